Source: an optimization exercise on an open RTL-to-GDS flow (aim: small area). Production flows keep margins and buffers that such runs may drop.
Where RTL was checked, it was by simulation tests only, not by an equivalence proof against the original.
Order is by start time. A run may have started before the one above it ended, and the first run may already hold edits.
Some runs may be left out. An edit can pass the tests and still lose a function that they never use.
No functional check of the RTL was part of runs 1 and 2.
The clock port is modelled as an ideal driver; clocking choices that lean on that would not hold on a real chip.
No activity file was given, so power comes from the tool's default toggle rates.

<file path="design/flow/constraint.sdc">
create_clock -name core_clock -period 13.4 [get_ports {i_CLK_74m25}]
set_input_delay 2.6800 -clock core_clock [delete_from_list [all_inputs] [get_ports {i_CLK_74m25}]]
set_output_delay 2.6800 -clock core_clock [all_outputs]
set_load 0.01 [all_outputs]
</file>
<file path="design/flow/design.v">
`timescale 1ns / 1ps
module crcSMPTE (
	input [17:0] crcIn,
	input [9:0] data,
	output [17:0] crcOut
);
	wire [9:0] t = crcIn[9:0] ^ data;
	assign crcOut[0]  = crcIn[10];
	assign crcOut[1]  = crcIn[11];
	assign crcOut[2]  = crcIn[12];
	assign crcOut[3]  = t[0] ^ crcIn[13];
	assign crcOut[4]  = t[0] ^ t[1] ^ crcIn[14];
	assign crcOut[5]  = t[1] ^ t[2] ^ crcIn[15];
	assign crcOut[6]  = t[2] ^ t[3] ^ crcIn[16];
	assign crcOut[7]  = t[3] ^ t[4] ^ crcIn[17];
	assign crcOut[8]  = t[0] ^ t[4] ^ t[5];
	assign crcOut[9]  = t[1] ^ t[5] ^ t[6];
	assign crcOut[10] = t[2] ^ t[6] ^ t[7];
	assign crcOut[11] = t[3] ^ t[7] ^ t[8];
	assign crcOut[12] = t[4] ^ t[8] ^ t[9];
	assign crcOut[13] = t[5] ^ t[9];
	assign crcOut[14] = t[6];
	assign crcOut[15] = t[7];
	assign crcOut[16] = t[8];
	assign crcOut[17] = t[9];
endmodule
`timescale 1ns / 100ps
module SMPTE274(
  input           i_CLK_74m25,
  input           i_RST_N,
  input           i_EN,
  input  [ 9 : 0] i_data_Y,
  input  [ 9 : 0] i_data_C,
  output [11 : 0] PIX_CNT_o,
  output [10 : 0] LINE_CNT_o,
  output          VSYNC_o,
  output          HSYNC_o,
  output          DATA_RQ_o,
  output [ 9 : 0] Y_data_o,
  output [ 9 : 0] C_data_o
  );
reg  [11 : 0] pix_cnt;
reg  [10 : 0] line_cnt;
reg           i_EN_d;
reg           running;       
reg           frame;         
reg           V;
reg           vsync;
reg           line_data_rq;
reg  [ 9 : 0] pdata_Y, pdata_C;
reg  [17 : 0] crc_Y, crc_C;
wire [11 : 0] p = pix_cnt;
wire [10 : 0] l = line_cnt;
wire hi      = p[11];                         
wire top     = &p[10:7];                      
wire pix_end = hi & p[7] & p[4] & p[2] & p[1] & p[0];      
wire sav     = hi & p[7] & p[4] & p[2];                    
wire q_lo    = ~|p[6:3];                                   
wire eav     = ~hi & top & q_lo & ~p[2];                   
wire lncrc   = ~hi & top & q_lo &  p[2];                   
wire trs     = eav | sav;                                  
wire data    = ~hi & ~top;                                 
wire H       = ~hi;                                        
wire line_end = l[10] & l[6] & l[5] & l[2] & l[0];         
wire line_41  = (l == 11'd41);
wire line_1121 = l[10] & l[6] & l[5] & ~l[2] & ~l[1] & l[0];
wire [10 : 0] line_inc = line_cnt + 1'b1;    
always @(negedge i_CLK_74m25 or negedge i_RST_N)
  if (!i_RST_N)
    pix_cnt <= 0;
  else if (pix_end)
    pix_cnt <= 0;
  else if (running)
    pix_cnt <= pix_cnt + 1'b1;
always @(posedge i_CLK_74m25 or negedge i_RST_N)
  if (!i_RST_N)
    line_cnt <= 0;
  else if (line_end)
    line_cnt <= 0;
  else if (pix_end)
    line_cnt <= line_inc;
always @(posedge i_CLK_74m25 or negedge i_RST_N)
  if (!i_RST_N) begin
    i_EN_d       <= 1'b0;
    running      <= 1'b0;
    frame        <= 1'b0;
    V            <= 1'b0;
    vsync        <= 1'b0;
    line_data_rq <= 1'b0;
  end else begin
    i_EN_d       <= i_EN;
    running      <= running | (i_EN ^ i_EN_d);
    frame        <= line_41 | (frame & ~line_1121);
    V            <= ~frame;
    vsync        <= V;
    line_data_rq <= frame & ~hi & ~top & ~(p[10:0] == 11'h77f);    
  end
assign HSYNC_o = hi | (top & |p[6:0]);        
wire [17:0] crcOut_Y, crcOut_C;
crcSMPTE CRC_Y (.crcIn(crc_Y), .data(pdata_Y), .crcOut(crcOut_Y));
crcSMPTE CRC_C (.crcIn(crc_C), .data(pdata_C), .crcOut(crcOut_C));
wire crc_clr = ~|p[10:0];
always @(posedge i_CLK_74m25) begin
  crc_Y <= crc_clr ? 18'd0 : crcOut_Y;
  crc_C <= crc_clr ? 18'd0 : crcOut_C;
end
wire [9:0] xyz  = {1'b1, 1'b0, V, H, V ^ H, H, V, V ^ H, 2'b00};
wire [9:0] ln0  = {~line_inc[6], line_inc[6:0], 2'b00};
wire [9:0] ln1  = {4'b1000, line_inc[10:7], 2'b00};
reg [9:0] w_Y, w_C;
always @* begin
  if (data) begin
    w_Y = i_data_Y;
    w_C = i_data_C;
  end else if (trs) begin
    case (p[1:0])
      2'd0:    begin w_Y = 10'h3ff; w_C = 10'h3ff; end
      2'd3:    begin w_Y = xyz;     w_C = xyz;     end
      default: begin w_Y = 10'h000; w_C = 10'h000; end
    endcase
  end else if (lncrc) begin
    case (p[1:0])
      2'd0:    begin w_Y = ln0; w_C = ln0; end
      2'd1:    begin w_Y = ln1; w_C = ln1; end
      2'd2:    begin w_Y = {~crcOut_Y[8], crcOut_Y[8:0]};
                     w_C = {~crcOut_C[8], crcOut_C[8:0]}; end
      default: begin w_Y = {~crc_Y[17], crc_Y[17:9]};
                     w_C = {~crc_C[17], crc_C[17:9]}; end
    endcase
  end else begin
    w_Y = 10'h040;
    w_C = 10'h200;
  end
end
always @(posedge i_CLK_74m25 or negedge i_RST_N)
  if (!i_RST_N) begin
    pdata_Y <= 0;
    pdata_C <= 0;
  end else begin
    pdata_Y <= w_Y;
    pdata_C <= w_C;
  end
assign PIX_CNT_o  = pix_cnt;
assign LINE_CNT_o = line_cnt;
assign Y_data_o   = pdata_Y;
assign C_data_o   = pdata_C;
assign VSYNC_o    = vsync;
assign DATA_RQ_o  = line_data_rq;
endmodule
</file>
<file path="design/flow/config.mk">
export PLATFORM = sky130hd
export DESIGN_NAME = SMPTE274
export DESIGN_NICKNAME = SMPTE274
export VERILOG_FILES = /design/flow/design.v
export SDC_FILE = /design/flow/constraint.sdc
export NUM_CORES = 4
export LEC_CHECK = 0
export CAP_MARGIN = 20
export CORE_MARGIN = 2
export CORE_UTILIZATION = 40
export PLACE_DENSITY = 0.6
export SLEW_MARGIN = 20
</file>
<file path="design/flow/run.sh">
#!/bin/bash
# synth_recipe.tcl (not shown) runs the flow's synth.tcl, then flattens the netlist and writes it again
# the make line also repeats each setting of config.mk as NAME=value (left out here)
make -C /OpenROAD-flow-scripts/flow DESIGN_CONFIG=/design/flow/config.mk WORK_HOME=/design/flow/orfs CLKGATE_MAP_FILE= SYNTH_SCRIPT=/design/flow/synth_recipe.tcl finish
</file>
==> results.ini, run 1 <==
[outcome]
status = finished clean

[timing]
hold_violations = 0
max_slew_margin_pct = 39.8
setup_tns_ns = 0
hold_slack_ns = 0.434
grt_setup_unrepaired = no
final_max_slew_viol_count = 0
final-setup-viol-count = 0
final.setup_skew_ns = 0.0251
tightest_slew_ns = 0.899

[power_and_ir_drop]
p_total_mw = 1.06
p_leak_nw = 2.13
ir_drop_v = 0.000123
power_density_nw_per_um2 = 198

[drt]
drtIter0Drc = 212
postRouteAntennaNets = 0
drc = 0
wire_per_inst_um = 17.8
first_pass_iters = 5
num_vias = 3635
via_per_inst = 5.47
routed_wl_mm = 11.8

[place]
place_congestion = 0.845
port_buffers = 68
dp_hpwl_mm = 8.58

[worst_hold_path]
worst_hold_path.endpoint = V$_DFF_PN0_
hold_depth = 1
hp-start = frame$_DFF_PN0_
hp-class = reg -> reg

[final_layout]
area_delta_synth_final_pct = 22.0
diodes = 0
fillers = 1021
layout-drive-gt1-share_pct = 6.49
final_nets = 549

[grt]
grt_pass1_wl_mm = 18.7
use_met2_pct = 32.8
grtUsageMet3_pct = 3.17
grt_max_degree = 36
busiest_layer = met2
grt_pass1_vias = 3485
grtUsageMet1_pct = 29.7
grt_overflow = 0
grt_usage_pct = 21.1
antenna_found_initial = 0

[clocking]
htree_levels = 3
cts.hold.buffers_added = 0
post_cts_buffers = 0
insertion_delay_ns = 0.36
clockRootBuffer = clkbuf_8
cts_buffer_depth = 2
cts_sinks = 85
cts.repair.resized = 0
clk_pin_slew_ns = 0.09
cts_tree = yes
cts_buffers = 9

[floorplan]
pin_count = 69
die_h_um = 109
core_region_area_um2 = 10800
fp.dieArea_um2 = 11800
die_w_um = 109
rows = 38
start_util_pct = 40.7

[synthesis]
syn_nets = 492
synth_top_area_cell = dfrtp_1
ys_warn_count = 1
yosysSeqAreaShare_pct = 44.3
yosys-top-cells-area = dfrtp_1 (21%), dfxtp_1 (16%), xnor2_1 (11%)
netlist_area_um2 = 4390
synth_ff_type = dfrtp_1
synth_top_area_share_pct = 21.1
synth_edf_count = 0
synthCells = 462
synth-seq-cells = 85
avgSynthCellArea_um2 = 9.51
synth_cell_types = 64
ys_async_sr_fraction_pct = 57.6

[setup_path]
crit_slowest_cell = ha_1
required_ns = 10.72
endpoint_kind = output port
crit_fanout = 15
critical_path_class = reg -> out
arrival_ns = 9.00
rr_endpoint = pdata_Y[4]$_DFF_PN0_
worstSetupStartpoint = pix_cnt[0]$_DFFE_NN0P_
start_kind = register
crit_chain = inv_1, ha_1, nand2_1, a21o_1, clkdlybuf4s50_1
regToRegSetupSlack_ns = 4.35
slowest_delay_ns = 0.48
r2r_cells = 7
crit-reg2reg-launch = pix_cnt[0]$_DFFE_NN0P_

[run]
drv_cap = 0

-- routing by layer --
layer,routed length (um),part of all wire [%]
met4,305,2.6
met2,5370,45
met1,5420,46
met3,745,6.3
met5,0,0
-- power breakdown --
group | internal, mW | switching [mW]
clock | 0.0890 | 0.103
combinational | 0.232 | 0.251
sequential | 0.336 | 0.0525
total | 0.657 | 0.407
-- logic make-up after synthesis --
group	synth area share, %
simple gates	17.5
compound gates	15.5
flops	44.3
xor+xnor	16.3
buf+inv	3.96
fa+ha+maj	1.99
mux	0.484
-- cell usage in the layout, fill, tap and decap left out, types with 4 or more instances in the layout --
cell type / instances
dfrtp_1: 37
a31oi_1: 7
a22oi_1: 4
clkbuf_8: 9
o22a_1: 8
buf_4: 4
dfrtn_1: 12
nand3_1: 11
dfxtp_1: 36
xnor2_1: 53
a211o_1: 4
nand2_1: 23
clkdlybuf4s50_1: 67
xor2_1: 18
or3_1: 4
nor3_1: 10
a21oi_1: 17
inv_1: 13
o21ai_0: 25
nor2_1: 64
nand4_1: 9
ha_1: 7
nor2b_1: 9
-- worst max-delay path: cells and delay by family (launching register included) --
family,cells,cell delay (ns)
flip-flops,1,0.41
buffers and inverters,2,0.64
AO/OA/AOI/OAI,1,0.24
adder cells (fa/ha/maj),1,0.48
AND/OR/NAND/NOR,1,0.19
-- final cells by class --
cell class                 instances  area, um^2  share of cell area (%)
timing repair buffer              72         706                    13.2
inverter                          14        52.6                   0.981
tap                              140         175                    3.27
clock inverter                     7        78.8                    1.47
multi-input combinational        337        2280                    42.5
clock buffer                       9         124                    2.31
sequential                        85        1950                    36.3
-- flip-flops by register name, summed over array words and instances (netlist names) --
name          cells
pdata_Y          10
line_data_rq      1
i_EN_d            1
crc_C            18
crc_Y            18
running           1
frame             1
line_cnt         11
vsync             1
pix_cnt          12
pdata_C          10
V                 1
-- synthesized netlist by cell type, types with 11 or more instances --
library cell,instances
a21oi_1,17
clkbuf_1,17
dfrtn_1,12
dfrtp_1,37
dfxtp_1,36
inv_1,13
nand2_1,23
nand3_1,11
nor2_1,65
o21ai_0,25
xnor2_1,53
xor2_1,18
-- per-stage QoR --
| stage | setup WS [ns] | area (um^2) | util, % | cells |
|---|---|---|---|---|
| 6_report | 1.72 | 5360 | 49.7 | 664 |
| 5_1_grt | 1.59 | 5360 | 49.7 | 664 |
| 4_1_cts | 1.72 | 5360 | 49.7 | 664 |
| 3_5_place_dp | 2.12 | 5160 | 47.8 | 648 |
| 3_3_place_gp | 2.13 | 5160 | 47.8 | 648 |
| 2_1_floorplan | 2.58 | 4390 | - | 462 |
-- worst max-delay path by stage --
| stage | slack, ns | to |
|---|---|---|
| final | 1.72 | HSYNC_o |
| after global routing | 1.59 | HSYNC_o |
| after CTS | 1.72 | HSYNC_o |
| after detailed placement | 2.12 | HSYNC_o |
| after global placement | 2.13 | HSYNC_o |
| after floorplan | 2.58 | HSYNC_o |
==> run 2, diff against run 1 <==
==> design/flow/flow/run.sh (new file) <==
#!/bin/bash
# Own layout flow: the standard flow (standard.sh) with
#  - an area-oriented ABC script for the combinational mapping (registers untouched),
#  - the smallest buffer for the port buffers,
# everything else as standard.sh runs it. Logs: flow.log here, ORFS logs under orfs/logs.
set -euo pipefail
W=$PWD
# Synthesis: the standard flow's own script, with abc given flow/area.abc instead of ORFS's script.
cat > "$W/flow_synth.tcl" <<TCL
proc abc {args} {
  set i [lsearch -exact \$args -script]
  if {\$i >= 0} { lset args [expr {\$i+1}] {$W/flow/area.abc} }
  yosys abc {*}\$args
}
source {$W/synth_recipe.tcl}
TCL
sed -e "s#SYNTH_SCRIPT=[^ ]*#SYNTH_SCRIPT=$W/flow_synth.tcl#" standard.sh > flow_standard.sh
grep -q "SYNTH_SCRIPT=$W/flow_synth.tcl" flow_standard.sh
export BUFFER_PORTS_ARGS="-buffer_cell sky130_fd_sc_hd__buf_1"
bash flow_standard.sh > "$W/flow.log" 2>&1
==> design/flow/flow/area.abc (new file) <==
strash
&get -n
&fraig -x
&put
dc2
strash
&get -n
&dch -f
&nf -a
&put
==> design/flow/standard.sh (new file) <==
#!/bin/bash
# synth_recipe.tcl (not shown) runs the flow's synth.tcl, then flattens the netlist and writes it again
# the make line also repeats each setting of config.mk as NAME=value (left out here)
make -C /OpenROAD-flow-scripts/flow DESIGN_CONFIG=/design/flow/config.mk WORK_HOME=/design/flow/orfs CLKGATE_MAP_FILE= SYNTH_SCRIPT=/design/flow/synth_recipe.tcl "${@:-finish}"
removed: design/flow/run.sh
==> run 2 against run 1 <==
  * Die area is 8.8% lower
  * Sequential power is 5.2% higher
  * Via count is 7.0% lower
  * Worst setup slack worse by 0.13 ns
  * Global-route usage is 0.73 points lower
  * Combinational power is 7.5% higher
  * Sequential cell count stayed put
  * Clock power hardly changed
  * Still clean
==> results.ini, run 2 <==
[setup_path]
crit_fanout = 11  ; -4
critical_path_buf_inv_count = 3  ; +1
start_kind = register
arrival_ns = 9.13  ; +0.13 ns
cp_top_family = simple AND/OR/NAND/NOR gates
crit_slowest_cell = or3_1
slowest_delay_ns = 0.63  ; +0.15 ns
crit_chain = clkinv_1, ha_1, clkinv_1, or3_1, nor2_1, nor2_1, buf_1
critical_path_class = reg -> out
required_ns = 10.72  ; about the same
endpoint_kind = output port

[place]
dp_hpwl_mm = 7.64  ; -11%
port_buffers = 68  ; unchanged
dpl_cell_area_um2 = 4440  ; -14%
place_congestion = 0.814  ; -3.6%

[synthesis]
synthCells = 417  ; -9.7%
synth_top_area_cell = dfrtp_1
synth_edf_count = 0  ; unchanged
ys_async_sr_fraction_pct = 57.6  ; unchanged
synth_cell_types = 42  ; -34%
avgSynthCellArea_um2 = 9.58  ; +0.73%
synth.most_common_cell = nor2_1
synth_ff_type = dfrtp_1
ys_warn_count = 1  ; unchanged
synth_common_cells = nor2_1 (40), a21oi_1 (37), dfrtp_1 (37)
synth-seq-cells = 85  ; unchanged
yosysSeqAreaShare_pct = 48.7  ; +4.4 points
yosys-top-cells-area = dfrtp_1 (23%), dfxtp_1 (18%), dfrtn_1 (7.5%)
syn_nets = 447  ; -9.1%
netlist_area_um2 = 4000  ; -9.1%
synth_top_area_share_pct = 23.2  ; +2.1 points

[timing]
grt_setup_unrepaired = no
final.setup_skew_ns = 0.0232  ; -0.00193 ns
final-setup-viol-count = 0  ; unchanged
setup_tns_ns = 0  ; unchanged
hold_violations = 0  ; unchanged
hold_slack_ns = 0.435  ; +0.00125 ns
tightest_slew_ns = 0.996  ; +0.0966 ns
max_slew_margin_pct = 33.6  ; -6.2 points
final_max_slew_viol_count = 0  ; unchanged

[floorplan]
rows = 36  ; -5.3%
start_util_pct = 41.1  ; +0.35 points
die_h_um = 104  ; -4.5%
pin_count = 69  ; unchanged
die_w_um = 104  ; -4.5%
fp.dieArea_um2 = 10800  ; -8.8%
core_region_area_um2 = 9730  ; -9.9%

[clocking]
cts_buffers = 9  ; unchanged
cts_tree = yes
insertion_delay_ns = 0.36  ; about the same
cts_buffer_depth = 2  ; unchanged
cts.repair.resized = 0  ; unchanged
clockRootBuffer = clkbuf_8
post_cts_buffers = 0  ; unchanged
cts_sinks = 85  ; unchanged
clk_pin_slew_ns = 0.09  ; about the same
htree_levels = 3  ; unchanged
cts.hold.buffers_added = 0  ; unchanged

[final_layout]
layout_common_cells = buf_1 (67), nor2_1 (40), dfrtp_1 (37)
final_common_cell = buf_1
final_area_um2 = 4650  ; -13%
diodes = 0  ; unchanged
top_regs = crc_C: 18 flops, crc_Y: 18 flops, pix_cnt: 12 flops
layout-drive-gt1-share_pct = 4.17  ; -2.3 points
area_delta_synth_final_pct = 16.4
final_nets = 528  ; -3.8%

[grt]
grt_pass1_vias = 3170  ; -9.0%
grt_overflow = 0  ; unchanged
grt_usage_pct = 20.3  ; -0.73 points
grt_max_degree = 50  ; +39%
grt_pass1_wl_mm = 17.3  ; -7.3%
antenna_found_initial = 0  ; unchanged

[worst_hold_path]
hp-class = reg -> reg

[drt]
via_per_inst = 5.31  ; -2.9%
drtIter0Drc = 199  ; -6.1%
first_pass_iters = 6  ; +1
postRouteAntennaNets = 0  ; unchanged
drc = 0  ; unchanged
num_vias = 3380  ; -7.0%
routed_wl_mm = 10.9  ; -8.3%
wire_per_inst_um = 17.1  ; -4.3%

[outcome]
status = finished clean

[power_and_ir_drop]
power_density_nw_per_um2 = 241  ; +22%
p_leak_nw = 1.84  ; -14%
ir_drop_v = 0.000119  ; -3.3%
p_total_mw = 1.12  ; +5.4%

[run]
drv_cap = 0  ; unchanged

[run 2: cell types whose count changed after synthesis, sizes merged, moves of 11 or more]
cell    previous run  this run
a21oi             18        37
clkbuf            17         0
clkinv             1        14
inv               13         0
nand2             23        35
nor2              65        40
xnor2             53        30
xor2              18        29
[run 2: power breakdown]
| part | leakage, nW | internal (mW) | switching [mW] |
|---|---|---|---|
| registers | 0.903 | 0.346 | 0.0621 |
| clock network | 0.105 | 0.0942 | 0.0996 |
| logic | 0.831 | 0.219 | 0.301 |
[run 2: path summary, 6_finish.rpt]
path                                   startpoint                      to  slack (ns)  cells after the start
max                        pix_cnt[0]$_DFFE_NN0P_                 HSYNC_o        1.59                      7
min                                   V$_DFF_PN0_         vsync$_DFF_PN0_        0.43                      0
max reg2reg                pix_cnt[0]$_DFFE_NN0P_    pdata_Y[6]$_DFF_PN0_        3.91                      8
min reg2reg                           V$_DFF_PN0_         vsync$_DFF_PN0_        0.43                      0
max in group asynchronous                 i_RST_N  pix_cnt[0]$_DFFE_NN0P_        3.91                      2
min in group asynchronous                 i_RST_N    pdata_C[6]$_DFF_PN0_        2.41                      2
[run 2: cell type report]
cell class | count | area, um^2
well taps | 133 | 166
flip-flops and latches | 85 | 1950
fillers | 953 | 5080
clock buffers | 10 | 138
inverters | 14 | 52.6
repair buffers | 71 | 279
clock inverters | 6 | 75.1
multi-input cells | 317 | 1990
[run 2: kinds of logic after synthesis]
family                   Yosys count  synth area share, %
buffers and inverters             15                 1.50
AND/OR/NAND/NOR                  131                 15.8
XOR/XNOR                          59                 12.9
flip-flops                        85                 48.7
AO/OA/AOI/OAI                    120                 18.8
adder cells (fa/ha/maj)            7                 2.19
[run 2: per-stage QoR]
step                      cells  setup slack, ns  utilization [%]
after floorplan             417             2.37                -
after global placement      620             2.05             45.6
after detailed placement    620             1.98             45.6
after CTS                   636             1.59             47.8
after global routing        636             1.37             47.8
final                       636             1.59             47.8
[run 2: worst reg2reg max path: stages, from the launching register on]
cell and delay, ns:
dfrtn_1 0.55, ha_1 0.19, buf_4 0.31, clkinv_1 0.48, nand2_1 0.36, nor2_1 0.08
a2111oi_0 0.40, o21ai_0 0.18, o21a_1 0.17
[run 2: layer usage]
layer | vias to the layer above | part of all wire, % | global-route usage (%)
met4 | 0 | 1.2 | 4.54
li1 | 1645 | - | -
met3 | 14 | 6.3 | 4.45
met1 | 1604 | 46 | 29.4
met2 | 117 | 46 | 31.3
met5 | - | 0 | 0
==> run 3, diff against run 2 <==
==> design/flow/design.v (replaced) <==
`timescale 1ns / 1ps
module crcSMPTE (
	input [17:0] crcIn,
	input [9:0] data,
	output [17:0] crcOut
);
	wire [9:0] t = crcIn[9:0] ^ data;
	assign crcOut[0]  = crcIn[10];
	assign crcOut[1]  = crcIn[11];
	assign crcOut[2]  = crcIn[12];
	assign crcOut[3]  = t[0] ^ crcIn[13];
	assign crcOut[4]  = t[0] ^ t[1] ^ crcIn[14];
	assign crcOut[5]  = t[1] ^ t[2] ^ crcIn[15];
	assign crcOut[6]  = t[2] ^ t[3] ^ crcIn[16];
	assign crcOut[7]  = t[3] ^ t[4] ^ crcIn[17];
	assign crcOut[8]  = t[0] ^ t[4] ^ t[5];
	assign crcOut[9]  = t[1] ^ t[5] ^ t[6];
	assign crcOut[10] = t[2] ^ t[6] ^ t[7];
	assign crcOut[11] = t[3] ^ t[7] ^ t[8];
	assign crcOut[12] = t[4] ^ t[8] ^ t[9];
	assign crcOut[13] = t[5] ^ t[9];
	assign crcOut[14] = t[6];
	assign crcOut[15] = t[7];
	assign crcOut[16] = t[8];
	assign crcOut[17] = t[9];
endmodule
`timescale 1ns / 100ps
module SMPTE274(
  input           i_CLK_74m25,
  input           i_RST_N,
  input           i_EN,
  input  [ 9 : 0] i_data_Y,
  input  [ 9 : 0] i_data_C,
  output [11 : 0] PIX_CNT_o,
  output [10 : 0] LINE_CNT_o,
  output          VSYNC_o,
  output          HSYNC_o,
  output          DATA_RQ_o,
  output [ 9 : 0] Y_data_o,
  output [ 9 : 0] C_data_o
  );
reg  [11 : 0] pix_cnt;
reg  [10 : 0] line_cnt;
reg           running;       
reg           frame;         
reg           V;
reg           vsync;
reg  [ 9 : 0] pdata_Y, pdata_C;
reg  [17 : 0] crc_Y, crc_C;
wire [11 : 0] p = pix_cnt;
wire [10 : 0] l = line_cnt;
wire [12 : 0] pc;
assign pc[0] = running;
genvar i;
generate for (i = 0; i < 12; i = i + 1) begin : g_pc
  assign pc[i+1] = pc[i] & p[i];
end endgenerate
wire pix_end = pc[3] & p[4] & p[7] & p[11];                
wire [11 : 0] pix_sum = p ^ pc[11:0];
wire [11 : 0] pix_clr = {pix_end, 3'b000, pix_end, 2'b00, pix_end, pix_end, 3'b000};
always @(negedge i_CLK_74m25 or negedge i_RST_N)
  if (!i_RST_N)
    pix_cnt <= 0;
  else
    pix_cnt <= pix_sum & ~pix_clr;
wire [11 : 0] lc;
assign lc[0] = 1'b1;
generate for (i = 0; i < 11; i = i + 1) begin : g_lc
  assign lc[i+1] = lc[i] & l[i];
end endgenerate
wire [10 : 0] line_inc = l ^ lc[10:0];      
wire line_end  = l[10] & l[6] & l[5] & l[2] & l[0];        
wire [10 : 0] line_clr = {line_end, 3'b000, line_end, line_end, 2'b00, line_end, 1'b0, line_end};
always @(posedge i_CLK_74m25 or negedge i_RST_N)
  if (!i_RST_N)
    line_cnt <= 0;
  else if (pix_end)
    line_cnt <= line_inc;
  else
    line_cnt <= l & ~line_clr;
wire hi      = p[11];                         
wire top     = &p[10:7];                      
wire sav     = hi & p[7] & p[4] & p[2];       
wire q_lo    = ~|p[6:3];                      
wire eav     = ~hi & top & q_lo & ~p[2];      
wire lncrc   = ~hi & top & q_lo &  p[2];      
wire trs     = eav | sav;                     
wire data    = ~hi & ~top;                    
wire blank   = ~data & ~trs & ~lncrc;         
wire s_3ff   = trs & ~p[1] & ~p[0];
wire s_xyz   = trs &  p[1] &  p[0];
wire x_eav   = s_xyz & ~hi;                   
wire s_ln0   = lncrc & ~p[1] & ~p[0];
wire s_ln1   = lncrc & ~p[1] &  p[0];
wire s_crc0  = lncrc &  p[1] & ~p[0];
wire s_crc1  = lncrc &  p[1] &  p[0];
wire line_41   = l[5] & l[3] & l[0];
wire line_1121 = l[10] & l[6] & l[5] & l[0];
always @(posedge i_CLK_74m25 or negedge i_RST_N)
  if (!i_RST_N) begin
    running      <= 1'b0;
    frame        <= 1'b0;
    V            <= 1'b0;
    vsync        <= 1'b0;
  end else begin
    running      <= running | i_EN;
    frame        <= line_41 | (frame & ~line_1121);
    V            <= ~frame;       
    vsync        <= V;
  end
wire crc_clr = ~|p[10:0];
assign DATA_RQ_o = data & ~crc_clr & ~V;
assign HSYNC_o = hi | (top & |p[6:0]);        
wire [17:0] crcOut_Y, crcOut_C;
crcSMPTE CRC_Y (.crcIn(crc_Y), .data(pdata_Y), .crcOut(crcOut_Y));
crcSMPTE CRC_C (.crcIn(crc_C), .data(pdata_C), .crcOut(crcOut_C));
always @(posedge i_CLK_74m25) begin
  crc_Y <= crcOut_Y & ~{18{crc_clr}};
  crc_C <= crcOut_C & ~{18{crc_clr}};
end
wire vh = x_eav ^ (s_xyz & V);                
wire xv = s_xyz & V;
wire [9:0] cw;
assign cw[0] = s_3ff;
assign cw[1] = s_3ff;
assign cw[2] = s_3ff | vh    | s_ln0 & line_inc[0] | s_ln1 & line_inc[7];
assign cw[3] = s_3ff | xv    | s_ln0 & line_inc[1] | s_ln1 & line_inc[8];
assign cw[4] = s_3ff | x_eav | s_ln0 & line_inc[2] | s_ln1 & line_inc[9];
assign cw[5] = s_3ff | vh    | s_ln0 & line_inc[3] | s_ln1 & line_inc[10];
assign cw[6] = s_3ff | x_eav | s_ln0 & line_inc[4];
assign cw[7] = s_3ff | xv    | s_ln0 & line_inc[5];
assign cw[8] = s_3ff |         s_ln0 & line_inc[6];
assign cw[9] = s_3ff | s_xyz | s_ln0 & ~line_inc[6] | s_ln1;
wire [9:0] crc0_Y = {~crcOut_Y[8], crcOut_Y[8:0]};
wire [9:0] crc0_C = {~crcOut_C[8], crcOut_C[8:0]};
wire [9:0] crc1_Y = {~crc_Y[17], crc_Y[17:9]};
wire [9:0] crc1_C = {~crc_C[17], crc_C[17:9]};
wire [9:0] w_Y = {10{data}} & i_data_Y | {10{s_crc0}} & crc0_Y | {10{s_crc1}} & crc1_Y
               | cw | {3'b000, blank, 6'b000000};                   
wire [9:0] w_C = {10{data}} & i_data_C | {10{s_crc0}} & crc0_C | {10{s_crc1}} & crc1_C
               | cw | {blank, 9'b000000000};                        
always @(posedge i_CLK_74m25 or negedge i_RST_N)
  if (!i_RST_N) begin
    pdata_Y <= 0;
    pdata_C <= 0;
  end else begin
    pdata_Y <= w_Y;
    pdata_C <= w_C;
  end
assign PIX_CNT_o  = pix_cnt;
assign LINE_CNT_o = line_cnt;
assign Y_data_o   = pdata_Y;
assign C_data_o   = pdata_C;
assign VSYNC_o    = vsync;
endmodule
==> design/flow/flow/run.sh (replaced) <==
#!/bin/bash
# Own layout flow: the standard flow (standard.sh) with
#  - an area-oriented ABC script for the combinational mapping (the registers
#    come from the same synthesis steps as before, untouched by ABC),
#  - the smallest buffer for the port buffers,
#  - a clock tree of few buffers (flow/cts_args).
# Each tool's log stays where ORFS writes it (orfs/logs/...); make's output is in flow.log.
set -euo pipefail
W=$PWD
cat > "$W/flow_synth.tcl" <<TCL
proc abc {args} {
  set i [lsearch -exact \$args -script]
  if {\$i >= 0} { lset args [expr {\$i+1}] {$W/flow/area.abc} }
  yosys abc {*}\$args
}
source {$W/synth_recipe.tcl}
TCL
sed -e "s#SYNTH_SCRIPT=[^ ]*#SYNTH_SCRIPT=$W/flow_synth.tcl#" standard.sh > flow_standard.sh
grep -q "SYNTH_SCRIPT=$W/flow_synth.tcl" flow_standard.sh
export BUFFER_PORTS_ARGS="-buffer_cell sky130_fd_sc_hd__buf_1"
if [[ -s flow/cts_args ]]; then export CTS_ARGS="$(cat flow/cts_args)"; fi
bash flow_standard.sh "$@" > "$W/flow.log" 2>&1
==> design/flow/flow/area.abc (replaced) <==
strash
&get -n
&deepsyn -T 20
&put
strash
&get -n
&dch -f
&nf -a
&put
==> design/flow/flow/cts_args (new file) <==
-sink_clustering_enable -repair_clock_nets -dont_use_dummy_load
==> run 3 against run 2 <==
  * Synthesized cell count down 17%
  * Count of clock-buffer cells in the layout fell by 1
  * Non-clock buffer count increased by 1
  * Global-route usage decreased by 1.1 points
==> results.ini, run 3 <==
[timing]
hold_violations = 0  ; unchanged
tightest_slew_ns = 0.767  ; -0.228 ns
grt_setup_unrepaired = no
hold_slack_ns = 0.470  ; +0.0355 ns
final.setup_skew_ns = 0.0269  ; +0.00373 ns
worst_slack_ns = 2.03  ; +0.443 ns
max_slew_margin_pct = 48.2  ; +15 points
final-setup-viol-count = 0  ; unchanged
setup_tns_ns = 0  ; unchanged
final_max_slew_viol_count = 0  ; unchanged

[synthesis]
syn_nets = 389  ; -13%
synth_ff_type = dfxtp_1
ys_warn_count = 1  ; unchanged
yosys-top-cells-area = dfrtp_1 (24%), dfxtp_1 (20%), xnor2_1 (8.6%)
yosysSeqAreaShare_pct = 52.0  ; +3.3 points
synth_top_area_cell = dfrtp_1
synth_cell_types = 34  ; -19%
synthCells = 346  ; -17%
synth_edf_count = 0  ; unchanged
netlist_area_um2 = 3650  ; -8.7%
avgSynthCellArea_um2 = 10.5  ; +10%
synth.most_common_cell = nor2_1
synth_top_area_share_pct = 24.0  ; +0.85 points
ys_async_sr_fraction_pct = 56.6  ; -1.0 points
synth-seq-cells = 83  ; -2.4%
synth_common_cells = nor2_1 (45), dfxtp_1 (36), xnor2_1 (36)

[drt]
num_vias = 2788  ; -18%
drc = 0  ; unchanged
postRouteAntennaNets = 0  ; unchanged
first_pass_iters = 4  ; -2
wire_per_inst_um = 16.9  ; -1.1%
routed_wl_mm = 9.02  ; -17%
via_per_inst = 5.22  ; -1.8%
drtIter0Drc = 82  ; -59%

[final_layout]
diodes = 0  ; unchanged
layout-drive-gt1-share_pct = 3.52  ; -0.65 points
final_util_pct = 47.8  ; about the same
area_delta_synth_final_pct = 14.8
fillers = 851  ; -11%
final_common_cell = buf_1
final_nets = 471  ; -11%
layout_common_cells = buf_1 (67), nor2_1 (44), xnor2_1 (36), dfxtp_1 (36), dfrtp_1 (35)
top_regs = crc_C: 18 flops, crc_Y: 18 flops, pix_cnt: 12 flops

[place]
place_ws_ns = 2.40  ; +0.417 ns
dp_hpwl_mm = 6.65  ; -13%
place_congestion = 0.825  ; +1.4%
port_buffers = 68  ; unchanged

[worst_hold_path]
hp-class = reg -> reg

[run]
drv_cap = 0  ; unchanged

[clocking]
cts_sinks = 83  ; -2.4%
htree_levels = 3  ; unchanged
cts_buffer_depth = 2  ; unchanged
insertion_delay_ns = 0.35  ; about the same
clk_pin_slew_ns = 0.07  ; -0.02 ns
cts.hold.buffers_added = 0  ; unchanged
cts_buffers = 9  ; unchanged
post_cts_buffers = 0  ; unchanged
cts.repair.resized = 0  ; unchanged
cts_tree = yes
clockRootBuffer = clkbuf_8

[setup_path]
crit_fanout = 7  ; -4
arrival_ns = 8.69  ; -0.44 ns
crit_chain = nor4_1, nand3_1, nor2_2, nor4_1, buf_1
cp_top_family = simple AND/OR/NAND/NOR gates
critical_path_buf_inv_count = 1  ; -2
start_kind = register
endpoint_kind = output port
required_ns = 10.72  ; about the same
slowest_delay_ns = 0.51  ; -0.12 ns
critical_path_class = reg -> out
crit_slowest_cell = nor4_1
crit_path_frequent_cell = nor4_1

[grt]
grt_usage_pct = 19.2  ; -1.1 points
grt_pass1_vias = 2881  ; -9.1%
grt_pass1_wl_mm = 14.6  ; -16%
grt_max_degree = 48  ; -4.0%
grt_overflow = 0  ; unchanged
antenna_found_initial = 0  ; unchanged

[power_and_ir_drop]
p_leak_nw = 1.87  ; +1.4%
p_total_mw = 0.837  ; -25%
power_density_nw_per_um2 = 200  ; -17%
ir_drop_v = 0.000102  ; -14%

[floorplan]
die_w_um = 99.5  ; -4.3%
start_util_pct = 41.6  ; +0.54 points
core_region_area_um2 = 8760  ; -9.9%
rows = 34  ; -5.6%
die_h_um = 99.5  ; -4.3%
fp.dieArea_um2 = 9890  ; -8.4%
pin_count = 69  ; unchanged

[outcome]
status = finished clean

-- run 3: changes by cell type after synthesis, moves of 8 or more --
cell,change
xor2_1,-11
ha_1,+13
a211oi_1,-8
nand4_1,+8
a21oi_1,-30
clkinv_1,-8
o21ai_0,-21
-- run 3: cell type report --
cell class / count / area [um^2] / area share, %
sequential: 83 / 1900 / 45.3
multi-input combinational: 256 / 1720 / 41.1
timing repair buffer: 72 / 287 / 6.84
tap: 108 / 135 / 3.23
clock buffer: 9 / 124 / 2.96
inverter: 6 / 22.5 / 0.538
-- run 3: kinds of logic (layout without fill, tap and decap cells) --
group           count (synthesis)  in the layout  synth area share [%]
simple gates                  132            132                  17.0
compound gates                 46             46                  9.13
mux                             4              4                  1.24
xor+xnor                       54             54                  13.0
fa+ha+maj                      20             20                  6.86
buf+inv                         7             87                 0.824
flops                          83             83                  52.0
-- run 3: metal layers --
layer | part of all wire (%) | track usage, %
met2 | 46 | 29.9
met3 | 5.4 | 5.97
met5 | 0 | 0
met1 | 47 | 25.6
met4 | 1.9 | 6.22
-- run 3: through the flow --
step                instance area [um^2]  cells
floorplan                           3650    346
global placement                    4060    525
detailed placement                  4060    525
CTS                                 4190    534
global route                        4190    534
finish                              4190    534
-- run 3: worst paths after layout --
check / startpoint / end / slack (ns) / depth (start not counted)
min in group asynchronous: i_RST_N / pdata_C[1]$_DFF_PN0_ / 2.42 / 2
min: frame$_DFF_PN0_ / V$_DFF_PN0_ / 0.47 / 1
max reg2reg: pix_cnt[4]$_DFF_NN0_ / pdata_Y[2]$_DFF_PN0_ / 3.81 / 6
max: pix_cnt[4]$_DFF_NN0_ / DATA_RQ_o / 2.03 / 5
min reg2reg: frame$_DFF_PN0_ / V$_DFF_PN0_ / 0.47 / 1
max in group asynchronous: i_RST_N / pix_cnt[1]$_DFF_NN0_ / 3.88 / 2
-- run 3: power breakdown --
| group | switching (mW) | leakage, nW | internal, mW | total [mW] |
|---|---|---|---|---|
| Clock | 0.0783 | 0.0647 | 0.0602 | 0.138 |
| Combinational | 0.171 | 0.917 | 0.148 | 0.318 |
| Sequential | 0.0512 | 0.884 | 0.329 | 0.380 |
| Total | 0.300 | 1.87 | 0.537 | 0.837 |
==> run 4, diff against run 3 <==
==> design/flow/flow/area.abc (replaced) <==
strash
&get -n
&deepsyn -T 20
&put
strash
&get -n
&dch -f
&nf -a -p -R 1000 -F 8 -A 8
&put
--- a/design/flow/config.mk
+++ b/design/flow/config.mk
@@ -9,4 +9,4 @@
 export CORE_MARGIN = 2
-export CORE_UTILIZATION = 40
-export PLACE_DENSITY = 0.6
+export CORE_UTILIZATION = 75
+export PLACE_DENSITY = 0.85
 export SLEW_MARGIN = 20
==> run 4 against run 3 <==
  * Count of clock-buffer cells in the layout stayed put
  * Register-to-register slack worse by 0.17 ns
  * Utilization is 39 points higher
  * Global-route usage is 14 points higher
  * Non-clock buffer count is 1 lower
  * Cell count is 11% lower
  * First-iteration DRC count grew to 2.7 times the previous value
  * Via count is 3.9% higher
  * Sequential cell count stayed put
  * Combinational power is 2% higher
  * Total power is 0.43% higher
  * Wire length is 6.7% lower
  * Critical endpoint unchanged
  * Highest routed layer unchanged
==> results.ini, run 4 <==
[outcome]
status = finished clean

[synthesis]
avgSynthCellArea_um2 = 10.6  ; +0.91%
synth_top_area_share_pct = 24.2  ; +0.13 points
yosysSeqAreaShare_pct = 52.3  ; +0.29 points
syn_nets = 384  ; -1.3%
synth-seq-cells = 83  ; unchanged
synth_ff_type = dfxtp_1
synth_cell_types = 32  ; -5.9%
ys_async_sr_fraction_pct = 56.6  ; unchanged
synthCells = 341  ; -1.4%
ys_warn_count = 1  ; unchanged
netlist_area_um2 = 3630  ; -0.55%
yosys-top-cells-area = dfrtp_1 (24%), dfxtp_1 (20%), xnor2_1 (8.9%)
synth_common_cells = nor2_1 (47), xnor2_1 (37), dfxtp_1 (36)
synth_top_area_cell = dfrtp_1
synth_edf_count = 0  ; unchanged
synth.most_common_cell = nor2_1

[final_layout]
final_nets = 465  ; -1.3%
multi_input_comb_area_um2 = 1710  ; -0.80%
layout_common_cells = buf_1 (67), nor2_1 (45), xnor2_1 (37)
diodes = 0  ; unchanged
top_regs = crc_C: 18 flops, crc_Y: 18 flops, pix_cnt: 12 flops
area_delta_synth_final_pct = 12.9
register_area_um2 = 1900  ; unchanged
layout-drive-gt1-share_pct = 3.57  ; +0.050 points
final_common_cell = buf_1
fillers = 257  ; -70%

[setup_path]
critical_path_class = reg -> out
arrival_ns = 9.07  ; +0.38 ns
start_kind = register
required_ns = 10.72  ; about the same
endpoint_kind = output port
cp_top_family = simple AND/OR/NAND/NOR gates
critical_path_buf_inv_count = 2  ; +1
slowest_delay_ns = 0.62  ; +0.11 ns
crit_fanout = 31  ; +24
crit_slowest_cell = or4_1
crit_chain = or4_1, nor2_1, nand2_1, nor2_2, buf_4, nor3b_1, buf_1

[clocking]
cts.repair.resized = 0  ; unchanged
htree_levels = 3  ; unchanged
cts_tree = yes
insertion_delay_ns = 0.35  ; about the same
cts_buffer_depth = 2  ; unchanged
post_cts_buffers = 0  ; unchanged
cts.hold.buffers_added = 0  ; unchanged
cts_sinks = 83  ; unchanged
clk_pin_slew_ns = 0.05  ; -0.02 ns
cts_buffers = 9  ; unchanged
clockRootBuffer = clkbuf_8

[grt]
grt_pass1_vias = 2853  ; -0.97%
grt_max_degree = 48  ; unchanged
antenna_found_initial = 0  ; unchanged
grt_overflow = 0  ; unchanged
grt_pass1_wl_mm = 13.3  ; -8.4%
grt_usage_pct = 33.6  ; +14 points

[floorplan]
fp.dieArea_um2 = 5410  ; -45%
rows = 25  ; -26%
core_region_area_um2 = 4690  ; -46%
die_h_um = 73.5  ; -26%
start_util_pct = 77.3  ; +36 points
pin_count = 69  ; unchanged
die_w_um = 73.5  ; -26%

[power_and_ir_drop]
p_leak_nw = 1.85  ; -0.93%
power_density_nw_per_um2 = 205  ; +2.7%
ir_drop_v = 0.000121  ; +18%

[drt]
postRouteAntennaNets = 0  ; unchanged
wl_met2_mm = 4.27  ; +2.9%
wl_met3_um = 462  ; -4.3%
drc = 0  ; unchanged
num_vias = 2896  ; +3.9%
via_per_inst = 6.11  ; +17%
wl_met1_mm = 3.39  ; -20%
first_pass_iters = 5  ; +1
drtIter0Drc = 219  ; +170%
highest_layer = met4
wire_per_inst_um = 17.7  ; +5.1%
routed_wl_mm = 8.41  ; -6.7%

[timing]
final_max_slew_viol_count = 0  ; unchanged
max_slew_margin_pct = 34.7  ; -13 points
final.setup_skew_ns = 0.0275  ; +0.000666 ns
grt_setup_unrepaired = no
hold_violations = 0  ; unchanged
final-setup-viol-count = 0  ; unchanged
tightest_slew_ns = 0.979  ; +0.211 ns
worst_slack_ns = 1.65  ; -0.384 ns
setup_tns_ns = 0  ; unchanged

[place]
dp_hpwl_mm = 6.03  ; -9.2%
port_buffers = 68  ; unchanged
place_ws_ns = 2.06  ; -0.336 ns
place_congestion = 0.853  ; +3.3%

[worst_hold_path]
hp-class = reg -> reg

[run]
drv_cap = 0  ; unchanged

[run 4: changes by cell type after synthesis, sizes merged, moves of 2 or more]
cell / change
nand4: -5
o21ai: +2
nand3: -2
o211ai: -3
nor2: +2
o21a: -2
o311ai: +3
and2: +3
nor4: -3
a221o: +3
nand2: -2
nor2b: +3
[run 4: final timing paths]
check / slack [ns] / startpoint / end / depth (start not counted)
hold reg to reg: 0.49 / pix_cnt[5]$_DFF_NN0_ / pix_cnt[5]$_DFF_NN0_ / 1
setup reg to reg: 3.64 / pix_cnt[4]$_DFF_NN0_ / pdata_C[5]$_DFF_PN0_ / 6
setup / recovery: 1.65 / pix_cnt[4]$_DFF_NN0_ / DATA_RQ_o / 7
max in group asynchronous: 3.91 / i_RST_N / pix_cnt[6]$_DFF_NN0_ / 2
hold / removal: 0.49 / pix_cnt[5]$_DFF_NN0_ / pix_cnt[5]$_DFF_NN0_ / 1
min in group asynchronous: 2.41 / i_RST_N / line_cnt[1]$_DFFE_PN0P_ / 2
[run 4: kinds of logic (layout without fill, tap and decap cells)]
logic type	Yosys count	after routing	share of synthesized area, %
xor+xnor	54	54	13.0
simple gates	126	126	16.0
fa+ha+maj	20	20	6.90
flops	83	83	52.3
buf+inv	6	85	0.725
compound gates	48	48	9.73
mux	4	4	1.24
[run 4: stage by stage]
step	util, %	hold slack [ns]	instance area [um^2]	cells	total power, mW
finish	87.3	0.485	4090	474	0.840
global route	87.3	0.500	4090	474	0.893
CTS	87.2	0.486	4090	474	0.837
detailed placement	84.6	0.452	3970	465	0.699
global placement	84.6	0.427	3970	465	0.682
floorplan	-	0.403	3630	341	0.617
[run 4: power by group]
part           switching (mW)  internal, mW  leakage (nW)
registers              0.0536         0.329         0.884
logic                   0.177         0.146         0.900
clock network          0.0745        0.0600        0.0647
[run 4: area by class of cell]
type	count	share of cell area, %
Multi-Input combinational cell	252	41.7
Timing Repair Buffer	71	6.82
Inverter	5	0.458
Sequential cell	83	46.3
Tap cell	54	1.65
Clock buffer	9	3.03
[run 4: worst register-to-register path, stage by stage, from the launching register on]
cell and delay, ns:
dfrtn_1 0.41, or4_1 0.62, nor3_1 0.37, and3_1 0.26, and2_0 0.78, a22oi_1 0.26, o311ai_0 0.21
[run 4: layer usage]
layer | up-vias | GRT usage, %
met4 | 0 | 18.6
met1 | 1390 | 42.9
met2 | 130 | 54.5
met5 | - | 0
li1 | 1351 | -
met3 | 25 | 5.76
==> run 5, diff against run 4 <==
--- a/design/flow/flow/run.sh
+++ b/design/flow/flow/run.sh
@@ -21,2 +21,3 @@
 if [[ -s flow/cts_args ]]; then export CTS_ARGS="$(cat flow/cts_args)"; fi
+if [[ -s flow/clock_tree.tcl ]]; then export PRE_CTS_TCL="$W/flow/clock_tree.tcl"; fi
 bash flow_standard.sh "$@" > "$W/flow.log" 2>&1
==> design/flow/flow/clock_tree.tcl (new file) <==
# Clock tree by hand: the registers in NLEAF groups by location, each group
# driven by one LEAF buffer at its centre, the leaves by one ROOT buffer.
proc my_clock_tree {nleaf leaf root} {
  set block [ord::get_db_block]
  set dbu [$block getDbUnitsPerMicron]
  set clk [$block findNet i_CLK_74m25]
  set pts {}
  foreach it [$clk getITerms] {
    set b [[$it getInst] getBBox]
    lappend pts [list [expr {([$b xMin] + [$b xMax]) / 2.0 / $dbu}] [expr {([$b yMin] + [$b yMax]) / 2.0 / $dbu}] [[$it getInst] getName]/[[$it getMTerm] getName]]
  }
  # k-means with a deterministic start: sinks sorted by angle around the centre
  set n [llength $pts]
  set cx 0; set cy 0
  foreach p $pts { set cx [expr {$cx + [lindex $p 0]}]; set cy [expr {$cy + [lindex $p 1]}] }
  set cx [expr {$cx / $n}]; set cy [expr {$cy / $n}]
  set cent {}
  for {set k 0} {$k < $nleaf} {incr k} {
    set a [expr {2 * 3.14159265 * ($k + 0.5) / $nleaf}]
    lappend cent [list [expr {$cx + 20 * cos($a)}] [expr {$cy + 20 * sin($a)}]]
  }
  for {set iter 0} {$iter < 50} {incr iter} {
    set groups {}
    for {set k 0} {$k < $nleaf} {incr k} { lappend groups {} }
    foreach p $pts {
      set best 0; set bd 1e18
      for {set k 0} {$k < $nleaf} {incr k} {
        set c [lindex $cent $k]
        set d [expr {abs([lindex $p 0] - [lindex $c 0]) + abs([lindex $p 1] - [lindex $c 1])}]
        if {$d < $bd} { set bd $d; set best $k }
      }
      lset groups $best [concat [lindex $groups $best] [list $p]]
    }
    set newc {}
    for {set k 0} {$k < $nleaf} {incr k} {
      set g [lindex $groups $k]
      if {[llength $g] == 0} { lappend newc [lindex $cent $k]; continue }
      set sx 0; set sy 0
      foreach p $g { set sx [expr {$sx + [lindex $p 0]}]; set sy [expr {$sy + [lindex $p 1]}] }
      lappend newc [list [expr {$sx / [llength $g]}] [expr {$sy / [llength $g]}]]
    }
    set cent $newc
  }
  for {set k 0} {$k < $nleaf} {incr k} {
    set g [lindex $groups $k]
    if {[llength $g] == 0} continue
    set pins {}
    foreach p $g { lappend pins [get_pins [lindex $p 2]] }
    set c [lindex $cent $k]
    puts "clock leaf $k: [llength $g] sinks at $c"
    insert_buffer -buffer_cell $leaf -net i_CLK_74m25 -load_pins $pins -location $c -buffer_name clkbuf_leaf_$k -net_name clknet_leaf_$k
  }
  insert_buffer -buffer_cell $root -net i_CLK_74m25 -location [list $cx $cy] -buffer_name clkbuf_root -net_name clknet_root
}
my_clock_tree 6 sky130_fd_sc_hd__clkbuf_8 sky130_fd_sc_hd__clkbuf_2
==> run 5 against run 4 <==
  * Die area stayed put
  * Worst setup slack worse by 0.10 ns
  * Global-route usage is 1.6 points lower
  * Via count is 0.90% lower
  * Highest routed layer unchanged
  * Synthesized area stayed put
  * Sequential share of layout area is 0.41 points higher
  * Critical path depth stayed put
  * Combinational power hardly changed
  * Worst hold slack worse by 0.012 ns
  * First-iteration DRC count is 17% lower
==> results.ini, run 5 <==
[place]
dp_hpwl_mm = 6.03  ; unchanged
port_buffers = 68  ; unchanged
dpl_cell_area_um2 = 3970  ; unchanged
place_congestion = 0.853  ; unchanged

[floorplan]
die_h_um = 73.5  ; unchanged
start_util_pct = 77.3  ; unchanged
rows = 25  ; unchanged
die_w_um = 73.5  ; unchanged
core_region_area_um2 = 4690  ; unchanged
fp.dieArea_um2 = 5410  ; unchanged
pin_count = 69  ; unchanged

[drt]
drc = 0  ; unchanged
postRouteAntennaNets = 0  ; unchanged
wl_met2_mm = 4.25  ; -0.49%
drtIter0Drc = 182  ; -17%
num_vias = 2870  ; -0.90%
wire_per_inst_um = 17.8  ; +0.23%
highest_layer = met4
wl_met1_mm = 3.26  ; -4.0%
first_pass_iters = 4  ; -1
wl_met3_um = 616  ; +33%
via_per_inst = 6.08  ; -0.48%
routed_wl_mm = 8.39  ; -0.19%

[synthesis]
synth_ff_type = dfxtp_1
synth_cell_types = 32  ; unchanged
synth-seq-cells = 83  ; unchanged
yosys-top-cells-area = dfrtp_1 (24%), dfxtp_1 (20%), xnor2_1 (8.9%)
ys_warn_count = 1  ; unchanged
synth_top_area_cell = dfrtp_1
avgSynthCellArea_um2 = 10.6  ; unchanged
netlist_area_um2 = 3630  ; unchanged
synth_edf_count = 0  ; unchanged
synth_common_cells = nor2_1 (47), xnor2_1 (37), dfxtp_1 (36)
synthCells = 341  ; unchanged
syn_nets = 384  ; unchanged
ys_async_sr_fraction_pct = 56.6  ; unchanged
synth.most_common_cell = nor2_1
yosysSeqAreaShare_pct = 52.3  ; unchanged
synth_top_area_share_pct = 24.2  ; unchanged

[timing]
final-setup-viol-count = 0  ; unchanged
tightest_slew_ns = 1.00  ; +0.0246 ns
grt_setup_unrepaired = no
max_slew_margin_pct = 33.1  ; -1.6 points
setup_tns_ns = 0  ; unchanged
final_max_slew_viol_count = 0  ; unchanged
hold_violations = 0  ; unchanged
final.setup_skew_ns = 0.0628  ; +0.0352 ns

[setup_path]
endpoint_kind = output port
start_kind = register
regToRegSetupSlack_ns = 3.69  ; +0.05 ns
arrival_ns = 9.17  ; +0.10 ns
crit_chain = or4_1, nor2_1, nand2_1, nor2_2, buf_4, nor3b_1, buf_1
slowest_delay_ns = 0.62  ; about the same
required_ns = 10.72  ; about the same
rr_endpoint = pdata_C[5]$_DFF_PN0_
crit_fanout = 31  ; unchanged
crit_slowest_cell = or4_1
crit-reg2reg-launch = pix_cnt[4]$_DFF_NN0_
critical_path_class = reg -> out
r2r_cells = 6  ; unchanged

[grt]
grt_pass1_vias = 2812  ; -1.4%
grt_pass1_wl_mm = 13.3  ; -0.25%
grt_max_degree = 48  ; unchanged
antenna_found_initial = 0  ; unchanged
grt_usage_pct = 32.1  ; -1.6 points
grt_overflow = 0  ; unchanged

[final_layout]
layout-drive-gt1-share_pct = 3.11  ; -0.46 points
final_util_pct = 86.5  ; -0.77 points
layout_common_cells = buf_1 (67), nor2_1 (45), xnor2_1 (37)
fillers = 272  ; +5.8%
area_delta_synth_final_pct = 11.9
final_area_um2 = 4060  ; -0.89%
final_common_cell = buf_1
final_nets = 463  ; -0.43%
diodes = 0  ; unchanged
top_regs = crc_C: 18 flops, crc_Y: 18 flops, pix_cnt: 12 flops

[clocking]
clk_pin_slew_ns = 0.08  ; +0.03 ns
cts.repair.resized = 0  ; unchanged
post_cts_buffers = 0  ; unchanged
cts.hold.buffers_added = 0  ; unchanged
insertion_delay_ns = 0.51  ; +0.16 ns

[worst_hold_path]
hp-class = reg -> reg
hp-start = frame$_DFF_PN0_
hold_depth = 1  ; unchanged
worst_hold_path.endpoint = V$_DFF_PN0_

[power_and_ir_drop]
p_leak_nw = 1.83  ; -0.94%
ir_drop_v = 0.000137  ; +13%
power_density_nw_per_um2 = 201  ; -1.9%
p_total_mw = 0.817  ; -2.7%

[run]
drv_cap = 0  ; unchanged

[outcome]
status = finished clean

[run 5: cell counts after synthesis]
Identical to the previous run, type by type.
[run 5: per-layer routing]
metal | vias to the layer above | global-route usage, %
li1 | 1346 | -
met1 | 1383 | 41.8
met2 | 117 | 55.0
met3 | 24 | 4.12
met4 | 0 | 11.5
met5 | - | 0
[run 5: worst max-delay path, delay by kind of cell (launching register included)]
kind	cells	cell delay (ns)
buffers and inverters	2	0.46
DFF	1	0.42
and+or+nand+nor	5	1.13
[run 5: how the worst max path moves through the flow]
stage	start	end	slack (ns)
2_1_floorplan	pix_cnt[4]$_DFF_NN0_	DATA_RQ_o	1.61
3_3_place_gp	pix_cnt[4]$_DFF_NN0_	DATA_RQ_o	2.16
3_5_place_dp	pix_cnt[4]$_DFF_NN0_	DATA_RQ_o	2.06
4_1_cts	pix_cnt[4]$_DFF_NN0_	DATA_RQ_o	2.06
5_1_grt	pix_cnt[4]$_DFF_NN0_	DATA_RQ_o	1.41
6_report	pix_cnt[4]$_DFF_NN0_	DATA_RQ_o	1.55
[run 5: metrics by stage]
step / setup WS [ns] / hold slack, ns / instances
after detailed placement: 2.06 / 0.452 / 465
final: 1.55 / 0.474 / 472
after CTS: 2.06 / 0.456 / 472
after global routing: 1.41 / 0.480 / 472
after global placement: 2.16 / 0.427 / 465
after floorplan: 1.61 / 0.403 / 341
[run 5: cells by family after synthesis]
group | count (synthesis) | share of synthesized area, %
and+or+nand+nor | 126 | 16.0
xor gates and xnor gates | 54 | 13.0
adders and majority gates | 20 | 6.90
DFF | 83 | 52.3
buffers and inverters | 6 | 0.725
muxes | 4 | 1.24
AOI/OAI and AO/OA | 48 | 9.73
[run 5: power breakdown]
part           switching (mW)  total [mW]  internal (mW)
Combinational           0.176       0.322          0.146
Clock                  0.0718       0.113         0.0413
Sequential             0.0537       0.382          0.328
Total                   0.301       0.817          0.516
[run 5: layout make-up]
type                    instances  area (um^2)  area share, %
repair buffers                 71          279           6.88
inverters                       5         18.8          0.463
multi-input cells             252         1710           42.1
flip-flops and latches         83         1900           46.7
well taps                      54         67.6           1.67
==> run 6, diff against run 5 <==
--- a/design/flow/flow/run.sh
+++ b/design/flow/flow/run.sh
@@ -5,3 +5,7 @@
 #  - the smallest buffer for the port buffers,
-#  - a clock tree of few buffers (flow/cts_args).
+#  - no half-adder extraction before ABC (ADDER_MAP_FILE empty), so ABC maps
+#    the counters with the rest of the logic,
+#  - a clock tree built by hand before CTS (flow/clock_tree.tcl: the registers
+#    in six groups by location, a clkbuf_8 for each group, one root buffer);
+#    TritonCTS then finds the clock already buffered and leaves it as it is.
 # Each tool's log stays where ORFS writes it (orfs/logs/...); make's output is in flow.log.
@@ -19,4 +23,4 @@
 grep -q "SYNTH_SCRIPT=$W/flow_synth.tcl" flow_standard.sh
+export ADDER_MAP_FILE=
 export BUFFER_PORTS_ARGS="-buffer_cell sky130_fd_sc_hd__buf_1"
-if [[ -s flow/cts_args ]]; then export CTS_ARGS="$(cat flow/cts_args)"; fi
 if [[ -s flow/clock_tree.tcl ]]; then export PRE_CTS_TCL="$W/flow/clock_tree.tcl"; fi
removed: design/flow/flow/cts_args
==> run 6 against run 5 <==
  * Via count up 3.1%
  * Global-route usage is 1.5 points lower
  * Sequential cell count unchanged
  * Critical path depth is 2 lower
  * Synthesized area fell by 0.59%
  * Die area down 0.56%
  * Total power up 0.89%
  * Clock power hardly changed
  * Wire length is 1.8% lower
  * Final area shrank 0.28%
  * First-iteration DRC count grew 6.6%
  * Highest routed layer unchanged
==> results.ini, run 6 <==
[final_layout]
final_nets = 463  ; unchanged
layout-drive-gt1-share_pct = 2.97  ; -0.14 points
area_delta_synth_final_pct = 12.3
finalNonFillerCells = 492  ; +4.2%
top_regs = crc_C: 18 flops, crc_Y: 18 flops, pix_cnt: 12 flops
final_area_um2 = 4050  ; -0.28%
final_common_cell = buf_1
layout_common_cells = buf_1 (67), nand2_1 (52), xnor2_1 (43)
diodes = 0  ; unchanged
fillers = 270  ; -0.74%

[grt]
grt_overflow = 0  ; unchanged
antenna_found_initial = 0  ; unchanged
grt_usage_pct = 30.6  ; -1.5 points
grt_max_degree = 48  ; unchanged
grt_pass1_wl_mm = 13.0  ; -2.2%
grt_pass1_vias = 2806  ; -0.21%

[synthesis]
synthCells = 359  ; +5.3%
synth_common_cells = nand2_1 (52), xnor2_1 (43), dfxtp_1 (36)
yosys-top-cells-area = dfrtp_1 (24%), dfxtp_1 (20%), xnor2_1 (10%)
synth.most_common_cell = nand2_1
syn_nets = 382  ; -0.52%
avgSynthCellArea_um2 = 10.0  ; -5.6%
ys_warn_count = 1  ; unchanged
netlist_area_um2 = 3600  ; -0.59%
synth_cell_types = 37  ; +16%
synth_top_area_share_pct = 24.3  ; +0.14 points
ys_async_sr_fraction_pct = 56.6  ; unchanged
synth_top_area_cell = dfrtp_1
yosysSeqAreaShare_pct = 52.6  ; +0.31 points
synth_edf_count = 0  ; unchanged
synth-seq-cells = 83  ; unchanged
synth_ff_type = dfxtp_1

[timing]
grt_setup_unrepaired = no
final_max_slew_viol_count = 0  ; unchanged
tightest_slew_ns = 0.816  ; -0.187 ns
max_slew_margin_pct = 45.4  ; +12 points
hold_violations = 0  ; unchanged
worst_slack_ns = 2.17  ; +0.629 ns
final.setup_skew_ns = 0.0683  ; +0.00558 ns
hold_slack_ns = 0.449  ; -0.0252 ns
final-setup-viol-count = 0  ; unchanged
setup_tns_ns = 0  ; unchanged

[clocking]
insertion_delay_ns = 0.48  ; -0.03 ns
cts.repair.resized = 0  ; unchanged
post_cts_buffers = 0  ; unchanged
clk_pin_slew_ns = 0.08  ; about the same
cts.hold.buffers_added = 0  ; unchanged

[drt]
first_pass_iters = 5  ; +1
postRouteAntennaNets = 0  ; unchanged
wire_per_inst_um = 16.8  ; -5.8%
routed_wl_mm = 8.24  ; -1.8%
drtIter0Drc = 194  ; +6.6%
via_per_inst = 6.01  ; -1.1%
drc = 0  ; unchanged
num_vias = 2958  ; +3.1%

[setup_path]
arrival_ns = 8.55  ; -0.62 ns
crit_fanout = 22  ; -29%
critical_path_class = reg -> out
start_kind = register
endpoint_kind = output port
required_ns = 10.72  ; about the same

[outcome]
status = finished clean

[floorplan]
die_w_um = 73.3  ; -0.28%
rows = 25  ; unchanged
fp.dieArea_um2 = 5380  ; -0.56%
pin_count = 69  ; unchanged
core_region_area_um2 = 4690  ; unchanged
die_h_um = 73.3  ; -0.28%
start_util_pct = 76.8  ; -0.45 points

[power_and_ir_drop]
power_frac_seq_pct = 46.6  ; -0.2 points
ir_drop_v = 0.000132  ; -3.8%
power_frac_comb_pct = 39.7  ; +0.3 points
netSwitchingPower_mw = 0.301  ; about the same
clkPwrFrac_pct = 13.7  ; about the same
intPower_mw = 0.524  ; +1.5%
power_density_nw_per_um2 = 204  ; +1.2%
switching_share_pct = 36.5  ; -0.35 points
p_leak_nw = 1.66  ; -9.6%

[place]
dp_hpwl_mm = 5.94  ; -1.6%
port_buffers = 68  ; unchanged
placedCellCount = 484  ; +4.1%
place_congestion = 0.864  ; +1.3%
dpl_cell_area_um2 = 3950  ; -0.41%
place_ws_ns = 2.63  ; +0.570 ns

[worst_hold_path]
hp-class = reg -> reg

[run]
drv_cap = 0  ; unchanged

==> run 6: cell count changes after synthesis, moves of 5 or more <==
cell     previous run  this run
nand2_1            32        52
nor2_1             47        27
a21oi_1             7        14
ha_1               20         0
xnor2_1            37        43
and2_0              6         1
nand3_1            10        17
nor2b_1            16        26
a221o_1             6         0
o21ai_0             9        17
xor2_1             17        22
==> run 6: final timing paths <==
path	startpoint	endpoint	slack [ns]	cells past startpoint
min in group asynchronous	i_RST_N	running$_DFF_PN0_	2.28	2
min	frame$_DFF_PN0_	V$_DFF_PN0_	0.45	1
max in group asynchronous	i_RST_N	pix_cnt[11]$_DFF_NN0_	4.04	2
max reg2reg	pix_cnt[4]$_DFF_NN0_	pdata_C[3]$_DFF_PN0_	4.17	8
min reg2reg	frame$_DFF_PN0_	V$_DFF_PN0_	0.45	1
max	pix_cnt[8]$_DFF_NN0_	HSYNC_o	2.17	5
==> run 6: layout make-up <==
cell class                 count  area, um^2  share of cell area (%)
timing repair buffer          73         294                    7.27
tap                           54        67.6                    1.67
inverter                       2        7.51                   0.186
multi-input combinational    273        1690                    41.8
sequential                    83        1900                    46.9
==> run 6: through the flow <==
| step | util (%) | power (mW) |
|---|---|---|
| 6_report | 86.2 | 0.825 |
| 5_1_grt | 86.2 | 0.873 |
| 4_1_cts | 86.1 | 0.799 |
| 3_5_place_dp | 84.2 | 0.708 |
| 3_3_place_gp | 84.2 | 0.687 |
| 2_1_floorplan | - | 0.629 |
==> run 6: critical path: stages, from the launching register on <==
cell and delay (ns):
dfrtn_1 0.49, and4_1 0.32, nor2_1 0.07, buf_4 0.23, a21oi_1 0.15, buf_1 0.17
==> run 6: metal layers <==
metal	track usage (%)	vias up	share of wire, %
li1	-	1395	-
met1	41.1	1403	42
met2	53.4	140	49
met3	3.02	20	6.7
met4	8.08	0	2.2
met5	0	-	0
==> run 6: cell families after synthesis <==
family,synth area share (%)
buffers and inverters,0.417
AND/OR/NAND/NOR,19.4
XOR/XNOR,15.8
flip-flops,52.6
AO/OA/AOI/OAI,10.5
multiplexers,1.25
==> run 6: power groups by stage <==
stage / combinational [mW] / sequential, mW / clock [mW]
after floorplan: 0.246 / 0.383 / 0
after global placement: 0.304 / 0.383 / 0
after detailed placement: 0.319 / 0.389 / 0
after CTS: 0.323 / 0.389 / 0.0863
after global routing: 0.359 / 0.393 / 0.122
final: 0.327 / 0.384 / 0.113
==> run 7, diff against run 6 <==
--- a/design/flow/design.v
+++ b/design/flow/design.v
@@ -4,5 +4,6 @@
 	input [9:0] data,
+	input mask,
 	output [17:0] crcOut
 );
-	wire [9:0] t = crcIn[9:0] ^ data;
+	wire [9:0] t = (crcIn[9:0] ^ data) & ~{10{mask}};
 	assign crcOut[0]  = crcIn[10];
@@ -113,8 +114,11 @@
 assign HSYNC_o = hi | (top & |p[6:0]);        
+wire crc_m = pix_end | crc_clr;
 wire [17:0] crcOut_Y, crcOut_C;
-crcSMPTE CRC_Y (.crcIn(crc_Y), .data(pdata_Y), .crcOut(crcOut_Y));
-crcSMPTE CRC_C (.crcIn(crc_C), .data(pdata_C), .crcOut(crcOut_C));
+wire [17:0] crcv_Y = {crc_Y[17:13], ~crc_Y[12:10], crc_Y[9:0]};
+wire [17:0] crcv_C = {crc_C[17:13], ~crc_C[12:10], crc_C[9:0]};
+crcSMPTE CRC_Y (.crcIn(crcv_Y), .data(pdata_Y), .mask(crc_m), .crcOut(crcOut_Y));
+crcSMPTE CRC_C (.crcIn(crcv_C), .data(pdata_C), .mask(crc_m), .crcOut(crcOut_C));
 always @(posedge i_CLK_74m25) begin
-  crc_Y <= crcOut_Y & ~{18{crc_clr}};
-  crc_C <= crcOut_C & ~{18{crc_clr}};
+  crc_Y <= {crcOut_Y[17:13], ~crcOut_Y[12:10], crcOut_Y[9:8], crcOut_Y[7:0] & ~{8{crc_clr}}};
+  crc_C <= {crcOut_C[17:13], ~crcOut_C[12:10], crcOut_C[9:8], crcOut_C[7:0] & ~{8{crc_clr}}};
 end
@@ -135,4 +139,4 @@
 wire [9:0] crc0_C = {~crcOut_C[8], crcOut_C[8:0]};
-wire [9:0] crc1_Y = {~crc_Y[17], crc_Y[17:9]};
-wire [9:0] crc1_C = {~crc_C[17], crc_C[17:9]};
+wire [9:0] crc1_Y = {~crcv_Y[17], crcv_Y[17:9]};
+wire [9:0] crc1_C = {~crcv_C[17], crcv_C[17:9]};
 wire [9:0] w_Y = {10{data}} & i_data_Y | {10{s_crc0}} & crc0_Y | {10{s_crc1}} & crc1_Y
--- a/design/flow/flow/area.abc
+++ b/design/flow/flow/area.abc
@@ -9 +9,6 @@
 &put
+strash
+&get -n
+&dch -f
+&nf -a -p -R 1000 -F 8 -A 8
+&put
==> run 7 against run 6 <==
  * Largest power group unchanged
  * First-iteration DRC count up 65%
  * Final area is 2.2% lower
  * Utilization is 2.8 points higher
  * Clock skew is 0.0085 ns higher
  * Via count is 7.3% higher
  * Sequential share of layout area grew 1.1 points
  * Synthesized area fell by 2.2%
  * Largest cell class unchanged
  * Wire length grew 11%
  * Worst setup slack worse by 0.70 ns
  * Global-route usage up 4.9 points
  * Combinational power fell by 4%
==> results.ini, run 7 <==
[synthesis]
yosysSeqAreaShare_pct = 53.8  ; +1.2 points
synthSimpleGateAreaFrac_pct = 14.2  ; -5.2 points
synth_top_area_cell = dfrtp_1
synth_fa_ha_area_share_pct = 0  ; unchanged
synth_top_area_share_pct = 24.8  ; +0.54 points
synth_compound_area_share_pct = 16.7  ; +6.2 points
ys_warn_count = 1  ; unchanged
synth.most_common_cell = nand2_1
synth_common_cells = nand2_1 (39), dfxtp_1 (36), dfrtp_1 (35)
avgSynthCellArea_um2 = 9.99  ; -0.52%
synth_top_family_by_area = compound AO/OA/AOI/OAI gates
yosys-top-cells-area = dfrtp_1 (25%), dfxtp_1 (20%), dfrtn_1 (8.5%)
ys_async_sr_fraction_pct = 56.6  ; unchanged
synthCells = 353  ; -1.7%
syn_nets = 376  ; -1.6%
synth_cell_types = 37  ; unchanged
synth-seq-cells = 83  ; unchanged
synth_edf_count = 0  ; unchanged
netlist_area_um2 = 3530  ; -2.2%
synth.mux.area_fraction_pct = 0  ; -1.2 points
synthXorXnorAreaFrac_pct = 13.7  ; -2.1 points
synth_ff_type = dfxtp_1

[clocking]
cts.hold.buffers_added = 0  ; unchanged
cts.repair.resized = 0  ; unchanged
clk_pin_slew_ns = 0.10  ; +0.02 ns
insertion_delay_ns = 0.51  ; +0.03 ns
post_cts_buffers = 0  ; unchanged

[setup_path]
critical_path_class = reg -> out
rr_endpoint = pdata_Y[5]$_DFF_PN0_
endpoint_kind = output port
regToRegSetupSlack_ns = 3.26  ; -0.91 ns
required_ns = 10.72  ; about the same
crit_fanout = 18  ; -18%
start_kind = register
arrival_ns = 9.24  ; +0.69 ns
r2r_cells = 10  ; +2
crit-reg2reg-launch = pix_cnt[4]$_DFF_NN0_

[timing]
setup_tns_ns = 0  ; unchanged
max_slew_margin_pct = 45.3  ; -0.086 points
worst_slack_ns = 1.48  ; -0.697 ns
hold_violations = 0  ; unchanged
hold_slack_ns = 0.418  ; -0.0312 ns
final.setup_skew_ns = 0.0768  ; +0.00849 ns
final-setup-viol-count = 0  ; unchanged
tightest_slew_ns = 0.820  ; +0.00430 ns
final_max_slew_viol_count = 0  ; unchanged
grt_setup_unrepaired = no

[place]
port_buffers = 68  ; unchanged
dpl_cell_area_um2 = 3860  ; -2.2%
place_ws_ns = 2.02  ; -0.613 ns
dp_hpwl_mm = 6.24  ; +5.0%
place_congestion = 0.853  ; -1.3%
placedCellCount = 475  ; -1.9%

[final_layout]
area_delta_synth_final_pct = 12.2  ; about the same
finalNonFillerCells = 482  ; -2.0%
layout-drive-gt1-share_pct = 2.79  ; -0.18 points
layout_common_cells = buf_1 (67), nand2_1 (39), dfxtp_1 (36)
final_common_cell = buf_1
fillers = 220  ; -19%
final_nets = 455  ; -1.7%
top_regs = crc_C: 18 flops, crc_Y: 18 flops, pix_cnt: 12 flops
final_util_pct = 89.0  ; +2.8 points
diodes = 0  ; unchanged
final_area_um2 = 3960  ; -2.2%

[drt]
via_per_inst = 6.59  ; +9.5%
drc = 0  ; unchanged
drtIter0Drc = 320  ; +65%
routed_wl_mm = 9.13  ; +11%
wire_per_inst_um = 18.9  ; +13%
postRouteAntennaNets = 0  ; unchanged
first_pass_iters = 5  ; unchanged
num_vias = 3174  ; +7.3%

[grt]
antenna_found_initial = 0  ; unchanged
grt_max_degree = 48  ; unchanged
grt_usage_pct = 35.5  ; +4.9 points
grt_pass1_wl_mm = 14.6  ; +12%
grt_overflow = 0  ; unchanged
grt_pass1_vias = 3206  ; +14%

[floorplan]
die_w_um = 72.6  ; -1.0%
core_region_area_um2 = 4440  ; -5.3%
die_h_um = 72.6  ; -1.0%
start_util_pct = 79.3  ; +2.5 points
rows = 24  ; -4.0%
fp.dieArea_um2 = 5270  ; -2.1%
pin_count = 69  ; unchanged

[worst_hold_path]
hold_depth = 0  ; -1
hp-start = V$_DFF_PN0_
worst_hold_path.endpoint = vsync$_DFF_PN0_
hp-class = reg -> reg

[power_and_ir_drop]
p_total_mw = 0.816  ; -1.0%
ir_drop_v = 0.000154  ; +17%
p_leak_nw = 1.61  ; -2.8%
power_density_nw_per_um2 = 206  ; +1.2%

[run]
drv_cap = 0  ; unchanged

[outcome]
status = finished clean

==> run 7: routing by layer <==
metal	global-route usage, %	share of wire [%]	up-vias
li1	-	-	1411
met1	45.6	39	1546
met2	61.8	50	179
met3	4.03	7.7	38
met4	13.6	3.3	0
met5	0	0	-
==> run 7: worst max-delay path by stage <==
| stage | startpoint | endpoint | slack, ns | cells after the start |
|---|---|---|---|---|
| finish | pix_cnt[4]$_DFF_NN0_ | DATA_RQ_o | 1.48 | 5 |
| global placement | pix_cnt[3]$_DFF_NN0_ | DATA_RQ_o | 2.09 | 5 |
| CTS | pix_cnt[5]$_DFF_NN0_ | DATA_RQ_o | 2.01 | 5 |
| global route | pix_cnt[4]$_DFF_NN0_ | DATA_RQ_o | 1.37 | 5 |
| detailed placement | pix_cnt[4]$_DFF_NN0_ | DATA_RQ_o | 2.02 | 5 |
| floorplan | pix_cnt[3]$_DFF_NN0_ | DATA_RQ_o | 2.38 | 4 |
==> run 7: cell families after synthesis <==
group,count (synthesis)
flip-flops,83
AND/OR/NAND/NOR,109
XOR/XNOR,55
buffers and inverters,14
AO/OA/AOI/OAI,92
==> run 7: power breakdown <==
| group | switching, mW | internal, mW | leakage, nW | total [mW] |
|---|---|---|---|---|
| clock network | 0.0729 | 0.0414 | 0.0473 | 0.114 |
| logic | 0.188 | 0.127 | 0.680 | 0.315 |
| registers | 0.0575 | 0.330 | 0.881 | 0.387 |
| total | 0.318 | 0.498 | 1.61 | 0.816 |
==> run 7: cell type report <==
type	count	area, um^2	area share, %
Timing Repair Buffer	71	279	7.05
Inverter	13	48.8	1.23
Tap cell	52	65.1	1.64
Multi-Input combinational cell	256	1580	39.9
Sequential cell	83	1900	47.9
==> run 7: critical path, cell delays in order (launching register included) <==
cell     delay, ns
dfrtn_1       0.42
or4_1         0.56
nor2_1        0.15
and3_1        0.71
nor3b_1       0.10
buf_1         0.16
==> run 8, diff against run 7 <==
==> design/flow/flow/clock_tree.tcl (replaced) <==
# Clock tree by hand: the registers split into NLEAF groups of near-equal size
# by recursive bisection across the longer side of their bounding box; each
# group is driven by one LEAF buffer at its centre, the leaves by one ROOT
# buffer at the centre of all registers.
proc my_split {pts k} {
  if {$k <= 1} { return [list $pts] }
  set xs {}; set ys {}
  foreach p $pts { lappend xs [lindex $p 0]; lappend ys [lindex $p 1] }
  set xs [lsort -real $xs]; set ys [lsort -real $ys]
  set axis [expr {([lindex $xs end] - [lindex $xs 0]) >= ([lindex $ys end] - [lindex $ys 0]) ? 0 : 1}]
  set sorted [lsort -real -index $axis $pts]
  set k1 [expr {$k / 2}]
  set n1 [expr {int(round([llength $pts] * double($k1) / $k))}]
  return [concat [my_split [lrange $sorted 0 [expr {$n1 - 1}]] $k1] \
                 [my_split [lrange $sorted $n1 end] [expr {$k - $k1}]]]
}
proc my_clock_tree {nleaf leaf root} {
  set block [ord::get_db_block]
  set dbu [$block getDbUnitsPerMicron]
  set clk [$block findNet i_CLK_74m25]
  set pts {}
  foreach it [$clk getITerms] {
    set b [[$it getInst] getBBox]
    lappend pts [list [expr {([$b xMin] + [$b xMax]) / 2.0 / $dbu}] \
                      [expr {([$b yMin] + [$b yMax]) / 2.0 / $dbu}] \
                      [[$it getInst] getName]/[[$it getMTerm] getName]]
  }
  set pts [lsort -index 2 $pts]
  set cx 0; set cy 0
  foreach p $pts { set cx [expr {$cx + [lindex $p 0]}]; set cy [expr {$cy + [lindex $p 1]}] }
  set cx [expr {$cx / [llength $pts]}]; set cy [expr {$cy / [llength $pts]}]
  set k 0
  foreach g [my_split $pts $nleaf] {
    set pins {}; set sx 0; set sy 0
    foreach p $g {
      lappend pins [get_pins [lindex $p 2]]
      set sx [expr {$sx + [lindex $p 0]}]; set sy [expr {$sy + [lindex $p 1]}]
    }
    set c [list [expr {$sx / [llength $g]}] [expr {$sy / [llength $g]}]]
    puts "clock leaf $k: [llength $g] sinks at $c"
    insert_buffer -buffer_cell $leaf -net i_CLK_74m25 -load_pins $pins -location $c \
      -buffer_name clkbuf_leaf_$k -net_name clknet_leaf_$k
    incr k
  }
  insert_buffer -buffer_cell $root -net i_CLK_74m25 -location [list $cx $cy] \
    -buffer_name clkbuf_root -net_name clknet_root
}
my_clock_tree 5 sky130_fd_sc_hd__clkbuf_8 sky130_fd_sc_hd__clkbuf_2
==> run 8 against run 7 <==
  * Still clean
  * Die area stayed put
  * First-iteration DRC count shrank 2.8%
  * Final area decreased by 0.35%
  * Via count shrank 0.91%
  * Wire length is 2.4% lower
  * Clock skew shrank 0.022 ns
  * Combinational power fell by 1%
  * Worst hold slack better by 0.029 ns
  * Largest cell class unchanged
  * Highest routed layer unchanged
==> results.ini, run 8 <==
[floorplan]
rows = 24  ; unchanged
die_h_um = 72.6  ; unchanged
pin_count = 69  ; unchanged
core_region_area_um2 = 4440  ; unchanged
start_util_pct = 79.3  ; unchanged
die_w_um = 72.6  ; unchanged
fp.dieArea_um2 = 5270  ; unchanged

[power_and_ir_drop]
power_density_nw_per_um2 = 204  ; -1.1%
switching_share_pct = 38.8  ; -0.13 points
netSwitchingPower_mw = 0.312  ; -1.8%
power_frac_seq_pct = 48.1  ; +0.7 points
power_frac_comb_pct = 38.6  ; about the same
ir_drop_v = 0.000127  ; -18%
clkPwrFrac_pct = 13.2  ; -0.8 points
p_leak_nw = 1.60  ; -0.45%
intPower_mw = 0.492  ; -1.3%

[setup_path]
critical_path_buf_inv_count = 1  ; unchanged
crit-reg2reg-launch = pix_cnt[4]$_DFF_NN0_
required_ns = 10.72  ; about the same
crit_chain = or4_1, nor2_1, and3_1, nor3b_1, buf_1
endpoint_kind = output port
slowest_delay_ns = 0.69  ; -0.02 ns
crit_fanout = 18  ; unchanged
r2r_cells = 10  ; unchanged
crit_slowest_cell = and3_1
cp_top_family = simple AND/OR/NAND/NOR gates
arrival_ns = 9.21  ; -0.03 ns
rr_endpoint = pdata_C[5]$_DFF_PN0_
critical_path_class = reg -> out
regToRegSetupSlack_ns = 3.17  ; -0.09 ns
start_kind = register

[drt]
drtIter0Drc = 311  ; -2.8%
routed_wl_mm = 8.91  ; -2.4%
via_per_inst = 6.54  ; -0.71%
drc = 0  ; unchanged
num_vias = 3145  ; -0.91%
wire_per_inst_um = 18.5  ; -2.2%
postRouteAntennaNets = 0  ; unchanged
first_pass_iters = 5  ; unchanged

[synthesis]
netlist_area_um2 = 3530  ; unchanged
ys_async_sr_fraction_pct = 56.6  ; unchanged
synth_common_cells = nand2_1 (39), dfxtp_1 (36), dfrtp_1 (35)
yosysSeqAreaShare_pct = 53.8  ; unchanged
yosys-top-cells-area = dfrtp_1 (25%), dfxtp_1 (20%), dfrtn_1 (8.5%)
ys_warn_count = 1  ; unchanged
synth-seq-cells = 83  ; unchanged
synth.most_common_cell = nand2_1
synth_cell_types = 37  ; unchanged
synth_ff_type = dfxtp_1
synth_top_area_share_pct = 24.8  ; unchanged
synthCells = 353  ; unchanged
syn_nets = 376  ; unchanged
synth_top_area_cell = dfrtp_1
avgSynthCellArea_um2 = 9.99  ; unchanged
synth_edf_count = 0  ; unchanged

[worst_hold_path]
hp-start = pix_cnt[6]$_DFF_NN0_
hold_depth = 1  ; +1
hp-class = reg -> reg
worst_hold_path.endpoint = pix_cnt[6]$_DFF_NN0_

[place]
dp_hpwl_mm = 6.24  ; unchanged
place_congestion = 0.853  ; unchanged
dpl_cell_area_um2 = 3860  ; unchanged
port_buffers = 68  ; unchanged

[clocking]
insertion_delay_ns = 0.48  ; -0.03 ns
clk_pin_slew_ns = 0.07  ; -0.03 ns
cts.hold.buffers_added = 0  ; unchanged
cts.repair.resized = 0  ; unchanged
post_cts_buffers = 0  ; unchanged

[grt]
grt_pass1_wl_mm = 14.5  ; -0.85%
grt_pass1_vias = 3186  ; -0.62%
antenna_found_initial = 0  ; unchanged
grt_overflow = 0  ; unchanged
grt_usage_pct = 34.9  ; -0.58 points
grt_max_degree = 48  ; unchanged

[final_layout]
layout_common_cells = buf_1 (67), nand2_1 (39), dfxtp_1 (36)
final_nets = 454  ; -0.22%
area_delta_synth_final_pct = 11.8
layout-drive-gt1-share_pct = 2.56  ; -0.23 points
top_regs = crc_C: 18 flops, crc_Y: 18 flops, pix_cnt: 12 flops
final_area_um2 = 3940  ; -0.35%
fillers = 232  ; +5.5%
final_util_pct = 88.7  ; -0.31 points
final_common_cell = buf_1
diodes = 0  ; unchanged

[timing]
final-setup-viol-count = 0  ; unchanged
hold_violations = 0  ; unchanged
tightest_slew_ns = 0.792  ; -0.0278 ns
setup_tns_ns = 0  ; unchanged
grt_setup_unrepaired = no
hold_slack_ns = 0.447  ; +0.0293 ns
max_slew_margin_pct = 47.2  ; +1.9 points
final.setup_skew_ns = 0.0551  ; -0.0217 ns
final_max_slew_viol_count = 0  ; unchanged

[outcome]
status = finished clean

[run]
drv_cap = 0  ; unchanged

[run 8: cell type report]
| class | count | area (um^2) | area share (%) |
|---|---|---|---|
| multi-input combinational | 256 | 1580 | 40.1 |
| tap | 52 | 65.1 | 1.65 |
| sequential | 83 | 1900 | 48.1 |
| timing repair buffer | 71 | 279 | 7.08 |
| inverter | 13 | 48.8 | 1.24 |
[run 8: power groups by stage]
stage / logic [mW] / clock network (mW) / registers (mW)
6_report: 0.311 / 0.106 / 0.387
5_1_grt: 0.337 / 0.115 / 0.394
4_1_cts: 0.303 / 0.0787 / 0.391
3_5_place_dp: 0.297 / 0 / 0.390
3_3_place_gp: 0.286 / 0 / 0.382
2_1_floorplan: 0.226 / 0 / 0.383
[run 8: through the flow]
step           worst slack [ns]  power, mW  std cells
2_1_floorplan              2.38      0.608        353
3_3_place_gp               2.09      0.669        475
3_5_place_dp               2.02      0.687        475
4_1_cts                    2.02      0.773        481
5_1_grt                    1.40      0.847        481
6_report                   1.51      0.804        481
[run 8: kinds of logic after synthesis]
family | share of synthesized area (%)
AO/OA/AOI/OAI | 16.7
flip-flops | 53.8
buffers and inverters | 1.60
AND/OR/NAND/NOR | 14.2
XOR/XNOR | 13.7
[run 8: worst max path at each step]
stage	from	end	slack [ns]	depth (start not counted)
final	pix_cnt[4]$_DFF_NN0_	DATA_RQ_o	1.51	5
after floorplan	pix_cnt[3]$_DFF_NN0_	DATA_RQ_o	2.38	4
after global routing	pix_cnt[4]$_DFF_NN0_	DATA_RQ_o	1.40	5
after detailed placement	pix_cnt[4]$_DFF_NN0_	DATA_RQ_o	2.02	5
after CTS	pix_cnt[5]$_DFF_NN0_	DATA_RQ_o	2.02	5
after global placement	pix_cnt[3]$_DFF_NN0_	DATA_RQ_o	2.09	5
[run 8: worst register-to-register path, delay by kind of cell (launching register included)]
family	cells	cell delay (ns)
xor gates and xnor gates	1	0.13
DFF	1	0.42
AOI/OAI and AO/OA	4	1.13
and+or+nand+nor	5	1.79
[run 8: layer usage]
metal | up-vias | track usage [%] | routed length (um)
li1 | 1404 | - | -
met1 | 1511 | 45.4 | 3450
met2 | 193 | 59.9 | 4430
met3 | 37 | 4.17 | 772
met4 | 0 | 13.8 | 271
met5 | - | 0 | 0
==> run 9, diff against run 8 <==
--- a/design/flow/config.mk
+++ b/design/flow/config.mk
@@ -7,6 +7,7 @@
 export LEC_CHECK = 0
-export CAP_MARGIN = 20
+export CAP_MARGIN = 10
 export CORE_MARGIN = 2
 export CORE_UTILIZATION = 75
+export GPL_TIMING_DRIVEN = 0
 export PLACE_DENSITY = 0.85
-export SLEW_MARGIN = 20
+export SLEW_MARGIN = 10
==> run 9 against run 8 <==
  * Synthesized cell count stayed put
  * Worst hold slack hardly changed
  * Combinational power is 1% lower
  * Die area stayed put
  * Synthesized area stayed put
  * Final area is 0.19% higher
  * Critical path depth stayed put
  * Still clean on timing, DRC and antenna
  * Utilization is 0.17 points higher
  * Highest routed layer unchanged
==> results.ini, run 9 <==
[outcome]
status = finished clean

[floorplan]
die_w_um = 72.6  ; unchanged
pin_count = 69  ; unchanged
core_region_area_um2 = 4440  ; unchanged
start_util_pct = 79.3  ; unchanged
rows = 24  ; unchanged
fp.dieArea_um2 = 5270  ; unchanged
die_h_um = 72.6  ; unchanged

[worst_hold_path]
hp-start = crc_Y[10]$_DFF_P_
hp-class = reg -> reg
hold_depth = 1  ; unchanged
worst_hold_path.endpoint = crc_Y[0]$_DFF_P_

[synthesis]
synth_top_family_by_area = compound AO/OA/AOI/OAI gates
yosysSeqAreaShare_pct = 53.8  ; unchanged
synth_cell_types = 37  ; unchanged
synth_ff_type = dfxtp_1
avgSynthCellArea_um2 = 9.99  ; unchanged
ys_warn_count = 1  ; unchanged
yosys-top-cells-area = dfrtp_1 (25%), dfxtp_1 (20%), dfrtn_1 (8.5%)
synth.mux.area_fraction_pct = 0  ; unchanged
synthXorXnorAreaFrac_pct = 13.7  ; unchanged
synth_fa_ha_area_share_pct = 0  ; unchanged
synthSimpleGateAreaFrac_pct = 14.2  ; unchanged
netlist_area_um2 = 3530  ; unchanged
syn_nets = 376  ; unchanged
synth_compound_area_share_pct = 16.7  ; unchanged
synth_top_area_cell = dfrtp_1
synth_common_cells = nand2_1 (39), dfxtp_1 (36), dfrtp_1 (35)
synth.most_common_cell = nand2_1
ys_async_sr_fraction_pct = 56.6  ; unchanged
synth_top_area_share_pct = 24.8  ; unchanged
synth_edf_count = 0  ; unchanged
synthCells = 353  ; unchanged
synth-seq-cells = 83  ; unchanged

[grt]
grt_pass1_vias = 2944  ; -7.6%
antenna_found_initial = 0  ; unchanged
grt_max_degree = 26  ; -46%
grt_overflow = 0  ; unchanged
grt_pass1_wl_mm = 14.0  ; -3.6%
grt_usage_pct = 33.8  ; -1.2 points

[setup_path]
endpoint_kind = output port
crit_slowest_cell = and3_1
r2r_cells = 10  ; unchanged
crit-reg2reg-launch = pix_cnt[4]$_DFF_NN0_
arrival_ns = 9.21  ; about the same
start_kind = register
regToRegSetupSlack_ns = 3.24  ; +0.07 ns
critical_path_class = reg -> out
rr_endpoint = pdata_C[5]$_DFF_PN0_
required_ns = 10.72  ; about the same
crit_fanout = 18  ; unchanged
slowest_delay_ns = 0.70  ; about the same
crit_chain = or4_1, nor2_1, and3_1, nor3b_1, buf_1

[timing]
setup_tns_ns = 0  ; unchanged
grt_setup_unrepaired = no
worst_slack_ns = 1.51  ; +0.00609 ns
tightest_slew_ns = 0.969  ; +0.177 ns
final-setup-viol-count = 0  ; unchanged
hold_violations = 0  ; unchanged
final.setup_skew_ns = 0.0540  ; -0.00111 ns
final_max_slew_viol_count = 0  ; unchanged
max_slew_margin_pct = 35.4  ; -12 points

[place]
place_ws_ns = 1.96  ; -0.0558 ns
port_buffers = 68  ; unchanged
dp_hpwl_mm = 6.35  ; +1.8%
place_congestion = 0.839  ; -1.6%

[final_layout]
final_common_cell = buf_1
final_nets = 453  ; -0.22%
layout_common_cells = buf_1 (67), nand2_1 (39), dfxtp_1 (36)
layout-drive-gt1-share_pct = 2.57  ; +0.0060 points
area_delta_synth_final_pct = 12.0
top_regs = crc_C: 18 flops, crc_Y: 18 flops, pix_cnt: 12 flops
diodes = 0  ; unchanged

[clocking]
cts.repair.resized = 0  ; unchanged
post_cts_buffers = 0  ; unchanged
clk_pin_slew_ns = 0.09  ; +0.02 ns
cts.hold.buffers_added = 0  ; unchanged
insertion_delay_ns = 0.46  ; -0.02 ns

[power_and_ir_drop]
p_leak_nw = 1.60  ; +0.15%
p_total_mw = 0.800  ; -0.54%
ir_drop_v = 0.000130  ; +2.6%
power_density_nw_per_um2 = 202  ; -0.73%

[drt]
num_vias = 3100  ; -1.4%
routed_wl_mm = 8.86  ; -0.65%
postRouteAntennaNets = 0  ; unchanged
first_pass_iters = 5  ; unchanged
drtIter0Drc = 296  ; -4.8%
wire_per_inst_um = 18.5  ; -0.44%
via_per_inst = 6.46  ; -1.2%
drc = 0  ; unchanged

[run]
drv_cap = 0  ; unchanged

==> run 9: changes by cell type in the layout (fill, tap and decap cells not counted), sizes merged <==
cell	before	now
clkbuf	7	6
==> run 9: how the worst max path moves through the flow <==
stage,start,depth (start not counted),end,slack [ns]
floorplan,pix_cnt[3]$_DFF_NN0_,4,DATA_RQ_o,2.38
global placement,i_RST_N,1,pix_cnt[4]$_DFF_NN0_,1.72
detailed placement,pix_cnt[8]$_DFF_NN0_,4,DATA_RQ_o,1.96
CTS,pix_cnt[8]$_DFF_NN0_,4,DATA_RQ_o,1.95
global route,pix_cnt[4]$_DFF_NN0_,5,DATA_RQ_o,1.39
finish,pix_cnt[4]$_DFF_NN0_,5,DATA_RQ_o,1.51
==> run 9: final cells by class <==
class | count | area, um^2
inverter | 13 | 48.8
fill | 232 | 494
timing repair buffer | 69 | 277
tap | 52 | 65.1
sequential | 83 | 1900
multi-input combinational | 256 | 1580
buffer | 1 | 7.51
==> run 9: routing by layer <==
metal / wire length (um) / up-vias / GRT usage [%]
li1: - / 1404 / -
met1: 3480 / 1497 / 44.5
met2: 4470 / 169 / 60.3
met3: 656 / 30 / 2.92
met4: 243 / 0 / 8.85
met5: 0 / - / 0
==> run 9: through the flow <==
| step | hold slack, ns | cells | util (%) | instance area, um^2 |
|---|---|---|---|---|
| after detailed placement | 0.426 | 474 | 87.0 | 3870 |
| after global placement | 0.423 | 473 | 86.5 | 3850 |
| final | 0.447 | 480 | 88.9 | 3950 |
| after global routing | 0.461 | 480 | 88.9 | 3950 |
| after floorplan | 0.395 | 353 | - | 3530 |
| after CTS | 0.428 | 480 | 88.7 | 3940 |
==> run 9: where the power goes <==
| part | switching (mW) | total, mW | internal [mW] |
|---|---|---|---|
| Sequential | 0.0573 | 0.387 | 0.329 |
| Combinational | 0.180 | 0.307 | 0.127 |
| Clock | 0.0710 | 0.106 | 0.0352 |
| Total | 0.308 | 0.800 | 0.492 |
==> run 9: worst max-delay path: cells and delay by family, from the launching register on <==
family | cells | cell delay, ns
buf+inv | 1 | 0.16
flops | 1 | 0.42
simple gates | 4 | 1.50
==> run 9: cells by family after synthesis <==
logic type / Yosys count
DFF: 83
buffers and inverters: 14
xor gates and xnor gates: 55
and+or+nand+nor: 109
AOI/OAI and AO/OA: 92
==> run 10, diff against run 9 <==
--- a/design/flow/config.mk
+++ b/design/flow/config.mk
@@ -7,3 +7,3 @@
 export LEC_CHECK = 0
-export CAP_MARGIN = 10
+export CAP_MARGIN = 20
 export CORE_MARGIN = 2
@@ -12,2 +12,2 @@
 export PLACE_DENSITY = 0.85
-export SLEW_MARGIN = 10
+export SLEW_MARGIN = 20
==> run 10 against run 9 <==
  * Sequential cell count unchanged
  * Still clean
  * Synthesized area unchanged
  * Highest routed layer unchanged
  * Wire length unchanged
  * Die area unchanged
  * Total power unchanged
  * Combinational power about the same
  * Cell count unchanged
==> results.ini, run 10 <==
[synthesis]
synth-seq-cells = 83  ; unchanged
synth_edf_count = 0  ; unchanged
synth.most_common_cell = nand2_1
synth_ff_type = dfxtp_1
synthCells = 353  ; unchanged
synth_common_cells = nand2_1 (39), dfxtp_1 (36), dfrtp_1 (35)
avgSynthCellArea_um2 = 9.99  ; unchanged
ys_async_sr_fraction_pct = 56.6  ; unchanged
syn_nets = 376  ; unchanged
synth_top_area_share_pct = 24.8  ; unchanged
synth_cell_types = 37  ; unchanged
synth_top_area_cell = dfrtp_1
yosysSeqAreaShare_pct = 53.8  ; unchanged
yosys-top-cells-area = dfrtp_1 (25%), dfxtp_1 (20%), dfrtn_1 (8.5%)
netlist_area_um2 = 3530  ; unchanged
ys_warn_count = 1  ; unchanged

[run]
drv_cap = 0  ; unchanged

[timing]
tightest_slew_ns = 0.969  ; unchanged
hold_slack_ns = 0.447  ; unchanged
final_max_slew_viol_count = 0  ; unchanged
setup_tns_ns = 0  ; unchanged
final.setup_skew_ns = 0.0540  ; unchanged
hold_violations = 0  ; unchanged
final-setup-viol-count = 0  ; unchanged
max_slew_margin_pct = 35.4  ; unchanged
grt_setup_unrepaired = no

[grt]
grt_pass1_wl_mm = 14.0  ; unchanged
grt_overflow = 0  ; unchanged
antenna_found_initial = 0  ; unchanged
grt_usage_pct = 33.8  ; unchanged
grt_pass1_vias = 2944  ; unchanged
grt_max_degree = 26  ; unchanged

[drt]
num_vias = 3100  ; unchanged
first_pass_iters = 5  ; unchanged
postRouteAntennaNets = 0  ; unchanged
routed_wl_mm = 8.86  ; unchanged
wire_per_inst_um = 18.5  ; unchanged
drtIter0Drc = 296  ; unchanged
drc = 0  ; unchanged
via_per_inst = 6.46  ; unchanged

[final_layout]
layout_common_cells = buf_1 (67), nand2_1 (39), dfxtp_1 (36)
final_nets = 453  ; unchanged
final_common_cell = buf_1
layout-drive-gt1-share_pct = 2.57  ; unchanged
top_regs = crc_C: 18 flops, crc_Y: 18 flops, pix_cnt: 12 flops
multi_input_comb_area_um2 = 1580  ; unchanged
area_delta_synth_final_pct = 12.0  ; unchanged
register_area_um2 = 1900  ; unchanged
final_area_um2 = 3950  ; unchanged
diodes = 0  ; unchanged
fillers = 232  ; unchanged

[place]
dp_hpwl_mm = 6.35  ; about the same
place_congestion = 0.839  ; unchanged
port_buffers = 68  ; unchanged
dpl_cell_area_um2 = 3870  ; unchanged

[floorplan]
die_w_um = 72.6  ; unchanged
rows = 24  ; unchanged
die_h_um = 72.6  ; unchanged
start_util_pct = 79.3  ; unchanged
core_region_area_um2 = 4440  ; unchanged
pin_count = 69  ; unchanged
fp.dieArea_um2 = 5270  ; unchanged

[power_and_ir_drop]
ir_drop_v = 0.000130  ; unchanged
p_leak_nw = 1.60  ; unchanged
power_density_nw_per_um2 = 202  ; unchanged
p_total_mw = 0.800  ; unchanged

[clocking]
cts.repair.resized = 0  ; unchanged
insertion_delay_ns = 0.46  ; about the same
post_cts_buffers = 0  ; unchanged
cts.hold.buffers_added = 0  ; unchanged
clk_pin_slew_ns = 0.09  ; about the same

[setup_path]
arrival_ns = 9.21  ; about the same
critical_path_class = reg -> out
endpoint_kind = output port
crit_fanout = 18  ; unchanged
start_kind = register
required_ns = 10.72  ; about the same

[outcome]
status = finished clean

[worst_hold_path]
hp-class = reg -> reg

## run 10: path summary, 6_finish.rpt
kind,from,endpoint,slack [ns],cells after the start
max,pix_cnt[4]$_DFF_NN0_,DATA_RQ_o,1.51,5
min,crc_Y[10]$_DFF_P_,crc_Y[0]$_DFF_P_,0.45,1
max reg2reg,pix_cnt[4]$_DFF_NN0_,pdata_C[5]$_DFF_PN0_,3.24,10
min reg2reg,crc_Y[10]$_DFF_P_,crc_Y[0]$_DFF_P_,0.45,1
max in group asynchronous,i_RST_N,pix_cnt[6]$_DFF_NN0_,4.00,2
min in group asynchronous,i_RST_N,pdata_Y[7]$_DFF_PN0_,2.20,1
## run 10: where the power goes
| group | switching (mW) | total, mW | internal [mW] |
|---|---|---|---|
| combinational | 0.180 | 0.307 | 0.127 |
| clock | 0.0710 | 0.106 | 0.0352 |
| sequential | 0.0573 | 0.387 | 0.329 |
## run 10: kinds of logic after synthesis
logic type	after synthesis	synth area share (%)
flip-flops	83	53.8
buffers and inverters	14	1.60
AO/OA/AOI/OAI	92	16.7
XOR/XNOR	55	13.7
AND/OR/NAND/NOR	109	14.2
## run 10: layout make-up
| cell class | count | share of cell area, % |
|---|---|---|
| Tap cell | 52 | 1.65 |
| Multi-Input combinational cell | 256 | 40.0 |
| Inverter | 13 | 1.24 |
| Sequential cell | 83 | 48.0 |
| Buffer | 1 | 0.190 |
| Timing Repair Buffer | 69 | 7.00 |
## run 10: critical path: stages, from the launching register on
cell and delay (ns):
dfrtn_1 0.42, or4_1 0.56, nor2_1 0.14, and3_1 0.70, nor3b_1 0.10, buf_1 0.16
## run 10: routing by layer
layer | part of all wire [%] | GRT usage [%] | vias up
met5 | 0 | 0 | -
met2 | 50 | 60.3 | 169
met4 | 2.7 | 8.85 | 0
li1 | - | - | 1404
met1 | 39 | 44.5 | 1497
met3 | 7.4 | 2.92 | 30
## run 10: metrics by stage
step / setup WS (ns) / cells / utilization (%)
global placement: 1.72 / 473 / 86.5
detailed placement: 2.02 / 474 / 87.0
floorplan: 2.38 / 353 / -
global route: 1.39 / 480 / 88.9
finish: 1.51 / 480 / 88.9
CTS: 2.02 / 480 / 88.7
==> run 11, diff against run 10 <==
--- a/design/flow/config.mk
+++ b/design/flow/config.mk
@@ -9,5 +9,4 @@
 export CORE_MARGIN = 2
-export CORE_UTILIZATION = 75
-export GPL_TIMING_DRIVEN = 0
-export PLACE_DENSITY = 0.85
+export CORE_UTILIZATION = 85
+export PLACE_DENSITY = 0.92
 export SLEW_MARGIN = 20
==> run 11 against run 10 <==
  * The run now fails in global placement
  * Synthesized cell count unchanged
  * Synthesized area unchanged
==> results.ini, run 11 <==
[synthesis]
yosysSeqAreaShare_pct = 53.8  ; unchanged
synth.most_common_cell = nand2_1
synthCells = 353  ; unchanged
yosys-top-cells-area = dfrtp_1 (25%), dfxtp_1 (20%), dfrtn_1 (8.5%)
ys_warn_count = 1  ; unchanged
synth_common_cells = nand2_1 (39), dfxtp_1 (36), dfrtp_1 (35)
synth_top_area_cell = dfrtp_1
netlist_area_um2 = 3530  ; unchanged
synth_cell_types = 37  ; unchanged
synth_edf_count = 0  ; unchanged
syn_nets = 376  ; unchanged
avgSynthCellArea_um2 = 9.99  ; unchanged
synth_ff_type = dfxtp_1
synth_top_area_share_pct = 24.8  ; unchanged
ys_async_sr_fraction_pct = 56.6  ; unchanged
synth-seq-cells = 83  ; unchanged

[floorplan]
die_h_um = 68.4  ; -5.7%
pin_count = 69  ; unchanged
rows = 23  ; -4.2%
start_util_pct = 88.1  ; +8.8 points
die_w_um = 68.4  ; -5.7%

[outcome]
status = stopped before the end
tool.error = [ERROR GPL-0301] Utilization 101.915 % exceeds 100%.
lastStage = global placement

[place]
port_buffers = 68  ; unchanged

==> run 11: cell counts after synthesis <==
Identical to the previous run, type by type.
==> run 11: logic make-up after synthesis <==
logic type      count (synthesis)  synth area share (%)
xor+xnor                       55                  13.7
compound gates                 92                  16.7
flops                          83                  53.8
simple gates                  109                  14.2
buf+inv                        14                  1.60
==> run 12, diff against run 11 <==
--- a/design/flow/config.mk
+++ b/design/flow/config.mk
@@ -9,4 +9,4 @@
 export CORE_MARGIN = 2
-export CORE_UTILIZATION = 85
-export PLACE_DENSITY = 0.92
+export CORE_UTILIZATION = 65
+export PLACE_DENSITY = 0.75
 export SLEW_MARGIN = 20
==> run 12 against run 11 <==
  * Now clean on timing, DRC and antenna
  * Synthesized cell count stayed put
  * Synthesized area unchanged
==> results.ini, run 12 <==
[final_layout]
final_nets = 454
finalNonFillerCells = 499
top_regs = crc_C: 18 flops, crc_Y: 18 flops, pix_cnt: 12 flops
area_delta_synth_final_pct = 12.5
diodes = 0
final_common_cell = buf_1
final_area_um2 = 3970
layout-drive-gt1-share_pct = 2.56
layout_common_cells = buf_1 (67), nand2_1 (39), dfxtp_1 (36)

[drt]
num_vias = 2940
highest_layer = met4
via_per_inst = 5.89
wl_met1_mm = 3.49
first_pass_iters = 4
wl_met3_um = 491
wl_met2_mm = 4.11
drtIter0Drc = 187
postRouteAntennaNets = 0
routed_wl_mm = 8.29
wire_per_inst_um = 16.6
drc = 0

[synthesis]
netlist_area_um2 = 3530  ; unchanged
synth_ff_type = dfxtp_1
yosysSeqAreaShare_pct = 53.8  ; unchanged
ys_async_sr_fraction_pct = 56.6  ; unchanged
synth_common_cells = nand2_1 (39), dfxtp_1 (36), dfrtp_1 (35)
synth-seq-cells = 83  ; unchanged
synth_top_area_share_pct = 24.8  ; unchanged
synth.most_common_cell = nand2_1
synth_top_area_cell = dfrtp_1
synthCells = 353  ; unchanged
ys_warn_count = 1  ; unchanged
avgSynthCellArea_um2 = 9.99  ; unchanged
yosys-top-cells-area = dfrtp_1 (25%), dfxtp_1 (20%), dfrtn_1 (8.5%)
synth_cell_types = 37  ; unchanged
synth_edf_count = 0  ; unchanged
syn_nets = 376  ; unchanged

[floorplan]
start_util_pct = 68.2  ; -20 points
core_region_area_um2 = 5170
rows = 26  ; +13%
die_w_um = 77.7  ; +14%
fp.dieArea_um2 = 6030
die_h_um = 77.7  ; +14%
pin_count = 69  ; unchanged

[clocking]
clk_pin_slew_ns = 0.10
cts.hold.buffers_added = 0
insertion_delay_ns = 0.48
post_cts_buffers = 0
cts.repair.resized = 0

[setup_path]
critical_path_class = reg -> out
regToRegSetupSlack_ns = 3.37
crit_chain = or4_1, nor2_1, and3_1, nor3b_1, buf_1
crit_fanout = 18
rr_endpoint = pdata_Y[5]$_DFF_PN0_
endpoint_kind = output port
start_kind = register
crit_slowest_cell = and3_1
required_ns = 10.72
worstSetupStartpoint = pix_cnt[3]$_DFF_NN0_
slowest_delay_ns = 0.65
crit-reg2reg-launch = pix_cnt[3]$_DFF_NN0_
arrival_ns = 9.17
r2r_cells = 10

[grt]
grt_pass1_wl_mm = 13.8
grt_pass1_vias = 2927
grt_max_degree = 48
antenna_found_initial = 0
grt_overflow = 0
grt_usage_pct = 28.1

[place]
place_congestion = 0.869
placedCellCount = 493
dp_hpwl_mm = 5.97
port_buffers = 68  ; unchanged
dpl_cell_area_um2 = 3880

[timing]
final-setup-viol-count = 0
grt_setup_unrepaired = no
final_max_slew_viol_count = 0
hold_violations = 0
hold_slack_ns = 0.439
max_slew_margin_pct = 50.8
final.setup_skew_ns = 0.0548
tightest_slew_ns = 0.738
setup_tns_ns = 0

[worst_hold_path]
hp-class = reg -> reg
hp-start = crc_C[10]$_DFF_P_
hold_depth = 1
worst_hold_path.endpoint = crc_C[0]$_DFF_P_

[power_and_ir_drop]
ir_drop_v = 0.000116
p_total_mw = 0.791
power_density_nw_per_um2 = 200
p_leak_nw = 1.60

[outcome]
status = finished clean

[run]
drv_cap = 0

==> run 12: area by class of cell <==
type                    instances  area, um^2
flip-flops and latches         83        1900
multi-input cells             256        1580
fillers                       389        1210
repair buffers                 71         279
well taps                      70        87.6
inverters                      13        48.8
==> run 12: critical path, delay by kind of cell, from the launching register on <==
family	cells	cell delay, ns
and+or+nand+nor	4	1.50
DFF	1	0.37
buffers and inverters	1	0.16
==> run 12: per-stage QoR <==
stage,util (%),setup slack [ns]
after floorplan,-,2.38
after global placement,75.1,2.07
final,76.7,1.55
after global routing,76.7,1.41
after detailed placement,75.1,2.03
after CTS,76.5,2.05
==> run 12: where the power goes <==
group / switching [mW] / internal (mW) / total, mW
logic: 0.175 / 0.127 / 0.302
registers: 0.0530 / 0.329 / 0.382
clock network: 0.0715 / 0.0351 / 0.107
==> run 12: logic make-up after synthesis <==
kind of cell	count (synthesis)	share of synthesized area [%]
AOI/OAI and AO/OA	92	16.7
xor gates and xnor gates	55	13.7
buffers and inverters	14	1.60
DFF	83	53.8
and+or+nand+nor	109	14.2
==> run 12: how the worst max path moves through the flow <==
stage,end,slack [ns],depth (start not counted)
CTS,DATA_RQ_o,2.05,5
finish,DATA_RQ_o,1.55,5
detailed placement,DATA_RQ_o,2.03,5
global placement,DATA_RQ_o,2.07,5
floorplan,DATA_RQ_o,2.38,4
global route,DATA_RQ_o,1.41,5
==> run 12: layer usage <==
| layer | vias to the layer above | track usage (%) |
|---|---|---|
| li1 | 1412 | - |
| met1 | 1397 | 36.1 |
| met2 | 112 | 50.3 |
| met3 | 19 | 3.14 |
| met4 | 0 | 7.68 |
| met5 | - | 0 |
==> run 13, diff against run 12 <==
--- a/design/flow/flow/run.sh
+++ b/design/flow/flow/run.sh
@@ -8,3 +8,3 @@
 #  - a clock tree built by hand before CTS (flow/clock_tree.tcl: the registers
-#    in six groups by location, a clkbuf_8 for each group, one root buffer);
+#    in five equal groups by location, a clkbuf_8 for each group, one root buffer);
 #    TritonCTS then finds the clock already buffered and leaves it as it is.
--- a/design/flow/config.mk
+++ b/design/flow/config.mk
@@ -9,4 +9,4 @@
 export CORE_MARGIN = 2
-export CORE_UTILIZATION = 65
-export PLACE_DENSITY = 0.75
+export CORE_UTILIZATION = 75
+export PLACE_DENSITY = 0.85
 export SLEW_MARGIN = 20
==> run 13 against run 12 <==
  * Synthesized area unchanged
  * Combinational power increased by 3%
  * Wire length increased by 7.5%
  * Critical path depth unchanged
  * Largest cell class unchanged
  * Final area decreased by 0.57%
  * Critical endpoint unchanged
  * First-iteration DRC count increased by 66%
  * Utilization increased by 12 points
  * Sequential share of layout area increased by 0.27 points
  * Clock power about the same
  * Worst setup slack got worse by 0.043 ns
  * Clock skew about the same
  * Worst hold slack improved by 0.0076 ns
==> results.ini, run 13 <==
[timing]
tightest_slew_ns = 0.792  ; +0.0539 ns
max_slew_margin_pct = 47.2  ; -3.6 points
hold_violations = 0  ; unchanged
worst_slack_ns = 1.51  ; -0.0429 ns
final_max_slew_viol_count = 0  ; unchanged
grt_setup_unrepaired = no
hold_slack_ns = 0.447  ; +0.00761 ns
final.setup_skew_ns = 0.0551  ; +0.000297 ns
setup_tns_ns = 0  ; unchanged
final-setup-viol-count = 0  ; unchanged

[synthesis]
synth_compound_area_share_pct = 16.7  ; unchanged
synth_fa_ha_area_share_pct = 0  ; unchanged
ys_warn_count = 1  ; unchanged
synth-seq-cells = 83  ; unchanged
synth_common_cells = nand2_1 (39), dfxtp_1 (36), dfrtp_1 (35)
syn_nets = 376  ; unchanged
synth.most_common_cell = nand2_1
synthCells = 353  ; unchanged
synth_edf_count = 0  ; unchanged
synth.mux.area_fraction_pct = 0  ; unchanged
netlist_area_um2 = 3530  ; unchanged
yosysSeqAreaShare_pct = 53.8  ; unchanged
ys_async_sr_fraction_pct = 56.6  ; unchanged
yosys-top-cells-area = dfrtp_1 (25%), dfxtp_1 (20%), dfrtn_1 (8.5%)
synth_ff_type = dfxtp_1
synth_top_area_share_pct = 24.8  ; unchanged
synth_top_area_cell = dfrtp_1
synth_cell_types = 37  ; unchanged
synthSimpleGateAreaFrac_pct = 14.2  ; unchanged
synthXorXnorAreaFrac_pct = 13.7  ; unchanged
synth_top_family_by_area = compound AO/OA/AOI/OAI gates
avgSynthCellArea_um2 = 9.99  ; unchanged

[final_layout]
area_delta_synth_final_pct = 11.8
final_nets = 454  ; unchanged
final_common_cell = buf_1
finalNonFillerCells = 481  ; -3.6%
final_area_um2 = 3940  ; -0.57%
fillers = 232  ; -40%
layout-drive-gt1-share_pct = 2.56  ; unchanged
diodes = 0  ; unchanged
top_regs = crc_C: 18 flops, crc_Y: 18 flops, pix_cnt: 12 flops
final_util_pct = 88.7  ; +12 points
layout_common_cells = buf_1 (67), nand2_1 (39), dfxtp_1 (36)

[floorplan]
rows = 24  ; -7.7%
fp.dieArea_um2 = 5270  ; -13%
die_w_um = 72.6  ; -6.5%
die_h_um = 72.6  ; -6.5%
core_region_area_um2 = 4440  ; -14%
start_util_pct = 79.3  ; +11 points
pin_count = 69  ; unchanged

[setup_path]
crit_fanout = 18  ; unchanged
cp_top_family = simple AND/OR/NAND/NOR gates
required_ns = 10.72  ; about the same
start_kind = register
crit_end = DATA_RQ_o
cp.depth = 5  ; unchanged
worstSetupStartpoint = pix_cnt[4]$_DFF_NN0_
slowest_delay_ns = 0.69  ; +0.04 ns
regToRegSetupSlack_ns = 3.17  ; -0.20 ns
crit_chain = or4_1, nor2_1, and3_1, nor3b_1, buf_1
endpoint_kind = output port
critical_path_class = reg -> out
critical_path_buf_inv_count = 1  ; unchanged
rr_endpoint = pdata_C[5]$_DFF_PN0_
crit-reg2reg-launch = pix_cnt[4]$_DFF_NN0_
r2r_cells = 10  ; unchanged
crit_slowest_cell = and3_1
arrival_ns = 9.21  ; +0.04 ns

[grt]
grt_max_degree = 48  ; unchanged
use_met2_pct = 59.9  ; +9.6 points
grtUsageMet3_pct = 4.17  ; +1.0 points
grt_overflow = 0  ; unchanged
grtUsageMet1_pct = 45.4  ; +9.3 points
grt_usage_pct = 34.9  ; +6.8 points
antenna_found_initial = 0  ; unchanged
busiest_layer = met2
grt_pass1_vias = 3186  ; +8.8%
grt_pass1_wl_mm = 14.5  ; +5.4%

[clocking]
clk_pin_slew_ns = 0.07  ; -0.03 ns
cts.hold.buffers_added = 0  ; unchanged
post_cts_buffers = 0  ; unchanged
insertion_delay_ns = 0.48  ; about the same
cts.repair.resized = 0  ; unchanged

[drt]
drc = 0  ; unchanged
postRouteAntennaNets = 0  ; unchanged
num_vias = 3145  ; +7.0%
wire_per_inst_um = 18.5  ; +12%
via_per_inst = 6.54  ; +11%
first_pass_iters = 5  ; +1
drtIter0Drc = 311  ; +66%
routed_wl_mm = 8.91  ; +7.5%

[run]
drv_cap = 0  ; unchanged

[place]
place_congestion = 0.853  ; -1.9%
dp_hpwl_mm = 6.24  ; +4.4%
port_buffers = 68  ; unchanged
placedCellCount = 475  ; -3.7%
place_ws_ns = 2.02  ; -0.0170 ns
dpl_cell_area_um2 = 3860  ; -0.58%

[outcome]
status = finished clean

[power_and_ir_drop]
p_leak_nw = 1.60  ; unchanged
power_density_nw_per_um2 = 204  ; +2.2%
p_total_mw = 0.804  ; +1.6%
ir_drop_v = 0.000127  ; +9.6%

[worst_hold_path]
hp-class = reg -> reg

[run 13: cell counts after synthesis]
No cell type changed its count.
[run 13: cells by family after synthesis]
logic type                Yosys count
AOI/OAI and AO/OA                  92
xor gates and xnor gates           55
buffers and inverters              14
DFF                                83
and+or+nand+nor                   109
[run 13: final cells by class]
class                   instances  area, um^2  area share [%]
inverters                      13        48.8            1.24
multi-input cells             256        1580            40.1
flip-flops and latches         83        1900            48.1
well taps                      52        65.1            1.65
repair buffers                 71         279            7.08
[run 13: worst min-delay path by stage]
stage               depth (start not counted)  slack (ns)              endpoint                 start
floorplan                                   0        0.40       vsync$_DFF_PN0_           V$_DFF_PN0_
global placement                            1        0.42      crc_Y[0]$_DFF_P_     crc_Y[10]$_DFF_P_
detailed placement                          1        0.43           V$_DFF_PN0_       frame$_DFF_PN0_
CTS                                         1        0.43           V$_DFF_PN0_       frame$_DFF_PN0_
global route                                0        0.47       vsync$_DFF_PN0_           V$_DFF_PN0_
finish                                      1        0.45  pix_cnt[6]$_DFF_NN0_  pix_cnt[6]$_DFF_NN0_
[run 13: metal layers]
metal	wire [um]	vias up
li1	-	1404
met1	3450	1511
met2	4430	193
met3	772	37
met4	271	0
met5	0	-
[run 13: power by group]
part	leakage (nW)	switching (mW)	internal [mW]
Clock	0.0401	0.0712	0.0351
Sequential	0.881	0.0576	0.330
Combinational	0.680	0.183	0.127
[run 13: worst register-to-register path, stage by stage, from the launching register on]
cell	delay [ns]
dfrtn_1	0.42
or4_1	0.56
nor4b_2	0.63
nor2b_1	0.12
and2_0	0.37
a21oi_1	0.33
xor2_1	0.13
nor2_1	0.11
o21ai_0	0.24
o21bai_1	0.27
a221o_1	0.29
